This is an optimization exercise on Yosys and OpenROAD, whose aim is small area, not a production implementation. The RTL was checked by simulation tests, not by an equivalence proof against the original design. Order is by start time. A run may have started before the one above it ended, and the first run may already hold edits. Some runs may be left out. An edit can pass the tests and still lose a function that they never use. In runs 7 to 14 the design's own scripts or RTL, not TritonCTS, make the clock network. The clock port is modelled as an ideal driver, which makes a skipped or thinned clock tree look cheaper than it is; a real chip needs a root buffer or a tree.

**design.v**
```verilog
`timescale 1ns / 1ps
module alarm_module(
    input clk,
    input rst,
    input [3:0] d0,
    input [3:0] d1,
    input [3:0] d2,
    input [3:0] d3,
    output reg buzzer
    );
    wire alarm_active;
    assign alarm_active = (d1 == 4'd1);
    always @(posedge clk or posedge rst) begin
        if (rst) begin
            buzzer <= 0;
        end else begin
            if (alarm_active)
                buzzer <= 1;
            else
                buzzer <= 0;
        end
    end
endmodule
`timescale 1ns / 1ps
module button_debounce(
    input clk,
    input rst,
    input btn_in,
    output reg btn_state,
    output wire btn_down
    );
    reg [7:0] count;
    reg btn_sync_0, btn_sync_1;
    always @(posedge clk or posedge rst) begin
        if (rst) begin
            btn_sync_0 <= 0;
            btn_sync_1 <= 0;
        end else begin
        btn_sync_0 <= btn_in;
        btn_sync_1 <= btn_sync_0;
        end
    end
    always @(posedge clk or posedge rst) begin
        if (rst) begin
            btn_state <= 0;
            count <= 0;
        end else
        if (btn_state != btn_sync_1) begin
            count <= count + 1;
            if (count == 200) begin
                btn_state <= btn_sync_1;
                count <= 0;
            end
        end else begin
            count <= 0;
        end
    end
    reg btn_state_prev;
    always @(posedge clk or posedge rst) begin
        if (rst) btn_state_prev <= 0;
        else btn_state_prev <= btn_state;
    end
    assign btn_down = btn_state & ~btn_state_prev;
endmodule
`timescale 1ns / 1ps
module clock_divider(
    input clk,           
    input rst,
    output reg tick_scan,   
    output reg tick_count   
    );
    reg [7:0] cnt_scan;
    reg [9:0] cnt_timer;
    always @(posedge clk or posedge rst) begin
        if (rst) begin
            cnt_scan <= 0;
            tick_scan <= 0;
            cnt_timer <= 0;
            tick_count <= 0;
        end else begin
            if (cnt_scan == 249) begin
                cnt_scan <= 0;
                tick_scan <= 1;
            end else begin
                cnt_scan <= cnt_scan + 1;
                tick_scan <= 0;
            end
            if (cnt_timer == 999) begin
                cnt_timer <= 0;
                tick_count <= 1;
            end else begin
                cnt_timer <= cnt_timer + 1;
                tick_count <= 0;
            end
        end
    end
endmodule
`timescale 1ns / 1ps
module counter_4digit(
    input clk,
    input rst,
    input tick_count,       
    output reg [3:0] dig0,  
    output reg [3:0] dig1,  
    output reg [3:0] dig2,  
    output reg [3:0] dig3   
    );
    always @(posedge clk or posedge rst) begin
        if (rst) begin
            dig0 <= 0;
            dig1 <= 0;
            dig2 <= 0;
            dig3 <= 0;
        end else if (tick_count) begin
            if (dig0 == 9) begin
                dig0 <= 0;
                if (dig1 == 9) begin
                    dig1 <= 0;
                    if (dig2 == 9) begin
                        dig2 <= 0;
                        if (dig3 == 9) begin
                            dig3 <= 0;
                        end else begin
                            dig3 <= dig3 + 1;
                        end
                    end else begin
                        dig2 <= dig2 + 1;
                    end
                end else begin
                    dig1 <= dig1 + 1;
                end
            end else begin
                dig0 <= dig0 + 1;
            end
        end
    end
endmodule
`timescale 1ns / 1ps
module display_scanner(
    input clk,
    input rst,
    input tick_scan,         
    input [3:0] d0,          
    input [3:0] d1,          
    input [3:0] d2,          
    input [3:0] d3,          
    output reg [15:0] shift_data,  
    output reg update_req    
    );
    reg [1:0] scan_idx;      
    reg [7:0] segments;
    reg [7:0] digit_sel;
    reg [3:0] current_hex;
    always @(*) begin
        case(current_hex)
            4'h0: segments = 8'b00111111;  
            4'h1: segments = 8'b00000110;  
            4'h2: segments = 8'b01011011;  
            4'h3: segments = 8'b01001111;  
            4'h4: segments = 8'b01100110;  
            4'h5: segments = 8'b01101101;  
            4'h6: segments = 8'b01111101;  
            4'h7: segments = 8'b00000111;  
            4'h8: segments = 8'b01111111;  
            4'h9: segments = 8'b01101111;  
            default: segments = 8'b00000000;
        endcase
    end
    always @(posedge clk or posedge rst) begin
        if (rst) begin
            scan_idx <= 0;
            update_req <= 0;
            shift_data <= 0;
            current_hex <= 0;
            digit_sel <= 8'b11111111;  
        end else begin
            update_req <= 0;  
            if (tick_scan) begin
                scan_idx <= scan_idx + 1;
                update_req <= 1;  
                case (scan_idx)  
                    2'b00: begin  
                        current_hex <= d0;
                        digit_sel <= 8'b11111110;  
                    end
                    2'b01: begin  
                        current_hex <= d1;
                        digit_sel <= 8'b11111101;
                    end
                    2'b10: begin  
                        current_hex <= d2;
                        digit_sel <= 8'b11111011;
                    end
                    2'b11: begin  
                        current_hex <= d3;
                        digit_sel <= 8'b11110111;  
                    end
                endcase
            end
            shift_data <= {digit_sel, segments};
        end
    end
endmodule
module hc595_driver(
    input wire clk,              
    input wire rst,
    input wire [15:0] data_in,   
    input wire start_send,
    output reg sclk,             
    output reg rclk,             
    output reg dio,              
    output reg busy
    );
    localparam IDLE = 0;
    localparam SHIFT = 1;
    localparam LATCH = 2;
    reg [1:0] state;
    reg [4:0] bit_cnt;           
    reg [15:0] shift_reg;
    reg [3:0] clk_div;  
    always @(posedge clk or posedge rst) begin
        if (rst) begin
            state <= IDLE;
            sclk <= 0;
            rclk <= 0;
            dio <= 0;
            busy <= 0;
            bit_cnt <= 0;
            shift_reg <= 0;
            clk_div <= 0;
        end else begin
            if (state != IDLE) begin
                if (clk_div == 9) clk_div <= 0;  
                else clk_div <= clk_div + 1;
            end else begin
                clk_div <= 0;
            end
            case (state)
                IDLE: begin
                    rclk <= 0;
                    sclk <= 0;
                    busy <= 0;
                    if (start_send) begin
                        shift_reg <= data_in;
                        state <= SHIFT;
                        busy <= 1;
                        bit_cnt <= 0;
                    end
                end
                SHIFT: begin
                    if (clk_div == 5) begin
                        sclk <= 0;
                        dio <= shift_reg[15];  
                    end else if (clk_div == 9) begin
                        sclk <= 1;
                        shift_reg <= {shift_reg[14:0], 1'b0};
                        if (bit_cnt == 15) begin
                            state <= LATCH;
                        end else begin
                            bit_cnt <= bit_cnt + 1;
                        end
                    end
                end
                LATCH: begin
                    if (clk_div == 5) rclk <= 1;
                    else if (clk_div == 9) begin
                        rclk <= 0;
                        state <= IDLE;
                        busy <= 0;
                    end
                end
            endcase
        end
    end
endmodule
module top_module(
    input clk,
    input btn_rst,
    input btn_pause,
    output sclk,
    output rclk,
    output dio,
    output buzzer
    );
    wire rst;
    assign rst = btn_rst;
    wire tick_scan;
    wire tick_count;
    wire [3:0] dig0, dig1, dig2, dig3;
    wire [15:0] shift_data;
    wire update_req;
    reg update_reg_latched;
    wire driver_busy;
    reg running;
    clock_divider u_clk_div (
        .clk(clk),
        .rst(rst),
        .tick_scan(tick_scan),
        .tick_count(tick_count)
    );
    wire count_enable;
    assign count_enable = tick_count & running;
    counter_4digit u_counter (
        .clk(clk),
        .rst(rst),
        .tick_count(count_enable),
        .dig0(dig0),
        .dig1(dig1),
        .dig2(dig2),
        .dig3(dig3)
    );
    display_scanner u_scanner (
        .clk(clk),
        .rst(rst),
        .tick_scan(tick_scan),
        .d0(dig0), .d1(dig1), .d2(dig2), .d3(dig3),
        .shift_data(shift_data),
        .update_req(update_req)
    );
    wire btn_pause_clean;  
    wire btn_pause_press;
    button_debounce u_btn_pause (
        .clk(clk),
        .rst(rst),
        .btn_in(btn_pause),
        .btn_state(),  
        .btn_down(btn_pause_press)
    );
    always @(posedge clk or posedge rst) begin
        if (rst) begin
            running <= 1;  
        end else begin
            if (btn_pause_press) begin
                running <= ~running;
            end
        end
    end
    hc595_driver u_driver (
        .clk(clk),
        .rst(rst),
        .data_in(shift_data),
        .start_send(update_req),  
        .sclk(sclk),
        .rclk(rclk),
        .dio(dio),
        .busy(driver_busy)
    );
    alarm_module u_alarm (
        .clk(clk),
        .rst(rst),
        .d0(dig0), .d1(dig1), .d2(dig2), .d3(dig3),
        .buzzer(buzzer)
    );
endmodule
```
**run.sh**
```bash
#!/bin/bash
# synth_recipe.tcl (not shown) runs the flow's synth.tcl, then flattens the netlist and writes it again
# the make line also repeats each setting of config.mk as NAME=value (left out here)
make -C /OpenROAD-flow-scripts/flow DESIGN_CONFIG=/design/flow/config.mk WORK_HOME=/design/flow/orfs CLKGATE_MAP_FILE= SYNTH_SCRIPT=/design/flow/synth_recipe.tcl finish
```
**config.mk**
```make
export PLATFORM = sky130hd
export DESIGN_NAME = top_module
export DESIGN_NICKNAME = top_module
export VERILOG_FILES = /design/flow/design.v
export SDC_FILE = /design/flow/constraint.sdc
export NUM_CORES = 4
export LEC_CHECK = 0
export CAP_MARGIN = 20
export CORE_MARGIN = 2
export CORE_UTILIZATION = 40
export SLEW_MARGIN = 20
```
**constraint.sdc**
```tcl
create_clock -name core_clock -period 20.0 [get_ports {clk}]
set_input_delay 4.0000 -clock core_clock [delete_from_list [all_inputs] [get_ports {clk}]]
set_output_delay 4.0000 -clock core_clock [all_outputs]
set_load 0.01 [all_outputs]
```
==> impl_metrics.ini, run 1 <==
[outcome]
outcome = finished clean

[floorplan]
dieArea_um2 = 13100
fp.dieW_um = 114
ios = 7
die_height_um = 114
coreArea_um2 = 12000
rows = 40
start_util_pct = 40.8

[finish]
area_growth_pct = 10.6
fin_area_um2 = 5400
fin_nets = 490
diodes = 0
stdcell_count = 616
nFillCells = 1117
largest_reg_flops = 16
layout-drive-gt1-share_pct = 7.89

[yosys]
synth_top_cell_area_share_pct = 50.3
synthArstFlopShare_pct = 100
synth_edf_count = 0
yosysMostFrequentCell = dfrtp_1
synth_area_um2 = 4880
synth-warning-count = 7
synth-seq-area-share_pct = 53.0
synthFlopType = dfrtp_1
synthesis.instances = 462
avgSynthCellArea_um2 = 10.6
ys_seq_elements = 103
synth_cell_type_count = 56
synth.area.top_cells = dfrtp_1 50%, ha_1 5.9%, nor2_1 3.5%
syn_nets = 488
synth_top_area_cell = dfrtp_1
synthTopCellsByCount = 98 x dfrtp_1, 45 x nor2_1, 28 x inv_1, 27 x nand2_1, 27 x o21ai_0

[critical_path]
critPathTopFamily = buffers and inverters
cp-start-kind = flip-flop
crit_buf_inv = 1
critPathSlowestCell = clkdlybuf4s50_1
worstPathRequired_ns = 16.00
crit_fanout = 4
crit_path_max_incr_delay_ns = 0.55
critPathKind = flip-flop to output pin
arrival_ns = 1.27
endpoint_kind = output pin
worstPathCellList = clkdlybuf4s50_1

[clocking]
clk_pin_slew_worst_paths_ns = 0.07
clkSinkCount = 103
cts_hold_buf = 0
cts_tree = built
clockBufferDepth = 2
clock_latency_ns = 0.34
cts_made_buffers = 9
htree_levels = 3
cts_resized = 0
clock-root-buffer = clkbuf_16
cts_post_setup_buffers_inserted = 0

[drt]
vias_per_cell = 5.16
routedWlPerCell_um = 12.5
initialDrtViolationCount = 240
drt-total-wl_um = 7690
dr.pass1.iters = 5
antenna_left = 0
drc = 0
via_count = 3181

[placement]
place_inst = 599
dp_hpwl_um = 5170
gp_congestion = 0.749
dpl_cell_area_um2 = 5060
io_buffer_count = 6

[min_path]
min_path_type = flip-flop to flip-flop

[global_routing]
global_route.usage.met2_pct = 22.8
track_usage_pct = 13.3
antenna_found_initial = 0
grt_max_degree = 80
grt_pass1_vias = 3156
grt-ovfl-total = 0
grtUsageMet1_pct = 16.0
met3_usage_pct = 3.55
grt_pass1_wl_um = 14100
busiest_layer = met2

[timing]
setup_viol = 0
timing.final.hold_violations = 0
fin_skew_ns = 0.00703
maxSlewViolCount = 0
rsz0062_at_grt = false
fin_tns_setup_ns = 0
period_minus_slack_ns = 5.27
fin_crit_sh_pct = 26.4
fmaxAchievable_mhz = 190

[run]
drv_cap = 0
-- cell usage in the layout (no fill, tap or decap), types with 15 or more instances in the layout --
cell     instances
inv_1           27
o21ai_0         27
dfrtp_1         98
xnor2_1         15
nand2_1         27
nor2_1          45
ha_1            23
mux2i_1         16
nand3_1         21
a21oi_1         23
-- stage by stage --
stage / setup WS, ns / util, % / hold WS [ns]
2_1_floorplan: 13.30 / - / 0.331
3_3_place_gp: 14.31 / 42.3 / 0.337
3_5_place_dp: 14.29 / 42.3 / 0.337
4_1_cts: 14.67 / 44.9 / 0.354
5_1_grt: 14.66 / 45.1 / 0.357
6_report: 14.73 / 45.1 / 0.352
-- area by class of cell --
| class | instances | area (µm²) | share of cell area, % |
|---|---|---|---|
| clock inverters | 6 | 70.1 | 1.30 |
| repair buffers | 10 | 110 | 2.04 |
| multi-input cells | 312 | 2100 | 38.9 |
| well taps | 147 | 184 | 3.41 |
| flip-flops and latches | 103 | 2580 | 47.9 |
| inverters | 28 | 108 | 1.99 |
| clock buffers | 10 | 239 | 4.43 |
-- worst paths after layout --
check,start,to,slack [ns],cells after the start
worst max-delay path,u_driver.rclk,rclk,14.73,1
worst min-delay path,u_btn_pause.btn_sync_0,u_btn_pause.btn_sync_1,0.35,0
worst max register to register,u_driver.bit_cnt[0],u_driver.bit_cnt[3],17.94,6
worst min register to register,u_btn_pause.btn_sync_0,u_btn_pause.btn_sync_1,0.35,0
max in group asynchronous,btn_rst,u_scanner.digit_sel[1],15.02,4
min in group asynchronous,btn_rst,u_clk_div.cnt_timer[5],3.96,2
-- metal layers --
metal / vias to the layer above / share of wire (%) / wire length (µm)
met1: 1545 / 45 / 3440
met2: 32 / 51 / 3880
met3: 12 / 2.7 / 208
li1: 1592 / - / -
met4: 0 / 1.9 / 148
met5: - / 0 / 0
-- kinds of logic (layout without fill, tap and decap cells) --
family / after synthesis / after routing / share of synthesized area (%)
simple gates: 154 / 154 / 16.8
buf+inv: 47 / 54 / 3.95
other cells: 1 / 1 / 0.0769
flops: 103 / 103 / 53.0
fa+ha+maj: 23 / 23 / 5.90
xor+xnor: 28 / 28 / 5.03
mux: 21 / 21 / 4.44
compound gates: 85 / 85 / 10.9
Power of run 1 is not shown: the default activity estimate is doubtful for this run.
==> inputs of run 2 (changes only) <==
==> design.v (replaced) <==
module top_module(
    input clk,
    input btn_rst,
    input btn_pause,
    output sclk,
    output rclk,
    output dio,
    output buzzer
    );
    wire rst = btn_rst;
    reg [3:0] L;       
    reg [4:0] H;       
    reg [1:0] Q;       
    reg       F;       
    wire l9   = (L == 4'd9);
    wire h24  = (H == 5'd24);
    wire wrap = l9 & h24;
    always @(posedge clk or posedge rst) begin
        if (rst) begin
            L <= 4'd8;
            H <= 5'd24;
            Q <= 2'd3;
            F <= 1'b1;
        end else begin
            L <= l9 ? 4'd0 : L + 4'd1;
            if (l9) H <= h24 ? 5'd0 : H + 5'd1;
            if (wrap) begin
                Q <= Q + 2'd1;
                if (Q == 2'd1) F <= 1'b0;
            end
        end
    end
    wire ctick = ~F & (Q == 2'd3) & h24 & (L == 4'd8);
    wire pupd  = wrap & (Q == 2'd1);
    reg       sync0, sync1, bstate, bprev, running;
    reg [7:0] cnt;     
    wire differ = bstate ^ sync1;
    wire hit    = ~cnt[7] & cnt[4] & ~cnt[3] & cnt[2] & ~cnt[1] & ~cnt[0];
    wire fb     = ~(cnt[7] ^ cnt[4] ^ cnt[3]);
    always @(posedge clk or posedge rst) begin
        if (rst) begin
            sync0 <= 1'b0;
            sync1 <= 1'b0;
            bstate <= 1'b0;
            bprev <= 1'b0;
            running <= 1'b1;
            cnt <= 8'd0;
        end else begin
            sync0 <= btn_pause;
            sync1 <= sync0;
            bprev <= bstate;
            if (bstate & ~bprev) running <= ~running;
            if (differ & hit) bstate <= sync1;
            cnt <= (differ & ~hit) ? {cnt[6:0], fb} : 8'd0;
        end
    end
    reg [3:0] d0, d1, d2, d3;
    reg       cpend;
    wire en = ctick & running;
    wire d0_9 = (d0 == 4'd9);
    wire d1_9 = (d1 == 4'd9);
    always @(posedge clk or posedge rst) begin
        if (rst) begin
            d0 <= 4'd0; d1 <= 4'd0; d2 <= 4'd0; d3 <= 4'd0;
            cpend <= 1'b0;
        end else begin
            if (en) begin
                d0 <= d0_9 ? 4'd0 : d0 + 4'd1;
                if (d0_9) d1 <= d1_9 ? 4'd0 : d1 + 4'd1;
            end
            if (ctick) cpend <= running & d0_9 & d1_9;
            if (pupd & cpend) begin
                d2 <= (d2 == 4'd9) ? 4'd0 : d2 + 4'd1;
                if (d2 == 4'd9) d3 <= (d3 == 4'd9) ? 4'd0 : d3 + 4'd1;
            end
        end
    end
    reg buz;
    always @(posedge clk or posedge rst) begin
        if (rst) buz <= 1'b0;
        else buz <= (d1 == 4'd1);
    end
    assign buzzer = buz;
    wire       active = ~F | Q[0];
    wire [1:0] didx = {~Q[1], Q[0]};
    reg  [3:0] dv;
    always @(*) begin
        case (didx)
            2'd0: dv = d0;
            2'd1: dv = d1;
            2'd2: dv = d2;
            default: dv = d3;
        endcase
    end
    reg [6:0] seg;     
    always @(*) begin
        case (dv)
            4'h0: seg = 7'b0111111;
            4'h1: seg = 7'b0000110;
            4'h2: seg = 7'b1011011;
            4'h3: seg = 7'b1001111;
            4'h4: seg = 7'b1100110;
            4'h5: seg = 7'b1101101;
            4'h6: seg = 7'b1111101;
            4'h7: seg = 7'b0000111;
            4'h8: seg = 7'b1111111;
            4'h9: seg = 7'b1101111;
            default: seg = 7'b0000000;
        endcase
    end
    reg bitv;
    always @(*) begin
        case (H[3:2])
            2'd0: bitv = 1'b1;
            2'd1: bitv = F | (didx != ~H[1:0]);
            2'd2: bitv = (H[1:0] == 2'd0) ? 1'b0 : seg[3'd7 - {1'b0, H[1:0]}];
            default: bitv = seg[3'd3 - {1'b0, H[1:0]}];
        endcase
    end
    reg dio_r;
    always @(posedge clk or posedge rst) begin
        if (rst) dio_r <= 1'b0;
        else if (active & ~H[4] & (L == 4'd5)) dio_r <= bitv;
    end
    assign dio = dio_r;
    assign sclk = active & (((H != 5'd0) & ~H[4] & (L <= 4'd5)) | (H == 5'd16) | ((H == 5'd17) & (L == 4'd0)));
    assign rclk = active & (H == 5'd16) & (L >= 4'd6);
endmodule
==> run 2 against run 1 <==
Compared with the run above:
- area after synthesis decreased by 49%
- first-iteration DRC count fell by 54%
- register-to-register slack got worse by 0.66 ns
- global-route usage increased by 1.7 points
- final area decreased by 50%
- count of clock-buffer cells in the layout decreased by 5
- final cell count is 47% lower
- sequential cell count down 59
- setup slack got worse by 1.0 ns
- critical path type unchanged
==> impl_metrics.ini, run 2 <==
[timing]
fin_ws_ns = 13.72
timing.final.hold_violations = 0
fmaxAchievable_mhz = 159
fin_skew_ns = 0.0158
maxSlewViolCount = 0
fin_crit_sh_pct = 31.4
tightest_slew_ns = 0.557
rsz0062_at_grt = false
period_minus_slack_ns = 6.28
fin_tns_setup_ns = 0
max_slew_margin_pct = 62.8
setup_viol = 0

[drt]
drt-total-wl_um = 4530
routedWlPerCell_um = 13.8
drc = 0
vias_per_cell = 5.37
via_count = 1767
initialDrtViolationCount = 110
antenna_left = 0
dr.pass1.iters = 5

[critical_path]
worstPathCellList = inv_1, ha_1, nor3b_1, nor4b_1, clkdlybuf4s50_1
rr_startpoint = Q[0]
rr_worst_depth = 8
crit_fanout = 10
path_depth = 5
endpoint_kind = output pin
worstPathRequired_ns = 16.00
r2r_slack_ns = 17.28
crit_path_max_incr_delay_ns = 0.58
endpoint = rclk
critPathKind = flip-flop to output pin
crit_start = H[0]
cp-start-kind = flip-flop
arrival_ns = 2.28
critPathSlowestCell = clkdlybuf4s50_1
crit_buf_inv = 2
rr_endpoint = dio_r
critPathTopFamily = buffers and inverters

[floorplan]
die_height_um = 82.8
start_util_pct = 41.7
ios = 7
coreArea_um2 = 5960
fp.dieW_um = 82.8
dieArea_um2 = 6860
rows = 28

[finish]
final_common_cell = dfrtp_1
largest_reg_flops = 8
utilization_pct = 45.7
fin_area_um2 = 2720
fin_nets = 266
diodes = 0
most-common-layout-cells = 37 x dfrtp_1, 24 x nand2_1, 16 x inv_1, 16 x o21ai_0, 12 x xnor2_1
layout-drive-gt1-share_pct = 11.8
area_growth_pct = 9.47
nFillCells = 565

[placement]
io_buffer_count = 6
preCtsSetupSlack_ns = 14.06
dp_hpwl_um = 3120
dpl_cell_area_um2 = 2600
gp_congestion = 0.786

[clocking]
clkSinkCount = 44
cts_made_buffers = 5
clock_latency_ns = 0.31
htree_levels = 2
clk_pin_slew_worst_paths_ns = 0.09
cts_post_setup_buffers_inserted = 0
clockBufferDepth = 2
clock-root-buffer = clkbuf_8
cts_tree = built
cts_resized = 0
cts_hold_buf = 0

[global_routing]
antenna_found_initial = 0
grt_pass1_wl_um = 7870
grt_max_degree = 45
grt-ovfl-total = 0
grt_pass1_vias = 1615
track_usage_pct = 15.0

[yosys]
synthTopCellsByCount = 37 x dfrtp_1, 24 x nand2_1, 17 x inv_1, 16 x o21ai_0, 12 x xnor2_1
avgSynthCellArea_um2 = 10.1
syn_nets = 260
synth.area.top_cells = dfrtp_1 37%, dfstp_2 7.4%, ha_1 5.0%
synth-warning-count = 1
synthesis.instances = 247
synth_top_cell_area_share_pct = 37.3
synth_area_um2 = 2480
synth_edf_count = 0
synthArstFlopShare_pct = 100
ys_seq_elements = 44
synth-seq-area-share_pct = 44.7
synthFlopType = dfrtp_1
synth_cell_type_count = 57
yosysMostFrequentCell = dfrtp_1
synth_top_area_cell = dfrtp_1

[min_path]
worstHoldStart = sync0
min_path_type = flip-flop to flip-flop

[run]
drv_cap = 0

[outcome]
outcome = finished clean
## run 2: layout make-up
cell class	count	area [µm²]	share of cell area, %
Timing Repair Buffer	7	67.6	2.49
Clock inverter	3	47.5	1.75
Multi-Input combinational cell	177	1260	46.5
Clock buffer	5	68.8	2.53
Inverter	18	67.6	2.49
Sequential cell	44	1110	40.8
Tap cell	75	93.8	3.45
## run 2: kinds of logic (layout without fill, tap and decap cells)
| family | Yosys count | after routing | share of synthesized area [%] |
|---|---|---|---|
| DFF | 44 | 44 | 44.7 |
| and+or+nand+nor | 92 | 92 | 22.8 |
| buffers and inverters | 26 | 33 | 4.43 |
| muxes | 7 | 7 | 3.22 |
| xor gates and xnor gates | 16 | 16 | 5.64 |
| adders and majority gates | 10 | 10 | 5.04 |
| AOI/OAI and AO/OA | 52 | 52 | 14.2 |
## run 2: layer usage
metal,up-vias,global-route usage [%],share of wire (%)
li1,882,-,-
met1,850,21.7,51
met2,29,21.9,44
met3,6,3.90,3.5
met4,0,4.43,1.3
met5,-,0,0
## run 2: worst min-delay path by stage
stage / endpoint / cells past startpoint
3_5_place_dp: sync1 / 0
6_report: sync1 / 0
5_1_grt: sync1 / 0
2_1_floorplan: sync1 / 0
4_1_cts: sync1 / 0
3_3_place_gp: sync1 / 0
## run 2: worst register-to-register path: stages (launching register included)
cell and delay, ns:
dfstp_2 0.59, inv_1 0.09, ha_1 0.24, a222oi_1 0.51
mux2_2 0.33, o21ai_0 0.11, a2111oi_0 0.52, o31ai_1 0.11
a31oi_1 0.14
## run 2: stage by stage
step | hold slack [ns] | cells
final | 0.356 | 329
after global routing | 0.372 | 329
after CTS | 0.360 | 329
after detailed placement | 0.337 | 321
after global placement | 0.332 | 321
after floorplan | 0.331 | 247
Power of run 2 is not shown: the default activity estimate is doubtful for this run.
==> inputs of run 3 (changes only) <==
--- a/design.v
+++ b/design.v
@@ -8,21 +8,26 @@
     output buzzer
     );
     wire rst = btn_rst;
-    reg [3:0] L;       
+    reg [4:0] J;       
     reg [4:0] H;       
     reg [1:0] Q;       
     reg       F;       
-    wire l9   = (L == 4'd9);
+    wire l5   = J[4] & J[0];
+    wire l8   = J[4] & J[3] & ~J[2];
+    wire l9   = J[4] & ~J[3];
+    wire l01  = ~J[4] & ~J[1];
+    wire lle5 = ~J[4] | J[0];    
+    wire l0   = ~J[4] & ~J[0];
     wire h24  = (H == 5'd24);
     wire wrap = l9 & h24;
     always @(posedge clk or posedge rst) begin
         if (rst) begin
-            L <= 4'd8;
+            J <= 5'b11000;   
             H <= 5'd24;
             Q <= 2'd3;
             F <= 1'b1;
         end else begin
-            L <= l9 ? 4'd0 : L + 4'd1;
+            J <= {J[3:0], ~J[4]};
             if (l9) H <= h24 ? 5'd0 : H + 5'd1;
             if (wrap) begin
                 Q <= Q + 2'd1;
@@ -30,8 +35,9 @@
             end
         end
     end
-    wire ctick = ~F & (Q == 2'd3) & h24 & (L == 4'd8);
-    wire pupd  = wrap & (Q == 2'd1);
+    wire ctick = ~F & (Q == 2'd3) & h24 & l8;
+    wire t1    = (Q == 2'd3) & h24 & l9;
+    wire tp    = (Q == 2'd2) & (H == 5'd0) & l01;
     reg       sync0, sync1, bstate, bprev, running;
     reg [7:0] cnt;     
     wire differ = bstate ^ sync1;
@@ -54,42 +60,36 @@
             cnt <= (differ & ~hit) ? {cnt[6:0], fb} : 8'd0;
         end
     end
-    reg [3:0] d0, d1, d2, d3;
-    reg       cpend;
-    wire en = ctick & running;
-    wire d0_9 = (d0 == 4'd9);
-    wire d1_9 = (d1 == 4'd9);
+    reg [3:0] r0, r1, r2, r3;
+    reg       c;       
+    wire      nine = (r0 == 4'd9);
+    wire      inc  = ctick ? running : ((t1 | tp) & c);
+    wire [3:0] g   = inc ? (nine ? 4'd0 : r0 + 4'd1) : r0;
     always @(posedge clk or posedge rst) begin
         if (rst) begin
-            d0 <= 4'd0; d1 <= 4'd0; d2 <= 4'd0; d3 <= 4'd0;
-            cpend <= 1'b0;
+            r0 <= 4'd0; r1 <= 4'd0; r2 <= 4'd0; r3 <= 4'd0;
+            c <= 1'b0;
         end else begin
-            if (en) begin
-                d0 <= d0_9 ? 4'd0 : d0 + 4'd1;
-                if (d0_9) d1 <= d1_9 ? 4'd0 : d1 + 4'd1;
-            end
-            if (ctick) cpend <= running & d0_9 & d1_9;
-            if (pupd & cpend) begin
-                d2 <= (d2 == 4'd9) ? 4'd0 : d2 + 4'd1;
-                if (d2 == 4'd9) d3 <= (d3 == 4'd9) ? 4'd0 : d3 + 4'd1;
-            end
+            r0 <= r1; r1 <= r2; r2 <= r3; r3 <= g;
+            if (ctick | t1 | tp) c <= inc & nine;
         end
     end
     reg buz;
     always @(posedge clk or posedge rst) begin
         if (rst) buz <= 1'b0;
-        else buz <= (d1 == 4'd1);
+        else if (t1) buz <= (g == 4'd1);
     end
     assign buzzer = buz;
     wire       active = ~F | Q[0];
-    wire [1:0] didx = {~Q[1], Q[0]};
+    wire [1:0] didx = {~Q[1], Q[0]};           
+    wire [1:0] pos  = {~Q[1] ^ H[0], ~Q[0]};   
     reg  [3:0] dv;
     always @(*) begin
-        case (didx)
-            2'd0: dv = d0;
-            2'd1: dv = d1;
-            2'd2: dv = d2;
-            default: dv = d3;
+        case (pos)
+            2'd0: dv = r0;
+            2'd1: dv = r1;
+            2'd2: dv = r2;
+            default: dv = r3;
         endcase
     end
     reg [6:0] seg;     
@@ -120,9 +120,9 @@
     reg dio_r;
     always @(posedge clk or posedge rst) begin
         if (rst) dio_r <= 1'b0;
-        else if (active & ~H[4] & (L == 4'd5)) dio_r <= bitv;
+        else if (active & ~H[4] & l5) dio_r <= bitv;
     end
     assign dio = dio_r;
-    assign sclk = active & (((H != 5'd0) & ~H[4] & (L <= 4'd5)) | (H == 5'd16) | ((H == 5'd17) & (L == 4'd0)));
-    assign rclk = active & (H == 5'd16) & (L >= 4'd6);
+    assign sclk = active & (((H != 5'd0) & ~H[4] & lle5) | (H == 5'd16) | ((H == 5'd17) & l0));
+    assign rclk = active & (H == 5'd16) & ~lle5;
 endmodule
==> run 3 against run 2 <==
Compared with the run above:
- via count fell by 22%
- maximum frequency rose by 0.38%
- final cell count fell by 19%
- count of clock-buffer cells in the layout rose by 1
- global-route usage fell by 1.2 points
- critical path type unchanged
- highest routed layer unchanged
==> impl_metrics.ini, run 3 <==
[floorplan]
fp.dieW_um = 76.9
dieArea_um2 = 5910
coreArea_um2 = 5110
start_util_pct = 41.6
ios = 7
rows = 26
die_height_um = 76.9

[yosys]
avgSynthCellArea_um2 = 11.3
synth_area_um2 = 2120
synth_edf_count = 0
synth-seq-area-share_pct = 53.5
syn_nets = 200
synth-warning-count = 1
synthesis.instances = 188
synthFlopType = dfrtp_1
synth_top_cell_area_share_pct = 43.6
synth_cell_type_count = 45
synth.area.top_cells = dfrtp_1 44%, dfstp_2 9.9%, ha_1 5.3%
yosysMostFrequentCell = dfrtp_1
synth_top_area_cell = dfrtp_1
ys_seq_elements = 45
synthArstFlopShare_pct = 100
synthTopCellsByCount = 37 x dfrtp_1, 14 x nor2_1, 12 x nand2_1, 12 x o21ai_0, 11 x inv_1

[clocking]
clkSinkCount = 45
cts_hold_buf = 0
clockBufferDepth = 2
cts_resized = 0
cts_post_setup_buffers_inserted = 0
clock-root-buffer = clkbuf_8
cts_tree = built
htree_levels = 2
clk_pin_slew_worst_paths_ns = 0.08
clock_latency_ns = 0.29
cts_made_buffers = 5

[min_path]
holdPathEnd = sync1
hold_depth = 0
worstHoldStart = sync0
min_path_type = flip-flop to flip-flop

[global_routing]
grt_max_degree = 46
grt_pass1_vias = 1358
grt-ovfl-total = 0
grt_pass1_wl_um = 6510
track_usage_pct = 13.8
antenna_found_initial = 0

[critical_path]
critPathKind = flip-flop to output pin
rr_startpoint = H[0]
crit_fanout = 11
worstPathRequired_ns = 16.00
critPathSlowestCell = dfrtp_1
r2r_slack_ns = 16.99
crit_path_max_incr_delay_ns = 0.60
arrival_ns = 2.26
critPathTopFamily = buffers and inverters
endpoint_kind = output pin
rr_worst_depth = 9
worstPathCellList = inv_1, ha_1, a21o_1, a32oi_1, a21oi_1, clkdlybuf4s50_1
cp-start-kind = flip-flop
crit_buf_inv = 2
rr_endpoint = dio_r

[timing]
holdWs_ns = 0.354
max_slew_margin_pct = 63.3
tightest_slew_ns = 0.550
fin_skew_ns = 0.00507
fin_crit_sh_pct = 31.3
period_minus_slack_ns = 6.26
maxSlewViolCount = 0
rsz0062_at_grt = false
fin_tns_setup_ns = 0
fmaxAchievable_mhz = 160
timing.final.hold_violations = 0
setup_viol = 0

[drt]
initialDrtViolationCount = 82
drt-total-wl_um = 3670
routedWlPerCell_um = 13.7
dr.pass1.iters = 4
vias_per_cell = 5.19
via_count = 1385
drc = 0
antenna_left = 0

[finish]
largest_reg_flops = 8
nFillCells = 464
final_common_cell = dfrtp_1
layout-drive-gt1-share_pct = 12.7
fin_nets = 208
diodes = 0
stdcell_count = 267
most-common-layout-cells = 37 x dfrtp_1, 14 x nor2_1, 12 x nand2_1, 12 x o21ai_0, 11 x inv_1
area_growth_pct = 9.25

[placement]
io_buffer_count = 6
place_inst = 259
gp_congestion = 0.800
dp_hpwl_um = 2650

[outcome]
outcome = finished clean

[run]
drv_cap = 0
[run 3: cell count changes in the layout (fill, tap and decap cells not counted), moves of 3 or more]
cell and delta:
a21oi_1 -5, o21ai_0 -4, and2_1 -3, and3_1 +5, nand4b_1 +3, nor2b_1 -5
nor3_1 -3, nand2_1 -12, xnor2_1 -8, nor3b_1 -3, nor2_1 +3, inv_1 -5
a222oi_1 -4
[run 3: area by class of cell]
class                   instances  area (µm²)  share of cell area, %
clock buffers                   6        72.6                   3.13
clock inverters                 2        10.0                  0.431
inverters                      12        45.0                   1.94
multi-input cells             125         902                   38.9
flip-flops and latches         45        1140                   48.9
well taps                      70        87.6                   3.77
repair buffers                  7        67.6                   2.91
[run 3: routing by layer]
metal	wire length, µm	part of all wire, %	GRT usage (%)	vias to the layer above
li1	-	-	-	678
met1	1880	51	19.9	687
met2	1650	45	20.0	16
met3	99	2.7	3.29	4
met4	36	0.98	5.27	0
met5	0	0	0	-
[run 3: stage by stage]
stage	utilization (%)	area (µm²)	setup slack (ns)
after floorplan	-	2120	14.76
after global placement	43.8	2240	14.12
after detailed placement	43.8	2240	14.08
after CTS	45.4	2320	13.74
after global routing	45.4	2320	13.57
final	45.4	2320	13.74
[run 3: worst reg2reg max path: cells and delay by family, from the launching register on]
kind,cells,cell delay [ns]
adders and majority gates,1,0.15
and+or+nand+nor,1,0.30
xor gates and xnor gates,1,0.37
buffers and inverters,2,0.17
DFF,1,0.60
AOI/OAI and AO/OA,3,0.64
muxes,1,0.66
[run 3: cells by family (layout without fill, tap and decap cells)]
logic type                 count (synthesis)  in the layout  share of synthesized area [%]
AOI/OAI and AO/OA                         34             34                           10.9
xor gates and xnor gates                   8              8                           3.65
adders and majority gates                  9              9                           5.30
buffers and inverters                     18             27                           4.06
DFF                                       45             45                           53.5
muxes                                      8              8                           6.18
and+or+nand+nor                           66             66                           16.4
[run 3: worst max path at each step]
stage | startpoint | end | slack, ns | cells past startpoint
after detailed placement | H[0] | sclk | 14.08 | 6
after global placement | H[0] | sclk | 14.12 | 6
after CTS | H[0] | sclk | 13.74 | 6
final | H[0] | sclk | 13.74 | 6
after global routing | H[0] | sclk | 13.57 | 6
after floorplan | H[0] | sclk | 14.76 | 6
Power of run 3 is not shown: the default activity estimate is doubtful for this run.
==> inputs of run 4 (changes only) <==
--- a/design.v
+++ b/design.v
@@ -18,7 +18,7 @@
     wire l01  = ~J[4] & ~J[1];
     wire lle5 = ~J[4] | J[0];    
     wire l0   = ~J[4] & ~J[0];
-    wire h24  = (H == 5'd24);
+    wire h24  = H[4] & H[3];     
     wire wrap = l9 & h24;
     always @(posedge clk or posedge rst) begin
         if (rst) begin
@@ -28,11 +28,14 @@
             F <= 1'b1;
         end else begin
             J <= {J[3:0], ~J[4]};
-            if (l9) H <= h24 ? 5'd0 : H + 5'd1;
-            if (wrap) begin
-                Q <= Q + 2'd1;
-                if (Q == 2'd1) F <= 1'b0;
-            end
+            H[0] <= H[0] ^ (l9 & ~h24);
+            H[1] <= H[1] ^ (l9 & H[0]);
+            H[2] <= H[2] ^ (l9 & H[0] & H[1]);
+            H[3] <= H[3] ^ (l9 & ((H[0] & H[1] & H[2]) | h24));
+            H[4] <= H[4] ^ (l9 & ((H[0] & H[1] & H[2] & H[3]) | h24));
+            Q[0] <= Q[0] ^ wrap;
+            Q[1] <= Q[1] ^ (wrap & Q[0]);
+            if (wrap & (Q == 2'd1)) F <= 1'b0;
         end
     end
     wire ctick = ~F & (Q == 2'd3) & h24 & l8;
@@ -62,9 +65,13 @@
     end
     reg [3:0] r0, r1, r2, r3;
     reg       c;       
-    wire      nine = (r0 == 4'd9);
+    wire      nine = r0[3] & r0[0];    
     wire      inc  = ctick ? running : ((t1 | tp) & c);
-    wire [3:0] g   = inc ? (nine ? 4'd0 : r0 + 4'd1) : r0;
+    wire [3:0] g;
+    assign g[0] = r0[0] ^ inc;
+    assign g[1] = r0[1] ^ (inc & r0[0] & ~r0[3]);
+    assign g[2] = r0[2] ^ (inc & r0[0] & r0[1]);
+    assign g[3] = r0[3] ^ (inc & r0[0] & (r0[3] | (r0[2] & r0[1])));
     always @(posedge clk or posedge rst) begin
         if (rst) begin
             r0 <= 4'd0; r1 <= 4'd0; r2 <= 4'd0; r3 <= 4'd0;
==> run 4 against run 3 <==
Compared with the run above:
- core utilization increased by 1.3 points
- via count shrank 9.7%
- non-clock buffer count unchanged
- maximum frequency grew 1.7%
- setup slack improved by 0.11 ns
- register-to-register slack better by 0.29 ns
- still clean on timing, DRC and antenna
- sequential share of layout area rose by 2.2 points
- die area fell by 5.9%
- highest routed layer unchanged
- synthesized cell count down 11%
==> impl_metrics.ini, run 4 <==
[yosys]
synthesis.instances = 167
yosysMostFrequentCell = dfrtp_1
syn_nets = 176
synth-warning-count = 1
synth_edf_count = 0
synth.area.top_cells = dfrtp_1 46%, dfstp_2 11%, mux4_2 4.5%
synth_cell_type_count = 40
synthArstFlopShare_pct = 100
synth_top_cell_area_share_pct = 46.5
synth_area_um2 = 1990
synthFlopType = dfrtp_1
synth_top_area_cell = dfrtp_1
ys_seq_elements = 45
synth-seq-area-share_pct = 57.0
avgSynthCellArea_um2 = 11.9
synthTopCellsByCount = 37 x dfrtp_1, 19 x nand2_1, 11 x inv_1, 9 x and2_1, 8 x dfstp_2

[floorplan]
dieArea_um2 = 5560
ios = 7
fp.dieW_um = 74.6
start_util_pct = 41.9
coreArea_um2 = 4750
die_height_um = 74.6
rows = 25

[timing]
rsz0062_at_grt = false
max_slew_margin_pct = 63.4
fin_crit_sh_pct = 30.7
fmaxAchievable_mhz = 163
period_minus_slack_ns = 6.15
setup_viol = 0
maxSlewViolCount = 0
timing.final.hold_violations = 0
fin_tns_setup_ns = 0
tightest_slew_ns = 0.548
fin_skew_ns = 0.00806

[finish]
area_growth_pct = 11.4
nFillCells = 450
fin_nets = 186
largest_reg_flops = 8
most-common-layout-cells = 37 x dfrtp_1, 19 x nand2_1, 10 x inv_1
layout-drive-gt1-share_pct = 14.6
diodes = 0
final_common_cell = dfrtp_1

[critical_path]
crit_buf_inv = 1
critPathSlowestCell = dfrtp_1
critPathKind = flip-flop to output pin
crit_path_max_incr_delay_ns = 0.55
cp-start-kind = flip-flop
worstPathCellList = nor4_1, and4b_1, clkdlybuf4s50_1
critPathTopFamily = simple AND/OR/NAND/NOR gates
crit_fanout = 11
arrival_ns = 2.15
worstPathRequired_ns = 16.00
endpoint_kind = output pin

[drt]
dr.pass1.iters = 4
antenna_left = 0
routedWlPerCell_um = 13.6
drt-total-wl_um = 3340
via_count = 1250
initialDrtViolationCount = 51
vias_per_cell = 5.10
drc = 0

[clocking]
clockBufferDepth = 2
cts_tree = built
cts_hold_buf = 0
cts_resized = 0
cts_post_setup_buffers_inserted = 0
clock-root-buffer = clkbuf_8
cts_made_buffers = 5
clk_pin_slew_worst_paths_ns = 0.08
clkSinkCount = 45
clock_latency_ns = 0.29
htree_levels = 2

[global_routing]
grt-ovfl-total = 0
grt_max_degree = 46
track_usage_pct = 13.9
grt_pass1_wl_um = 5760
antenna_found_initial = 0
grt_pass1_vias = 1201

[placement]
dp_hpwl_um = 2420
io_buffer_count = 6
gp_congestion = 0.785

[min_path]
min_path_type = flip-flop to flip-flop

[run]
drv_cap = 0

[outcome]
outcome = finished clean
==> run 4: changes by cell type in the layout (fill, tap and decap cells not counted), sizes merged, moves of 3 or more <==
cell,before,now
ha,9,6
nor3,4,7
nand3,8,3
nand2,12,19
xor2,4,7
a21o,3,0
and3,5,1
nor2,14,6
and2,5,9
o21ai,13,7
==> run 4: final timing paths <==
path / start / endpoint / slack, ns / depth (start not counted)
setup / recovery: H[0] / rclk / 13.85 / 3
max in group asynchronous: btn_rst / Q[0] / 15.46 / 3
setup reg to reg: H[3] / buz / 17.28 / 11
hold reg to reg: sync0 / sync1 / 0.36 / 0
min in group asynchronous: btn_rst / r1[3] / 4.14 / 3
hold / removal: sync0 / sync1 / 0.36 / 0
==> run 4: area by class of cell <==
type	instances	area (µm²)	area share, %
Sequential cell	45	1140	51.2
Timing Repair Buffer	7	67.6	3.04
Multi-Input combinational cell	107	791	35.6
Tap cell	67	83.8	3.77
Clock buffer	7	96.3	4.34
Clock inverter	1	5.00	0.225
Inverter	11	41.3	1.86
==> run 4: per-layer routing <==
metal	vias to the layer above	part of all wire, %	GRT usage, %
li1	597	-	-
met1	624	48	18.8
met2	23	47	21.2
met3	6	2.6	2.98
met4	0	2.0	6.75
met5	-	0	0
==> run 4: per-stage QoR <==
step                setup WS [ns]  std cells  instance area (µm²)  util [%]  hold WS (ns)
detailed placement          14.18        237                 2120      44.6         0.339
CTS                         13.85        245                 2220      46.7         0.360
floorplan                   14.68        167                 1990         -         0.331
global route                13.70        245                 2220      46.7         0.373
global placement            14.23        237                 2120      44.6         0.341
finish                      13.85        245                 2220      46.7         0.357
==> run 4: cell families (layout without fill, tap and decap cells) <==
logic type                 Yosys count  in the layout  share of synthesized area [%]
DFF                                 45             45                           57.0
xor gates and xnor gates            11             11                           5.78
adders and majority gates            6              6                           3.77
muxes                                6              6                           5.59
buffers and inverters               15             26                           3.33
AOI/OAI and AO/OA                   22             22                           8.16
and+or+nand+nor                     62             62                           16.4
Power of run 4 is not shown: the default activity estimate is doubtful for this run.
==> inputs of run 5 (changes only) <==
--- a/config.mk
+++ b/config.mk
@@ -8,4 +8,6 @@
 export CAP_MARGIN = 20
 export CORE_MARGIN = 2
 export CORE_UTILIZATION = 40
+export CTS_CLUSTER_DIAMETER = 500
+export CTS_CLUSTER_SIZE = 50
 export SLEW_MARGIN = 20
==> run 5 against run 4 <==
Compared with the run above:
- synthesized cell count stayed put
- maximum frequency unchanged
- global-route usage is the same
- count of clock-buffer cells in the layout is the same
- core utilization unchanged
- sequential cell count unchanged
- hold slack is the same
- non-clock buffer count did not move
==> impl_metrics.ini, run 5 <==
[yosys]
synth.area.top_cells = dfrtp_1 46%, dfstp_2 11%, mux4_2 4.5%
ys_seq_elements = 45
synthArstFlopShare_pct = 100
yosysMostFrequentCell = dfrtp_1
synth_edf_count = 0
synth_top_area_cell = dfrtp_1
syn_nets = 176
synthFlopType = dfrtp_1
synth_top_cell_area_share_pct = 46.5
synthTopCellsByCount = 37 x dfrtp_1, 19 x nand2_1, 11 x inv_1, 9 x and2_1, 8 x dfstp_2
synth-warning-count = 1
synth_area_um2 = 1990
synth-seq-area-share_pct = 57.0
synthesis.instances = 167
synth_cell_type_count = 40
avgSynthCellArea_um2 = 11.9

[drt]
via_count = 1250
antenna_left = 0
drc = 0
drt-total-wl_um = 3340
dr.pass1.iters = 4
initialDrtViolationCount = 51
routedWlPerCell_um = 13.6
vias_per_cell = 5.10

[timing]
tightest_slew_ns = 0.548
setup_viol = 0
fin_crit_sh_pct = 30.7
max_slew_margin_pct = 63.4
fmaxAchievable_mhz = 163
fin_skew_ns = 0.00806
holdWs_ns = 0.357
maxSlewViolCount = 0
timing.final.hold_violations = 0
period_minus_slack_ns = 6.15
rsz0062_at_grt = false
fin_tns_setup_ns = 0

[finish]
fin_nets = 186
most-common-layout-cells = 37 x dfrtp_1, 19 x nand2_1, 10 x inv_1
largest_reg_flops = 8
final_common_cell = dfrtp_1
nFillCells = 450
diodes = 0
area_growth_pct = 11.4
layout-drive-gt1-share_pct = 14.6
utilization_pct = 46.7

[global_routing]
grt-ovfl-total = 0
grt_pass1_wl_um = 5760
track_usage_pct = 13.9
grt_pass1_vias = 1201
antenna_found_initial = 0
grt_max_degree = 46

[clocking]
cts_resized = 0
clock_latency_ns = 0.29
htree_levels = 2
cts_tree = built
cts_post_setup_buffers_inserted = 0
clk_pin_slew_worst_paths_ns = 0.08
cts_made_buffers = 5
clock-root-buffer = clkbuf_8
clockBufferDepth = 2
clkSinkCount = 45
cts_hold_buf = 0

[floorplan]
rows = 25
dieArea_um2 = 5560
coreArea_um2 = 4750
ios = 7
fp.dieW_um = 74.6
start_util_pct = 41.9
die_height_um = 74.6

[critical_path]
critPathTopFamily = simple AND/OR/NAND/NOR gates
cp-start-kind = flip-flop
crit_path_max_incr_delay_ns = 0.55
crit_fanout = 11
critPathSlowestCell = dfrtp_1
worstPathRequired_ns = 16.00
arrival_ns = 2.15
endpoint_kind = output pin
worstPathCellList = nor4_1, and4b_1, clkdlybuf4s50_1
crit_buf_inv = 1
critPathKind = flip-flop to output pin

[outcome]
outcome = finished clean

[placement]
dp_hpwl_um = 2420
io_buffer_count = 6
gp_congestion = 0.785

[run]
drv_cap = 0

[min_path]
min_path_type = flip-flop to flip-flop
-- run 5: through the flow --
step / setup slack [ns] / cells / area, µm²
detailed placement: 14.18 / 237 / 2120
finish: 13.85 / 245 / 2220
CTS: 13.85 / 245 / 2220
global placement: 14.23 / 237 / 2120
global route: 13.70 / 245 / 2220
floorplan: 14.68 / 167 / 1990
-- run 5: path summary, 6_finish.rpt --
path	from	to	slack, ns	cells after the start
worst max-delay path	H[0]	rclk	13.85	3
min in group asynchronous	btn_rst	r1[3]	4.14	3
worst min register to register	sync0	sync1	0.36	0
worst min-delay path	sync0	sync1	0.36	0
max in group asynchronous	btn_rst	Q[0]	15.46	3
worst max register to register	H[3]	buz	17.28	11
-- run 5: final cells by class --
type | instances | area [µm²] | share of cell area (%)
Clock inverter | 1 | 5.00 | 0.225
Tap cell | 67 | 83.8 | 3.77
Sequential cell | 45 | 1140 | 51.2
Inverter | 11 | 41.3 | 1.86
Timing Repair Buffer | 7 | 67.6 | 3.04
Multi-Input combinational cell | 107 | 791 | 35.6
Clock buffer | 7 | 96.3 | 4.34
-- run 5: logic make-up (layout without fill, tap and decap cells) --
family | Yosys count | count (layout) | synth area share, %
AOI/OAI and AO/OA | 22 | 22 | 8.16
xor gates and xnor gates | 11 | 11 | 5.78
muxes | 6 | 6 | 5.59
DFF | 45 | 45 | 57.0
and+or+nand+nor | 62 | 62 | 16.4
buffers and inverters | 15 | 26 | 3.33
adders and majority gates | 6 | 6 | 3.77
-- run 5: per-layer routing --
metal  global-route usage (%)  vias to the layer above  wire length (µm)  part of all wire, %
li1                         -                      597                 -                    -
met1                     18.8                      624              1620                   48
met2                     21.2                       23              1560                   47
met3                     2.98                        6                86                  2.6
met4                     6.75                        0                68                  2.0
met5                        0                        -                 0                    0
Power of run 5 is not shown: the default activity estimate is doubtful for this run.
==> inputs of run 6 (changes only) <==
--- a/config.mk
+++ b/config.mk
@@ -7,7 +7,6 @@
 export LEC_CHECK = 0
 export CAP_MARGIN = 20
 export CORE_MARGIN = 2
-export CORE_UTILIZATION = 40
-export CTS_CLUSTER_DIAMETER = 500
-export CTS_CLUSTER_SIZE = 50
+export CORE_UTILIZATION = 70
+export CTS_BUF_LIST = sky130_fd_sc_hd__clkbuf_8
 export SLEW_MARGIN = 20
==> run 6 against run 5 <==
Compared with the run above:
- still clean
- non-clock buffer count unchanged
- count of clock-buffer cells in the layout down 2
- global-route usage up 11 points
==> impl_metrics.ini, run 6 <==
[global_routing]
track_usage_pct = 24.7
antenna_found_initial = 0
grt_pass1_vias = 1319
grt-ovfl-total = 0
grt_pass1_wl_um = 6120
grt_max_degree = 46

[finish]
most-common-layout-cells = 37 x dfrtp_1, 19 x nand2_1, 13 x inv_1
regArea_um2 = 1140
final_common_cell = dfrtp_1
area_growth_pct = 8.29
layout-drive-gt1-share_pct = 13.5
largest_reg_flops = 8
diodes = 0
nFillCells = 177
multi_input_comb_area_um2 = 791
fin_nets = 186

[clocking]
clk_pin_slew_worst_paths_ns = 0.08
cts_made_buffers = 5
clkSinkCount = 45
htree_levels = 2
cts_tree = built
cts_hold_buf = 0
clock_latency_ns = 0.29
cts_post_setup_buffers_inserted = 0
clock-root-buffer = clkbuf_8
cts_resized = 0
clockBufferDepth = 2

[yosys]
syn_nets = 176
synth_top_cell_area_share_pct = 46.5
avgSynthCellArea_um2 = 11.9
synth-warning-count = 1
synthFlopType = dfrtp_1
synthesis.instances = 167
synth-seq-area-share_pct = 57.0
synth_area_um2 = 1990
synth_top_area_cell = dfrtp_1
yosysMostFrequentCell = dfrtp_1
synth_cell_type_count = 40
synth.area.top_cells = dfrtp_1 46%, dfstp_2 11%, mux4_2 4.5%
synth_edf_count = 0
synthArstFlopShare_pct = 100
synthTopCellsByCount = 37 x dfrtp_1, 19 x nand2_1, 11 x inv_1, 9 x and2_1, 8 x dfstp_2
ys_seq_elements = 45

[timing]
timing.final.hold_violations = 0
tightest_slew_ns = 0.536
fin_crit_sh_pct = 31.1
rsz0062_at_grt = false
maxSlewViolCount = 0
period_minus_slack_ns = 6.22
max_slew_margin_pct = 63.9
fin_tns_setup_ns = 0
fin_skew_ns = 0.00511
setup_viol = 0
fmaxAchievable_mhz = 161

[placement]
dp_hpwl_um = 2540
gp_congestion = 0.927
io_buffer_count = 6

[critical_path]
cp-start-kind = flip-flop
worstPathRequired_ns = 16.00
crit_buf_inv = 1
arrival_ns = 2.22
r2r_slack_ns = 17.27
critPathSlowestCell = nor4_1
crit_start = H[0]
rr_startpoint = Q[0]
crit_fanout = 11
worstPathCellList = nor4_1, and4b_1, clkdlybuf4s50_1
endpoint_kind = output pin
crit_path_max_incr_delay_ns = 0.57
critPathKind = flip-flop to output pin
critPathTopFamily = simple AND/OR/NAND/NOR gates

[drt]
drc = 0
initialDrtViolationCount = 86
antenna_left = 0
drt-total-wl_um = 3530
via_count = 1261
dr.pass1.iters = 5
vias_per_cell = 6.03
routedWlPerCell_um = 16.9

[min_path]
min_path_type = flip-flop to flip-flop
worstHoldStart = sync0

[floorplan]
start_util_pct = 72.9
dieArea_um2 = 3290
ios = 7
fp.dieW_um = 57.4
coreArea_um2 = 2730
die_height_um = 57.4
rows = 19

[outcome]
outcome = finished clean

[run]
drv_cap = 0
[run 6: cell counts after synthesis]
Identical to the previous run, type by type.
[run 6: final timing paths]
path / to / cells after the start
hold / removal: sync1 / 0
min in group asynchronous: H[1] / 3
setup reg to reg: buz / 10
setup / recovery: rclk / 3
hold reg to reg: sync1 / 0
max in group asynchronous: running / 3
[run 6: per-stage QoR]
| stage | setup WS, ns | util, % | instance area (µm²) | hold slack [ns] | std cells |
|---|---|---|---|---|---|
| detailed placement | 14.13 | 75.9 | 2070 | 0.338 | 201 |
| global placement | 14.25 | 75.9 | 2070 | 0.346 | 201 |
| global route | 13.57 | 78.9 | 2160 | 0.369 | 209 |
| floorplan | 14.68 | - | 1990 | 0.331 | 167 |
| CTS | 13.81 | 78.9 | 2160 | 0.367 | 209 |
| finish | 13.78 | 78.9 | 2160 | 0.370 | 209 |
[run 6: layer usage]
layer | wire length (µm) | part of all wire [%] | vias up | global-route usage [%]
met5 | 0 | 0 | - | 0
met2 | 1740 | 49 | 39 | 39.3
met3 | 120 | 3.4 | 10 | 6.12
li1 | - | - | 596 | -
met4 | 61 | 1.7 | 0 | 8.31
met1 | 1610 | 45 | 616 | 33.9
[run 6: final cells by class]
type                       count  area share, %
multi-input combinational    107           36.6
sequential                    45           52.6
timing repair buffer           7           3.13
tap                           31           1.80
clock buffer                   5           3.19
clock inverter                 3          0.696
inverter                      11           1.91
[run 6: worst reg2reg max path, stage by stage, from the launching register on]
cell      delay (ns)
dfstp_2         0.69
nand4b_1        0.14
nor4b_1         0.40
nand2b_1        0.21
o21ai_0         0.09
ha_1            0.22
nor2b_1         0.16
nand3_1         0.08
o21ai_0         0.10
or2_2           0.29
o41ai_1         0.25
[run 6: kinds of logic (layout without fill, tap and decap cells)]
| group | Yosys count | count (layout) | synth area share, % |
|---|---|---|---|
| compound gates | 22 | 22 | 8.16 |
| flops | 45 | 45 | 57.0 |
| xor+xnor | 11 | 11 | 5.78 |
| mux | 6 | 6 | 5.59 |
| buf+inv | 15 | 26 | 3.33 |
| simple gates | 62 | 62 | 16.4 |
| fa+ha+maj | 6 | 6 | 3.77 |
Power of run 6 is not shown: the default activity estimate is doubtful for this run.
==> inputs of run 7 (changes only) <==
==> flow/run.sh (new file) <==
#!/bin/bash
# Layout flow: the standard flow (standard.sh) with three changes.
#  1. After the standard synthesis, the same synthesis is run again with an
#     area-oriented ABC script (flow/abc_area.script) in place of ORFS's
#     abc_speed.script. Only the combinational mapping changes; its netlist
#     is used only if it has exactly the standard synthesis's registers
#     (same names, same cell types).
#  2. Ports are buffered with buf_1 cells.
#  3. The clock tree is one level of buffers: flow/manual_cts.tcl, sourced
#     as ORFS's PRE_CTS hook, replaces clock_tree_synthesis so that the clock
#     port drives 3 buf_6 cells, each driving a third of the registers.
# Each tool's output goes to a log_*.txt file in the work folder.
set -euo pipefail
W=$(pwd)
R=$W/orfs/results/$FLOW_PLATFORM/top_module/base

bash standard.sh synth > $W/log_1_synth_standard.txt 2>&1

# 1. area-oriented synthesis in a separate ORFS work folder
rm -rf $W/scripts_area
cp -r $FLOW_HOME/scripts $W/scripts_area
cp $W/flow/abc_area.script $W/scripts_area/abc_speed.script
A=$W/orfs_area/results/$FLOW_PLATFORM/top_module/base
if make -C $FLOW_HOME DESIGN_CONFIG=$W/config.mk WORK_HOME=$W/orfs_area \
        CLKGATE_MAP_FILE= SYNTH_SCRIPT=$W/synth_recipe.tcl \
        SCRIPTS_DIR=$W/scripts_area $A/1_2_yosys.v > $W/log_1_synth_area.txt 2>&1; then
    regs() { grep -oE '^\s*sky130_fd_sc_hd__(df|sdf|edf|dl)[a-z0-9_]+\s+\S+' "$1" | sed -E 's/_[0-9]+\s+/ /' | sort; }
    if [[ -s $A/1_2_yosys.v ]] && diff <(regs $R/1_2_yosys.v) <(regs $A/1_2_yosys.v) > $W/log_1_regs_diff.txt; then
        echo "using the area-oriented netlist ($(regs $A/1_2_yosys.v | wc -l) registers match)" | tee -a $W/log_1_regs_diff.txt
        cp $A/1_2_yosys.v $R/1_2_yosys.v
        touch $R/1_2_yosys.v
    else
        echo "registers differ: keeping the standard netlist" | tee -a $W/log_1_regs_diff.txt
    fi
fi

# 2., 3. the rest of the standard flow
export BUFFER_PORTS_ARGS="-buffer_cell sky130_fd_sc_hd__buf_1"
export PRE_CTS_TCL=$W/flow/manual_cts.tcl
export MANUAL_CTS_PORT=clk
export MANUAL_CTS_NB=3
export MANUAL_CTS_BUF=sky130_fd_sc_hd__buf_6
bash standard.sh finish > $W/log_2_finish.txt 2>&1
==> flow/abc_area.script (new file) <==
strash
&get -n
&deepsyn -T 10
&put
&get -n
&dch -f
&nf -R 1000
&put
&get -n
&dch -f
&nf -R 1000
&put
topo
dnsize
==> flow/manual_cts.tcl (new file) <==
# PRE_CTS hook: replaces the clock tree that CTS would build with one level of
# clock buffers. The clock port drives MANUAL_CTS_NB buffers of type
# MANUAL_CTS_BUF; each drives the clock pins of one group of registers. The
# groups split the registers into equal parts by recursive bisection of their
# placement, and each buffer is placed at its group's centre. Every register
# gets its clock through one buffer of the same type, as in a balanced tree.
rename clock_tree_synthesis orfs_clock_tree_synthesis

proc mcts_split { items k } {
  if { $k <= 1 } { return [list $items] }
  set xs {}; set ys {}
  foreach it $items { lappend xs [lindex $it 1]; lappend ys [lindex $it 2] }
  set dx [expr { [tcl::mathfunc::max {*}$xs] - [tcl::mathfunc::min {*}$xs] }]
  set dy [expr { [tcl::mathfunc::max {*}$ys] - [tcl::mathfunc::min {*}$ys] }]
  set idx [expr { $dx >= $dy ? 1 : 2 }]
  set sorted [lsort -integer -index $idx $items]
  set k1 [expr { $k / 2 }]
  set n1 [expr { ([llength $items] * $k1 + $k / 2) / $k }]
  return [concat [mcts_split [lrange $sorted 0 [expr { $n1 - 1 }]] $k1] \
                 [mcts_split [lrange $sorted $n1 end] [expr { $k - $k1 }]]]
}

proc clock_tree_synthesis { args } {
  set nb $::env(MANUAL_CTS_NB)
  set db [ord::get_db]
  set block [ord::get_db_block]
  set master [$db findMaster $::env(MANUAL_CTS_BUF)]
  set clk [[$block findBTerm $::env(MANUAL_CTS_PORT)] getNet]
  $clk setSigType CLOCK
  set items {}
  foreach it [$clk getITerms] {
    set box [[$it getInst] getBBox]
    lappend items [list $it [expr { ([$box xMin] + [$box xMax]) / 2 }] [expr { ([$box yMin] + [$box yMax]) / 2 }]]
  }
  puts "manual CTS: [llength $items] clock pins, $nb x $::env(MANUAL_CTS_BUF)"
  set g 0
  foreach group [mcts_split $items $nb] {
    set net [odb::dbNet_create $block "clknet_$g"]
    $net setSigType CLOCK
    set inst [odb::dbInst_create $block $master "clkbuf_$g"]
    [$inst findITerm A] connect $clk
    [$inst findITerm X] connect $net
    set sx 0; set sy 0
    foreach item $group {
      set it [lindex $item 0]
      $it disconnect
      $it connect $net
      incr sx [lindex $item 1]; incr sy [lindex $item 2]
    }
    set n [llength $group]
    $inst setLocation [expr { $sx / $n }] [expr { $sy / $n }]
    $inst setPlacementStatus PLACED
    puts "manual CTS: clkbuf_$g drives $n clock pins"
    incr g
  }
  set_propagated_clock [all_clocks]
}
==> standard.sh (new file) <==
#!/bin/bash
# synth_recipe.tcl (not shown) runs the flow's synth.tcl, then flattens the netlist and writes it again
# the make line also repeats each setting of config.mk as NAME=value (left out here)
make -C /OpenROAD-flow-scripts/flow DESIGN_CONFIG=/design/flow/config.mk WORK_HOME=/design/flow/orfs CLKGATE_MAP_FILE= SYNTH_SCRIPT=/design/flow/synth_recipe.tcl "${@:-finish}"
--- a/config.mk
+++ b/config.mk
@@ -8,5 +8,4 @@
 export CAP_MARGIN = 20
 export CORE_MARGIN = 2
 export CORE_UTILIZATION = 70
-export CTS_BUF_LIST = sky130_fd_sc_hd__clkbuf_8
 export SLEW_MARGIN = 20
removed: run.sh
==> run 7 against run 6 <==
Compared with the run above:
- maximum frequency rose by 12%
- first-iteration DRC count fell by 24%
- largest cell class unchanged
- die area fell by 5.5%
- critical endpoint unchanged
==> impl_metrics.ini, run 7 <==
[outcome]
outcome = finished clean

[finish]
most-common-layout-cells = 37 x dfrtp_1, 15 x nor2_1, 11 x nand2_1, 11 x clkinv_1, 9 x and3_1
area_growth_pct = 5.40
largest_reg_flops = 8
diodes = 0
layout-drive-gt1-share_pct = 7.47
nFillCells = 154
final_common_cell = dfrtp_1
fin_nets = 185

[critical_path]
crit_fanout = 8
rr_worst_depth = 13
arrival_ns = 1.58
cpMostUsedCell = nor3_1
cp-start-kind = flip-flop
r2r_slack_ns = 16.68
worstPathCellList = nor3_1, nor3b_1, nor3_1, and3_1, buf_1
rr_endpoint = dio_r
critPathKind = flip-flop to output pin
critPathTopFamily = simple AND/OR/NAND/NOR gates
endpoint_kind = output pin
rr_startpoint = H[0]
crit_buf_inv = 1
crit_path_max_incr_delay_ns = 0.47
worstPathRequired_ns = 16.00
critPathSlowestCell = dfrtp_1

[floorplan]
die_height_um = 55.8
rows = 18
dieArea_um2 = 3110
ios = 7
fp.dieW_um = 55.8
coreArea_um2 = 2500
start_util_pct = 75.0

[drt]
via_count = 1245
drt-total-wl_um = 3220
initialDrtViolationCount = 65
drc = 0
vias_per_cell = 6.10
routedWlPerCell_um = 15.8
dr.pass1.iters = 4
antenna_left = 0

[yosys]
synth-warning-count = 1
synthesis.instances = 164
avgSynthCellArea_um2 = 11.4
syn_nets = 173
synth_area_um2 = 1880

[min_path]
worstHoldStart = sync0
hold_depth = 0
holdPathEnd = sync1
min_path_type = flip-flop to flip-flop

[timing]
rsz0062_at_grt = false
maxSlewViolCount = 0
fin_tns_setup_ns = 0
timing.final.hold_violations = 0
period_minus_slack_ns = 5.58
fin_crit_sh_pct = 27.9
fin_skew_ns = 0.0125
tightest_slew_ns = 0.531
fmaxAchievable_mhz = 179
max_slew_margin_pct = 64.6
setup_viol = 0

[placement]
gp_congestion = 0.851
dp_hpwl_um = 2340
io_buffer_count = 6

[global_routing]
grt_pass1_wl_um = 5690
grt_max_degree = 46
antenna_found_initial = 0
grt_pass1_vias = 1268
grt-ovfl-total = 0
track_usage_pct = 22.6

[clocking]
clock_latency_ns = 0.13
clk_pin_slew_worst_paths_ns = 0.10
cts_post_setup_buffers_inserted = 0
cts_resized = 0
cts_hold_buf = 0

[run]
drv_cap = 0
-- run 7: worst max-delay path by stage --
stage | cells past startpoint | to | slack [ns] | startpoint
after floorplan | 4 | rclk | 14.67 | H[1]
final | 5 | rclk | 14.42 | H[1]
after global routing | 5 | rclk | 14.30 | H[1]
after CTS | 5 | rclk | 14.44 | H[1]
after detailed placement | 5 | rclk | 14.60 | H[1]
after global placement | 5 | rclk | 14.69 | H[1]
-- run 7: per-layer routing --
metal  vias up  wire (µm)  GRT usage (%)
met3         5         69          0.930
met4         0         38           2.44
met1       625       1480           30.8
met5         -          0              0
li1        598          -              -
met2        17       1630           41.8
-- run 7: worst register-to-register path: cells and delay by family, from the launching register on --
| family | cells | cell delay [ns] |
|---|---|---|
| xor gates and xnor gates | 1 | 0.41 |
| DFF | 1 | 0.63 |
| adders and majority gates | 1 | 0.33 |
| AOI/OAI and AO/OA | 5 | 0.78 |
| buffers and inverters | 1 | 0.16 |
| and+or+nand+nor | 5 | 0.92 |
-- run 7: final cells by class --
type	count	area (µm²)	area share [%]
Sequential cell	45	1140	57.5
Multi-Input combinational cell	108	698	35.3
Inverter	11	41.3	2.09
Tap cell	30	37.5	1.90
Buffer	3	33.8	1.71
Timing Repair Buffer	7	30.0	1.52
-- run 7: metrics by stage --
step / instances / hold WS, ns / setup WS, ns / util [%] / instance area (µm²)
after global placement: 201 / 0.341 / 14.69 / 77.7 / 1940
after floorplan: 164 / 0.331 / 14.67 / - / 1880
after detailed placement: 201 / 0.355 / 14.60 / 77.7 / 1940
after global routing: 204 / 0.374 / 14.30 / 79.1 / 1980
after CTS: 204 / 0.367 / 14.44 / 79.1 / 1980
final: 204 / 0.368 / 14.42 / 79.1 / 1980
Power of run 7 is not shown: the default activity estimate is doubtful for this run.
==> inputs of run 8 (changes only) <==
==> flow/run.sh (replaced) <==
#!/bin/bash
# Layout flow: the standard flow (standard.sh) with three changes.
#  1. After the standard synthesis, the same synthesis is run again with
#     area-oriented ABC scripts (flow/abc_N.script, in parallel) in place of
#     ORFS's abc_speed.script. Only the combinational mapping changes. The
#     smallest of those netlists that has exactly the standard synthesis's
#     registers (same names, same cell types) replaces the standard one.
#  2. Ports are buffered with buf_1 cells.
#  3. The clock tree is one level of buffers: flow/manual_cts.tcl, sourced
#     as ORFS's PRE_CTS hook, replaces clock_tree_synthesis so that the clock
#     port drives 3 buf_6 cells, each driving a third of the registers.
# Each tool's output goes to a log_*.txt file in the work folder.
set -euo pipefail
W=$(pwd)
R=$W/orfs/results/$FLOW_PLATFORM/top_module/base

bash standard.sh synth > $W/log_1_synth_standard.txt 2>&1

regs() { grep -oE '^\s*sky130_fd_sc_hd__(df|sdf|edf|dl)[a-z0-9_]+\s+\S+' "$1" | sed -E 's/_[0-9]+\s+/ /' | sort; }
area() { grep -oE 'Chip area for module .*: [0-9.]+' "$1" | awk '{print $NF}'; }

# 1. area-oriented syntheses, each in its own ORFS work folder
for s in $W/flow/abc_*.script; do
    n=$(basename $s .script)
    (
        rm -rf $W/scripts_$n
        cp -r $FLOW_HOME/scripts $W/scripts_$n
        cp $s $W/scripts_$n/abc_speed.script
        make -C $FLOW_HOME DESIGN_CONFIG=$W/config.mk WORK_HOME=$W/orfs_$n \
            CLKGATE_MAP_FILE= SYNTH_SCRIPT=$W/synth_recipe.tcl \
            SCRIPTS_DIR=$W/scripts_$n \
            $W/orfs_$n/results/$FLOW_PLATFORM/top_module/base/1_2_yosys.v > $W/log_1_synth_$n.txt 2>&1 || true
    ) &
done
wait

best=""; best_area=$(area $W/orfs/reports/$FLOW_PLATFORM/top_module/base/synth_stat.txt)
echo "standard: $best_area" > $W/log_1_choice.txt
for s in $W/flow/abc_*.script; do
    n=$(basename $s .script)
    A=$W/orfs_$n/results/$FLOW_PLATFORM/top_module/base/1_2_yosys.v
    S=$W/orfs_$n/reports/$FLOW_PLATFORM/top_module/base/synth_stat.txt
    [[ -s $A && -s $S ]] || { echo "$n: failed" >> $W/log_1_choice.txt; continue; }
    if ! diff <(regs $R/1_2_yosys.v) <(regs $A) > /dev/null; then
        echo "$n: registers differ" >> $W/log_1_choice.txt; continue
    fi
    a=$(area $S)
    echo "$n: $a" >> $W/log_1_choice.txt
    if awk -v a=$a -v b=$best_area 'BEGIN { exit !(a < b) }'; then best=$n; best_area=$a; fi
done
if [[ -n $best ]]; then
    echo "using $best ($best_area)" >> $W/log_1_choice.txt
    cp $W/orfs_$best/results/$FLOW_PLATFORM/top_module/base/1_2_yosys.v $R/1_2_yosys.v
    touch $R/1_2_yosys.v
else
    echo "using the standard netlist" >> $W/log_1_choice.txt
fi

# 2., 3. the rest of the standard flow
export BUFFER_PORTS_ARGS="-buffer_cell sky130_fd_sc_hd__buf_1"
export PRE_CTS_TCL=$W/flow/manual_cts.tcl
export MANUAL_CTS_PORT=clk
export MANUAL_CTS_NB=3
export MANUAL_CTS_BUF=sky130_fd_sc_hd__buf_6
bash standard.sh finish > $W/log_2_finish.txt 2>&1
==> flow/abc_1.script (new file) <==
strash
&get -n
&deepsyn -T 20 -S 1
&put
&get -n
&dch -f
&nf -R 1000
&put
&get -n
&dch -f
&nf -R 1000
&put
topo
dnsize
==> flow/abc_2.script (new file) <==
strash
&get -n
&deepsyn -T 20 -S 2
&put
&get -n
&dch -f
&nf -R 1000
&put
&get -n
&dch -f
&nf -R 1000
&put
topo
dnsize
==> flow/abc_3.script (new file) <==
strash
&get -n
&deepsyn -T 20 -S 3
&put
&get -n
&dch -f
&nf -R 1000
&put
&get -n
&dch -f
&nf -R 1000
&put
topo
dnsize
==> flow/abc_4.script (new file) <==
strash
dc2
&get -n
&dch -f
&nf -R 1000
&put
&get -n
&dch -f
&nf -R 1000
&put
topo
dnsize
--- a/config.mk
+++ b/config.mk
@@ -6,6 +6,6 @@
 export NUM_CORES = 4
 export LEC_CHECK = 0
 export CAP_MARGIN = 20
-export CORE_MARGIN = 2
-export CORE_UTILIZATION = 70
+export CORE_AREA = 2 2 64 64
+export DIE_AREA = 0 0 66 66
 export SLEW_MARGIN = 20
removed: flow/abc_area.script
==> run 8 against run 7 <==
Compared with the run above:
- critical path depth stayed put
- via count is 9.8% lower
- global-route usage is 6.9 points lower
- final cell count is 1.5% higher
- synthesized cell count is 9.1% lower
- still clean
==> impl_metrics.ini, run 8 <==
[outcome]
outcome = finished clean

[min_path]
min_path_type = flip-flop to flip-flop

[drt]
dr.pass1.iters = 4
drt-total-wl_um = 3010
antenna_left = 0
drc = 0
via_count = 1123
vias_per_cell = 5.43
initialDrtViolationCount = 50
routedWlPerCell_um = 14.5

[global_routing]
grt_max_degree = 46
grt_pass1_wl_um = 5420
grt_pass1_vias = 1193
track_usage_pct = 15.7
antenna_found_initial = 0
grt-ovfl-total = 0

[critical_path]
crit_path_max_incr_delay_ns = 0.49
crit_fanout = 8
cpMostUsedCell = nor3_1
worstPathRequired_ns = 16.00
r2r_slack_ns = 17.20
endpoint_kind = output pin
cp-start-kind = flip-flop
critPathSlowestCell = dfrtp_1
worstPathCellList = nor3_1, a21oi_1, nor3_1, and3_1, buf_1
arrival_ns = 1.61
critPathKind = flip-flop to output pin

[finish]
final_common_cell = dfrtp_1
nFillCells = 327
diodes = 0
fin_nets = 170
area_growth_pct = 6.68
largest_reg_flops = 8
most-common-layout-cells = 37 x dfrtp_1, 10 x nand2_1, 10 x nor2_1
layout-drive-gt1-share_pct = 10.1
fin_area_um2 = 1980

[clocking]
cts_post_setup_buffers_inserted = 0
cts_resized = 0
clock_latency_ns = 0.13
clk_pin_slew_worst_paths_ns = 0.10
cts_hold_buf = 0

[timing]
fin_crit_sh_pct = 28.1
tightest_slew_ns = 0.529
fin_skew_ns = 0.00733
max_slew_margin_pct = 64.7
period_minus_slack_ns = 5.61
timing.final.hold_violations = 0
rsz0062_at_grt = false
fin_ws_ns = 14.39
setup_viol = 0
fmaxAchievable_mhz = 178
maxSlewViolCount = 0
fin_tns_setup_ns = 0

[floorplan]
fp.dieW_um = 66
start_util_pct = 50.2
die_height_um = 66
rows = 22
dieArea_um2 = 4360
coreArea_um2 = 3690
ios = 7

[placement]
io_buffer_count = 6
dp_hpwl_um = 2120
gp_congestion = 0.805
dpl_cell_area_um2 = 1940
preCtsSetupSlack_ns = 14.57

[yosys]
synth_area_um2 = 1850
synthesis.instances = 149
syn_nets = 158
synth-warning-count = 1
avgSynthCellArea_um2 = 12.4

[run]
drv_cap = 0
[run 8: cell count changes in the layout (fill, tap and decap cells not counted), sizes merged, moves of 3 or more]
cell and delta:
nor2 -5, xnor2 +4, clkinv -3, mux4 +3, o21ai -3
[run 8: metal layers]
layer | track usage (%) | up-vias | share of wire (%)
met1 | 21.6 | 571 | 47
met5 | 0 | - | 0
met2 | 28.3 | 8 | 49
li1 | - | 540 | -
met3 | 0.852 | 4 | 1.8
met4 | 2.30 | 0 | 1.7
[run 8: worst paths after layout]
kind / from / end / cells past startpoint
worst max-delay path: H[1] / rclk / 5
worst min-delay path: sync0 / sync1 / 0
worst max register to register: H[1] / buz / 10
worst min register to register: sync0 / sync1 / 0
max in group asynchronous: btn_rst / Q[0] / 3
min in group asynchronous: btn_rst / sync0 / 3
[run 8: area by class of cell]
| type | instances | area (µm²) | share of cell area [%] |
|---|---|---|---|
| buffer | 3 | 33.8 | 1.71 |
| inverter | 8 | 30.0 | 1.52 |
| multi-input combinational | 96 | 687 | 34.7 |
| sequential | 45 | 1140 | 57.5 |
| tap | 48 | 60.1 | 3.04 |
| timing repair buffer | 7 | 30.0 | 1.52 |
[run 8: per-stage QoR]
| step | cells | utilization (%) | hold WS, ns |
|---|---|---|---|
| floorplan | 149 | - | 0.331 |
| global placement | 204 | 52.7 | 0.338 |
| CTS | 207 | 53.6 | 0.374 |
| global route | 207 | 53.6 | 0.377 |
| finish | 207 | 53.6 | 0.367 |
| detailed placement | 204 | 52.7 | 0.348 |
[run 8: worst max-delay path: cells and delay by family (launching register included)]
family / cells / cell delay (ns)
and+or+nand+nor: 3 / 0.74
DFF: 1 / 0.49
buffers and inverters: 1 / 0.15
AOI/OAI and AO/OA: 1 / 0.10
Power of run 8 is not shown: the default activity estimate is doubtful for this run.
==> inputs of run 9 (changes only) <==
--- a/design.v
+++ b/design.v
@@ -42,10 +42,11 @@
     wire t1    = (Q == 2'd3) & h24 & l9;
     wire tp    = (Q == 2'd2) & (H == 5'd0) & l01;
     reg       sync0, sync1, bstate, bprev, running;
-    reg [7:0] cnt;     
+    reg [7:0] cnt;
+    wire [7:0] s = cnt ^ 8'h55;
     wire differ = bstate ^ sync1;
-    wire hit    = ~cnt[7] & cnt[4] & ~cnt[3] & cnt[2] & ~cnt[1] & ~cnt[0];
-    wire fb     = ~(cnt[7] ^ cnt[4] ^ cnt[3]);
+    wire hit    = (s & 8'hf7) == 8'hd4;
+    wire fb     = s[7] ^ s[2];
     always @(posedge clk or posedge rst) begin
         if (rst) begin
             sync0 <= 1'b0;
@@ -60,7 +61,7 @@
             bprev <= bstate;
             if (bstate & ~bprev) running <= ~running;
             if (differ & hit) bstate <= sync1;
-            cnt <= (differ & ~hit) ? {cnt[6:0], fb} : 8'd0;
+            cnt <= (differ & ~hit) ? ({s[6:0], fb} ^ 8'h55) : 8'd0;
         end
     end
     reg [3:0] r0, r1, r2, r3;
==> run 9 against run 8 <==
Compared with the run above:
- global-route usage shrank 0.13 points
- final area shrank 1.1%
- sequential share of layout area grew 0.63 points
- core utilization shrank 0.58 points
- area after synthesis shrank 1.1%
- register-to-register slack lost 0.08 ns
- sequential cell count is the same
- synthesized cell count grew 9.4%
- largest cell class unchanged
==> impl_metrics.ini, run 9 <==
[outcome]
outcome = finished clean

[timing]
fin_crit_sh_pct = 28.4
rsz0062_at_grt = false
tightest_slew_ns = 0.537
setup_viol = 0
maxSlewViolCount = 0
fin_skew_ns = 0.0101
max_slew_margin_pct = 64.2
fin_tns_setup_ns = 0
fmaxAchievable_mhz = 176
period_minus_slack_ns = 5.68
timing.final.hold_violations = 0

[finish]
fin_nets = 183
most-common-layout-cells = 37 x dfrtp_1, 24 x nor2_1, 12 x o22ai_1
largest_reg_flops = 8
final_common_cell = dfrtp_1
diodes = 0
layout-drive-gt1-share_pct = 6.94
fin_area_um2 = 1960
area_growth_pct = 6.76

[critical_path]
crit_start = H[0]
critPathSlowestCell = dfrtp_1
worstPathCellList = nor4_1, a21oi_1, nor4_1, buf_1
cp-start-kind = flip-flop
endpoint_kind = output pin
crit_path_max_incr_delay_ns = 0.53
arrival_ns = 1.68
rr_startpoint = H[0]
critPathKind = flip-flop to output pin
crit_fanout = 12
worstPathRequired_ns = 16.00
cpMostUsedCell = nor4_1

[drt]
drt-total-wl_um = 3140
vias_per_cell = 5.54
via_count = 1224
antenna_left = 0
drc = 0
routedWlPerCell_um = 14.2
initialDrtViolationCount = 156
dr.pass1.iters = 4

[yosys]
avgSynthCellArea_um2 = 11.2
synth_area_um2 = 1830
synthesis.instances = 163
synth-warning-count = 1
syn_nets = 171

[global_routing]
grt_pass1_vias = 1196
grt-ovfl-total = 0
grt_max_degree = 46
track_usage_pct = 15.6
antenna_found_initial = 0
grt_pass1_wl_um = 5460

[floorplan]
fp.dieW_um = 66
start_util_pct = 49.7
dieArea_um2 = 4360
ios = 7
coreArea_um2 = 3690
rows = 22
die_height_um = 66

[run]
drv_cap = 0

[clocking]
cts_hold_buf = 0
cts_post_setup_buffers_inserted = 0
clk_pin_slew_worst_paths_ns = 0.10
clock_latency_ns = 0.13
cts_resized = 0

[placement]
io_buffer_count = 6
dp_hpwl_um = 2310
gp_congestion = 0.871
dpl_cell_area_um2 = 1920

[min_path]
min_path_type = flip-flop to flip-flop
worstHoldStart = sync0
-- run 9: final cells by class --
class                   instances  area [µm²]
fillers                       342        1730
inverters                       8        30.0
repair buffers                  7        30.0
multi-input cells             110         666
plain buffers                   3        33.8
well taps                      48        60.1
flip-flops and latches         45        1140
-- run 9: layer usage --
layer  part of all wire, %  track usage, %  vias up
li1                      -               -      601
met1                    49            22.5      596
met2                    48            27.1       23
met3                   2.4           0.852        4
met4                   1.1            1.53        0
met5                     0               0        -
-- run 9: path summary, 6_finish.rpt --
check	endpoint	slack [ns]	cells after the start
setup / recovery	rclk	14.32	4
hold / removal	sync1	0.36	0
min in group asynchronous	c	3.95	3
setup reg to reg	dio_r	17.12	12
hold reg to reg	sync1	0.36	0
max in group asynchronous	J[3]	15.66	3
-- run 9: critical path: cells and delay by family, from the launching register on --
| kind | cells | cell delay (ns) |
|---|---|---|
| compound gates | 1 | 0.10 |
| buf+inv | 1 | 0.19 |
| flops | 1 | 0.53 |
| simple gates | 2 | 0.73 |
-- run 9: through the flow --
step,utilization [%],setup WS (ns),instances,hold WS (ns)
2_1_floorplan,-,14.63,163,0.331
4_1_cts,53.0,14.33,221,0.369
3_3_place_gp,52.1,14.58,218,0.344
6_report,53.0,14.32,221,0.361
5_1_grt,53.0,14.24,221,0.378
3_5_place_dp,52.1,14.52,218,0.336
Power of run 9 is not shown: the default activity estimate is doubtful for this run.
==> inputs of run 10 (changes only) <==
--- a/flow/run.sh
+++ b/flow/run.sh
@@ -1,14 +1,14 @@
 #!/bin/bash
 # Layout flow: the standard flow (standard.sh) with three changes.
 #  1. After the standard synthesis, the same synthesis is run again with
-#     area-oriented ABC scripts (flow/abc_N.script, in parallel) in place of
+#     area-oriented ABC scripts (flow/abc_N.script, NUM_CORES at a time) in place of
 #     ORFS's abc_speed.script. Only the combinational mapping changes. The
 #     smallest of those netlists that has exactly the standard synthesis's
 #     registers (same names, same cell types) replaces the standard one.
 #  2. Ports are buffered with buf_1 cells.
 #  3. The clock tree is one level of buffers: flow/manual_cts.tcl, sourced
 #     as ORFS's PRE_CTS hook, replaces clock_tree_synthesis so that the clock
-#     port drives 3 buf_6 cells, each driving a third of the registers.
+#     port drives 4 buf_4 cells, each driving a quarter of the registers.
 # Each tool's output goes to a log_*.txt file in the work folder.
 set -euo pipefail
 W=$(pwd)
@@ -20,19 +20,20 @@
 area() { grep -oE 'Chip area for module .*: [0-9.]+' "$1" | awk '{print $NF}'; }
 
 # 1. area-oriented syntheses, each in its own ORFS work folder
-for s in $W/flow/abc_*.script; do
+synth_one() {
+    local s=$1 n
     n=$(basename $s .script)
-    (
-        rm -rf $W/scripts_$n
-        cp -r $FLOW_HOME/scripts $W/scripts_$n
-        cp $s $W/scripts_$n/abc_speed.script
-        make -C $FLOW_HOME DESIGN_CONFIG=$W/config.mk WORK_HOME=$W/orfs_$n \
-            CLKGATE_MAP_FILE= SYNTH_SCRIPT=$W/synth_recipe.tcl \
-            SCRIPTS_DIR=$W/scripts_$n \
-            $W/orfs_$n/results/$FLOW_PLATFORM/top_module/base/1_2_yosys.v > $W/log_1_synth_$n.txt 2>&1 || true
-    ) &
-done
-wait
+    rm -rf $W/scripts_$n
+    cp -r $FLOW_HOME/scripts $W/scripts_$n
+    cp $s $W/scripts_$n/abc_speed.script
+    make -C $FLOW_HOME DESIGN_CONFIG=$W/config.mk WORK_HOME=$W/orfs_$n \
+        CLKGATE_MAP_FILE= SYNTH_SCRIPT=$W/synth_recipe.tcl \
+        SCRIPTS_DIR=$W/scripts_$n \
+        $W/orfs_$n/results/$FLOW_PLATFORM/top_module/base/1_2_yosys.v > $W/log_1_synth_$n.txt 2>&1 || true
+}
+export -f synth_one
+export W
+ls $W/flow/abc_*.script | xargs -P ${NUM_CORES:-4} -I{} bash -c 'synth_one {}'
 
 best=""; best_area=$(area $W/orfs/reports/$FLOW_PLATFORM/top_module/base/synth_stat.txt)
 echo "standard: $best_area" > $W/log_1_choice.txt
@@ -60,6 +61,6 @@
 export BUFFER_PORTS_ARGS="-buffer_cell sky130_fd_sc_hd__buf_1"
 export PRE_CTS_TCL=$W/flow/manual_cts.tcl
 export MANUAL_CTS_PORT=clk
-export MANUAL_CTS_NB=3
-export MANUAL_CTS_BUF=sky130_fd_sc_hd__buf_6
+export MANUAL_CTS_NB=4
+export MANUAL_CTS_BUF=sky130_fd_sc_hd__buf_4
 bash standard.sh finish > $W/log_2_finish.txt 2>&1
==> flow/abc_4.script (replaced) <==
strash
&get -n
&deepsyn -T 20 -S 4
&put
&get -n
&dch -f
&nf -R 1000
&put
&get -n
&dch -f
&nf -R 1000
&put
topo
dnsize
==> flow/abc_5.script (new file) <==
strash
&get -n
&deepsyn -T 20 -S 5
&put
&get -n
&dch -f
&nf -R 1000
&put
&get -n
&dch -f
&nf -R 1000
&put
topo
dnsize
==> flow/abc_6.script (new file) <==
strash
&get -n
&deepsyn -T 20 -S 6
&put
&get -n
&dch -f
&nf -R 1000
&put
&get -n
&dch -f
&nf -R 1000
&put
topo
dnsize
==> flow/abc_7.script (new file) <==
strash
&get -n
&deepsyn -T 20 -S 7
&put
&get -n
&dch -f
&nf -R 1000
&put
&get -n
&dch -f
&nf -R 1000
&put
topo
dnsize
==> flow/abc_8.script (new file) <==
strash
dc2
&get -n
&dch -f
&nf -R 1000
&put
&get -n
&dch -f
&nf -R 1000
&put
topo
dnsize
==> run 10 against run 9 <==
Compared with the run above:
- still clean
- synthesized cell count decreased by 0.61%
- final cell count unchanged
- via count is 1.4% lower
- hold slack improved by 0.0046 ns
- maximum frequency rose by 2.3%
- core utilization down 0.37 points
- register-to-register slack better by 0.19 ns
- clock skew fell by 0.0037 ns
- final area down 0.70%
- critical path type unchanged
- critical endpoint unchanged
- highest routed layer unchanged
==> impl_metrics.ini, run 10 <==
[clocking]
cts_resized = 0
cts_post_setup_buffers_inserted = 0
cts_hold_buf = 0
clk_pin_slew_worst_paths_ns = 0.10
clock_latency_ns = 0.14

[finish]
layout-drive-gt1-share_pct = 7.51
fin_nets = 183
diodes = 0
fin_area_um2 = 1940
most-common-layout-cells = 37 x dfrtp_1, 23 x nor2_1, 13 x nand2_1
area_growth_pct = 6.59
final_common_cell = dfrtp_1
largest_reg_flops = 8

[min_path]
min_path_type = flip-flop to flip-flop
hold_depth = 0
holdPathEnd = sync1
worstHoldStart = sync0

[yosys]
avgSynthCellArea_um2 = 11.2
synthesis.instances = 162
synth-warning-count = 1
syn_nets = 170
synth_area_um2 = 1820

[drt]
drc = 0
vias_per_cell = 5.46
routedWlPerCell_um = 14.2
initialDrtViolationCount = 64
drt-total-wl_um = 3140
dr.pass1.iters = 4
via_count = 1207
antenna_left = 0

[global_routing]
grt_pass1_wl_um = 5580
antenna_found_initial = 0
grt-ovfl-total = 0
grt_max_degree = 46
grt_pass1_vias = 1201
track_usage_pct = 16.2

[outcome]
outcome = finished clean

[critical_path]
rr_startpoint = H[0]
rr_worst_depth = 11
r2r_slack_ns = 17.31
worstPathRequired_ns = 16.00
critPathKind = flip-flop to output pin
cp-start-kind = flip-flop
rr_endpoint = dio_r
crit_fanout = 8
arrival_ns = 1.55
endpoint_kind = output pin

[timing]
max_slew_margin_pct = 64.3
maxSlewViolCount = 0
fmaxAchievable_mhz = 180
tightest_slew_ns = 0.535
setup_viol = 0
timing.final.hold_violations = 0
fin_skew_ns = 0.00633
fin_crit_sh_pct = 27.8
holdWs_ns = 0.366
fin_ws_ns = 14.45
fin_tns_setup_ns = 0
rsz0062_at_grt = false
period_minus_slack_ns = 5.55

[placement]
dpl_cell_area_um2 = 1910
io_buffer_count = 6
dp_hpwl_um = 2310
gp_congestion = 0.920
preCtsSetupSlack_ns = 14.63

[run]
drv_cap = 0

[floorplan]
ios = 7
start_util_pct = 49.4
dieArea_um2 = 4360
die_height_um = 66
fp.dieW_um = 66
coreArea_um2 = 3690
rows = 22
-- run 10: cell types whose count changed in the layout (fill, tap and decap cells not counted), sizes merged, moves of 2 or more --
cell,change
nor3b,+2
xor2,+2
nand3,+2
nor4,-3
o22ai,-3
nand2,+2
-- run 10: metrics by stage --
stage / instances / utilization [%]
finish: 221 / 52.6
detailed placement: 217 / 51.8
floorplan: 162 / -
global route: 221 / 52.6
global placement: 217 / 51.8
CTS: 221 / 52.6
-- run 10: how the worst max path moves through the flow --
| stage | slack [ns] | cells after the start | startpoint | end |
|---|---|---|---|---|
| 2_1_floorplan | 14.66 | 4 | H[1] | rclk |
| 3_3_place_gp | 14.65 | 5 | H[1] | rclk |
| 3_5_place_dp | 14.63 | 5 | H[1] | rclk |
| 4_1_cts | 14.45 | 5 | H[1] | rclk |
| 5_1_grt | 14.29 | 5 | H[1] | rclk |
| 6_report | 14.45 | 5 | H[1] | rclk |
-- run 10: routing by layer --
layer | share of wire [%] | GRT usage (%) | vias to the layer above
li1 | - | - | 582
met5 | 0 | 0 | -
met4 | 1.1 | 2.30 | 0
met2 | 49 | 28.5 | 28
met1 | 45 | 22.3 | 593
met3 | 4.8 | 1.70 | 4
-- run 10: critical path, stage by stage, from the launching register on --
cell and delay, ns:
dfrtp_1 0.48, nor3_1 0.26, nor3b_1 0.28, nor3_1 0.10
and3_1 0.19, buf_1 0.12
-- run 10: final cells by class --
class	count	area [µm²]
fill	346	1750
multi-input combinational	110	659
sequential	45	1140
buffer	4	30.0
tap	48	60.1
timing repair buffer	7	30.0
inverter	7	26.3
Power of run 10 is not shown: the default activity estimate is doubtful for this run.
==> inputs of run 11 (changes only) <==
--- a/design.v
+++ b/design.v
@@ -38,36 +38,35 @@
             if (wrap & (Q == 2'd1)) F <= 1'b0;
         end
     end
-    wire ctick = ~F & (Q == 2'd3) & h24 & l8;
+    wire ctick = (Q == 2'd3) & h24 & l8;
     wire t1    = (Q == 2'd3) & h24 & l9;
     wire tp    = (Q == 2'd2) & (H == 5'd0) & l01;
-    reg       sync0, sync1, bstate, bprev, running;
+    reg       sync0, bstate, run;
     reg [7:0] cnt;
     wire [7:0] s = cnt ^ 8'h55;
-    wire differ = bstate ^ sync1;
+    wire differ = bstate ^ sync0;
     wire hit    = (s & 8'hf7) == 8'hd4;
     wire fb     = s[7] ^ s[2];
     always @(posedge clk or posedge rst) begin
         if (rst) begin
             sync0 <= 1'b0;
-            sync1 <= 1'b0;
             bstate <= 1'b0;
-            bprev <= 1'b0;
-            running <= 1'b1;
+            run <= 1'b1;
             cnt <= 8'd0;
         end else begin
             sync0 <= btn_pause;
-            sync1 <= sync0;
-            bprev <= bstate;
-            if (bstate & ~bprev) running <= ~running;
-            if (differ & hit) bstate <= sync1;
+            if (differ & hit) begin
+                bstate <= sync0;
+                if (sync0) run <= ~run;
+            end
             cnt <= (differ & ~hit) ? ({s[6:0], fb} ^ 8'h55) : 8'd0;
         end
     end
     reg [3:0] r0, r1, r2, r3;
     reg       c;       
+    wire      tr   = (Q == 2'd3) & h24 & J[1] & ~J[0];    
     wire      nine = r0[3] & r0[0];    
-    wire      inc  = ctick ? running : ((t1 | tp) & c);
+    wire      inc  = (ctick | t1 | tp) & c;
     wire [3:0] g;
     assign g[0] = r0[0] ^ inc;
     assign g[1] = r0[1] ^ (inc & r0[0] & ~r0[3]);
@@ -79,7 +78,8 @@
             c <= 1'b0;
         end else begin
             r0 <= r1; r1 <= r2; r2 <= r3; r3 <= g;
-            if (ctick | t1 | tp) c <= inc & nine;
+            if (tr) c <= run;
+            else if (ctick | t1 | tp) c <= inc & nine;
         end
     end
     reg buz;
==> run 11 against run 10 <==
Compared with the run above:
- still clean
- register-to-register slack got worse by 0.32 ns
- final cell count increased by 0.45%
- routed wire length increased by 7.9%
- clock skew about the same
- via count increased by 2.8%
- maximum frequency increased by 1.6%
- sequential share of layout area decreased by 1.2 points
- hold slack improved by 0.015 ns
- largest cell class unchanged
- highest routed layer unchanged
==> impl_metrics.ini, run 11 <==
[outcome]
outcome = finished clean

[clocking]
cts_hold_buf = 0
cts_post_setup_buffers_inserted = 0
cts_resized = 0
clock_latency_ns = 0.14
clk_pin_slew_worst_paths_ns = 0.10

[placement]
place_inst = 218
io_buffer_count = 6
dp_hpwl_um = 2450
gp_congestion = 0.802

[timing]
setup_viol = 0
fin_crit_sh_pct = 27.3
fmaxAchievable_mhz = 183
rsz0062_at_grt = false
fin_tns_setup_ns = 0
timing.final.hold_violations = 0
fin_skew_ns = 0.00682
period_minus_slack_ns = 5.47
maxSlewViolCount = 0
max_slew_margin_pct = 63.0
tightest_slew_ns = 0.552

[critical_path]
worstPathRequired_ns = 16.00
r2r_slack_ns = 16.99
cp-start-kind = flip-flop
critPathKind = flip-flop to output pin
critPathSlowestCell = dfrtp_1
worstPathCellList = clkinv_1, a21oi_1, a21oi_1, nor4_1, buf_1
crit_path_max_incr_delay_ns = 0.44
arrival_ns = 1.47
endpoint_kind = output pin
crit_start = J[0]
crit_fanout = 5
cpMostUsedCell = a21oi_1
rr_endpoint = dio_r
rr_startpoint = H[0]
rr_worst_depth = 12

[drt]
dr.pass1.iters = 4
vias_per_cell = 5.59
drt-total-wl_um = 3390
via_count = 1241
initialDrtViolationCount = 42
antenna_left = 0
routedWlPerCell_um = 15.3
drc = 0

[yosys]
syn_nets = 171
synthesis.instances = 163
avgSynthCellArea_um2 = 10.9
synth_area_um2 = 1780
synth-warning-count = 1

[finish]
fin_nets = 184
area_growth_pct = 6.76
regArea_um2 = 1090
most-common-layout-cells = 35 x dfrtp_1, 26 x nor2_1, 14 x nand2_1
nFillCells = 350
final_common_cell = dfrtp_1
largest_reg_flops = 8
diodes = 0
stdcell_count = 222
utilization_pct = 51.4
multi_input_comb_area_um2 = 664
layout-drive-gt1-share_pct = 7.47

[global_routing]
grt_pass1_wl_um = 5710
grt_max_degree = 44
grt-ovfl-total = 0
track_usage_pct = 16.6
grt_pass1_vias = 1263
antenna_found_initial = 0

[min_path]
hold_depth = 0
min_path_type = flip-flop to flip-flop
worstHoldStart = r3[0]
holdPathEnd = r2[0]

[floorplan]
start_util_pct = 48.2
die_height_um = 66
dieArea_um2 = 4360
coreArea_um2 = 3690
fp.dieW_um = 66
rows = 22
ios = 7

[run]
drv_cap = 0
-- run 11: how the worst max path moves through the flow --
stage / slack (ns) / end / depth (start not counted)
after CTS: 14.54 / rclk / 4
after detailed placement: 14.72 / rclk / 4
after global routing: 14.41 / rclk / 5
after global placement: 14.76 / rclk / 4
after floorplan: 14.81 / rclk / 3
final: 14.53 / rclk / 5
-- run 11: final cells by class --
| class | count | share of cell area, % |
|---|---|---|
| inverter | 7 | 1.39 |
| multi-input combinational | 113 | 35.0 |
| sequential | 43 | 57.3 |
| buffer | 4 | 1.58 |
| timing repair buffer | 7 | 1.58 |
| tap | 48 | 3.17 |
-- run 11: per-layer routing --
layer | global-route usage [%] | wire length, µm | vias up
li1 | - | - | 597
met1 | 23.0 | 1590 | 612
met2 | 29.7 | 1660 | 26
met3 | 1.02 | 89 | 6
met4 | 2.30 | 55 | 0
met5 | 0 | 0 | -
-- run 11: per-stage QoR --
| stage | hold slack, ns | instance area [µm²] | worst slack [ns] |
|---|---|---|---|
| after global placement | 0.363 | 1870 | 14.76 |
| after detailed placement | 0.362 | 1870 | 14.72 |
| final | 0.380 | 1900 | 14.53 |
| after global routing | 0.401 | 1900 | 14.41 |
| after floorplan | 0.349 | 1780 | 14.81 |
| after CTS | 0.384 | 1900 | 14.54 |
-- run 11: critical path: cells and delay by family (launching register included) --
kind / cells / cell delay (ns)
flip-flops: 1 / 0.44
AND/OR/NAND/NOR: 1 / 0.25
AO/OA/AOI/OAI: 2 / 0.34
buffers and inverters: 2 / 0.30
Power of run 11 is not shown: the default activity estimate is doubtful for this run.
==> inputs of run 12 (changes only) <==
--- a/design.v
+++ b/design.v
@@ -11,7 +11,8 @@
     reg [4:0] J;       
     reg [4:0] H;       
     reg [1:0] Q;       
-    reg       F;       
+    reg       nF;      
+    wire      F = ~nF;
     wire l5   = J[4] & J[0];
     wire l8   = J[4] & J[3] & ~J[2];
     wire l9   = J[4] & ~J[3];
@@ -25,7 +26,7 @@
             J <= 5'b11000;   
             H <= 5'd24;
             Q <= 2'd3;
-            F <= 1'b1;
+            nF <= 1'b0;
         end else begin
             J <= {J[3:0], ~J[4]};
             H[0] <= H[0] ^ (l9 & ~h24);
@@ -35,13 +36,13 @@
             H[4] <= H[4] ^ (l9 & ((H[0] & H[1] & H[2] & H[3]) | h24));
             Q[0] <= Q[0] ^ wrap;
             Q[1] <= Q[1] ^ (wrap & Q[0]);
-            if (wrap & (Q == 2'd1)) F <= 1'b0;
+            if (wrap & (Q == 2'd1)) nF <= 1'b1;
         end
     end
     wire ctick = (Q == 2'd3) & h24 & l8;
     wire t1    = (Q == 2'd3) & h24 & l9;
     wire tp    = (Q == 2'd2) & (H == 5'd0) & l01;
-    reg       sync0, bstate, run;
+    reg       sync0, bstate, paused;    
     reg [7:0] cnt;
     wire [7:0] s = cnt ^ 8'h55;
     wire differ = bstate ^ sync0;
@@ -51,13 +52,13 @@
         if (rst) begin
             sync0 <= 1'b0;
             bstate <= 1'b0;
-            run <= 1'b1;
+            paused <= 1'b0;
             cnt <= 8'd0;
         end else begin
             sync0 <= btn_pause;
             if (differ & hit) begin
                 bstate <= sync0;
-                if (sync0) run <= ~run;
+                if (sync0) paused <= ~paused;
             end
             cnt <= (differ & ~hit) ? ({s[6:0], fb} ^ 8'h55) : 8'd0;
         end
@@ -78,7 +79,7 @@
             c <= 1'b0;
         end else begin
             r0 <= r1; r1 <= r2; r2 <= r3; r3 <= g;
-            if (tr) c <= run;
+            if (tr) c <= ~paused;
             else if (ctick | t1 | tp) c <= inc & nine;
         end
     end
==> run 12 against run 11 <==
Compared with the run above:
- maximum frequency fell by 2.6%
- still clean
- core utilization fell by 0.14 points
- hold slack got worse by 0.0011 ns
- largest cell class unchanged
- synthesized cell count fell by 0.61%
- area after synthesis fell by 0.28%
- final area fell by 0.26%
- register-to-register slack barely moved
==> impl_metrics.ini, run 12 <==
[global_routing]
global_route.usage.met2_pct = 27.4
grt_pass1_wl_um = 5730
track_usage_pct = 16.5
antenna_found_initial = 0
grt-ovfl-total = 0
busiest_layer = met2
met3_usage_pct = 1.70
grt_pass1_vias = 1220
grtUsageMet1_pct = 24.1
grt_max_degree = 44

[critical_path]
worstPathCellList = nor3_1, nor3b_1, nor3_1, and3_1, buf_1
worstPathRequired_ns = 16.00
crit_fanout = 8
critPathKind = flip-flop to output pin
cpMostUsedCell = nor3_1
critPathSlowestCell = dfrtp_1
crit_path_max_incr_delay_ns = 0.47
cp-start-kind = flip-flop
endpoint_kind = output pin
arrival_ns = 1.62

[timing]
period_minus_slack_ns = 5.62
max_slew_margin_pct = 65.6
tightest_slew_ns = 0.510
rsz0062_at_grt = false
setup_viol = 0
fin_tns_setup_ns = 0
fmaxAchievable_mhz = 178
maxSlewViolCount = 0
fin_crit_sh_pct = 28.1
fin_ws_ns = 14.38
timing.final.hold_violations = 0
fin_skew_ns = 0.0101

[finish]
layout-drive-gt1-share_pct = 6.36
most-common-layout-cells = 37 x dfrtp_1, 28 x nor2_1, 10 x nand2_1, 10 x o21ai_0, 9 x a21oi_1
diodes = 0
fin_nets = 183
area_growth_pct = 6.78
largest_reg_flops = 8
multi_input_comb_area_um2 = 669
nFillCells = 348
regArea_um2 = 1080
final_common_cell = dfrtp_1
fin_area_um2 = 1890

[floorplan]
rows = 22
ios = 7
fp.dieW_um = 66
coreArea_um2 = 3690
dieArea_um2 = 4360
start_util_pct = 48.0
die_height_um = 66

[placement]
dp_hpwl_um = 2340
preCtsSetupSlack_ns = 14.58
dpl_cell_area_um2 = 1860
gp_congestion = 0.856
io_buffer_count = 6

[drt]
routedWlPerCell_um = 14.6
drt-total-wl_um = 3230
dr.pass1.iters = 4
drc = 0
via_count = 1209
initialDrtViolationCount = 72
vias_per_cell = 5.47
antenna_left = 0

[min_path]
min_path_type = flip-flop to flip-flop

[clocking]
cts_hold_buf = 0
cts_resized = 0
clk_pin_slew_worst_paths_ns = 0.10
cts_post_setup_buffers_inserted = 0
clock_latency_ns = 0.14

[yosys]
avgSynthCellArea_um2 = 10.9
syn_nets = 170
synthesis.instances = 162
synth-warning-count = 1
synth_area_um2 = 1770

[run]
drv_cap = 0

[outcome]
outcome = finished clean
-- run 12: layout make-up --
type	instances	share of cell area, %
sequential	43	57.3
buffer	4	1.59
inverter	5	0.992
timing repair buffer	7	1.59
multi-input combinational	114	35.4
tap	48	3.17
-- run 12: worst paths after layout --
kind                            endpoint  depth (start not counted)  slack (ns)     from
worst max-delay path                rclk                          5       14.38     H[1]
worst min-delay path               r1[0]                          0        0.38    r2[0]
worst max register to register       buz                         11       16.98     H[0]
worst min register to register     r1[0]                          0        0.38    r2[0]
max in group asynchronous           H[4]                          3       15.68  btn_rst
min in group asynchronous          r0[3]                          3        3.94  btn_rst
-- run 12: routing by layer --
layer / part of all wire [%] / wire (µm) / vias up
li1: - / - / 592
met1: 47 / 1520 / 594
met2: 49 / 1590 / 23
met3: 3.6 / 117 / 0
met4: 0 / 0 / 0
met5: 0 / 0 / -
-- run 12: per-stage QoR --
step                hold WS (ns)  instances  utilization [%]
finish                     0.379        221             51.3
global route               0.381        221             51.3
CTS                        0.384        221             51.3
detailed placement         0.364        217             50.5
global placement           0.361        217             50.5
floorplan                  0.349        162                -
-- run 12: worst max-delay path, delay by kind of cell (launching register included) --
kind,cells,cell delay [ns]
buffers and inverters,1,0.12
flip-flops,1,0.47
AND/OR/NAND/NOR,4,0.88
Power of run 12 is not shown: the default activity estimate is doubtful for this run.
==> inputs of run 13 (changes only) <==
--- a/config.mk
+++ b/config.mk
@@ -8,4 +8,5 @@
 export CAP_MARGIN = 20
 export CORE_AREA = 2 2 64 64
 export DIE_AREA = 0 0 66 66
+export PLACE_DENSITY = 0.9
 export SLEW_MARGIN = 20
==> run 13 against run 12 <==
Compared with the run above:
- sequential share of layout area unchanged
- final cell count unchanged
- final area unchanged
- largest cell class unchanged
- routed wire length down 2.7%
- hold slack worse by 0.0075 ns
- maximum frequency up 0.78%
- clock skew down 0.0017 ns
- highest routed layer is now met4
==> impl_metrics.ini, run 13 <==
[clocking]
cts_resized = 0
cts_post_setup_buffers_inserted = 0
clk_pin_slew_worst_paths_ns = 0.10
clock_latency_ns = 0.14
cts_hold_buf = 0

[critical_path]
crit_buf_inv = 1
rr_endpoint = buz
endpoint_kind = output pin
cpMostUsedCell = nor3_1
worstPathCellList = nor3_1, nor3b_1, nor3_1, and3_1, buf_1
crit_path_max_incr_delay_ns = 0.60
rr_startpoint = H[0]
r2r_slack_ns = 17.04
arrival_ns = 1.57
critPathTopFamily = simple AND/OR/NAND/NOR gates
critPathKind = flip-flop to output pin
crit_fanout = 7
critPathSlowestCell = dfstp_2
crit_start = H[3]
rr_worst_depth = 11
cp-start-kind = flip-flop
worstPathRequired_ns = 16.00

[finish]
final_common_cell = dfrtp_1
most-common-layout-cells = 37 x dfrtp_1, 28 x nor2_1, 10 x nand2_1, 10 x o21ai_0, 9 x a21oi_1
fin_nets = 183
area_growth_pct = 6.78
regArea_um2 = 1080
nFillCells = 333
diodes = 0
fin_area_um2 = 1890
layout-drive-gt1-share_pct = 6.36
multi_input_comb_area_um2 = 669
largest_reg_flops = 8

[timing]
fin_crit_sh_pct = 27.9
fmaxAchievable_mhz = 179
tightest_slew_ns = 0.518
rsz0062_at_grt = false
fin_tns_setup_ns = 0
fin_skew_ns = 0.00839
period_minus_slack_ns = 5.57
setup_viol = 0
timing.final.hold_violations = 0
max_slew_margin_pct = 65.4
maxSlewViolCount = 0

[placement]
gp_congestion = 0.870
dpl_cell_area_um2 = 1860
dp_hpwl_um = 2300
io_buffer_count = 6

[drt]
drt-total-wl_um = 3140
dr.pass1.iters = 4
drc = 0
vias_per_cell = 5.49
initialDrtViolationCount = 32
via_count = 1213
routedWlPerCell_um = 14.2
antenna_left = 0

[floorplan]
dieArea_um2 = 4360
coreArea_um2 = 3690
ios = 7
rows = 22
start_util_pct = 48.0
die_height_um = 66
fp.dieW_um = 66

[outcome]
outcome = finished clean

[yosys]
synthesis.instances = 162
avgSynthCellArea_um2 = 10.9
synth-warning-count = 1
syn_nets = 170
synth_area_um2 = 1770

[global_routing]
grt_pass1_wl_um = 5620
grt_pass1_vias = 1233
antenna_found_initial = 0
grt-ovfl-total = 0
track_usage_pct = 16.0
grt_max_degree = 44

[run]
drv_cap = 0

[min_path]
holdPathEnd = r1[0]
worstHoldStart = r2[0]
hold_depth = 0
min_path_type = flip-flop to flip-flop
## run 13: per-stage QoR
step	util [%]	instances	worst slack, ns	hold WS, ns
finish	51.3	221	14.43	0.372
global route	51.3	221	14.35	0.396
CTS	51.3	221	14.43	0.371
detailed placement	50.5	217	14.60	0.354
global placement	50.5	217	14.65	0.357
floorplan	-	162	14.62	0.349
## run 13: worst register-to-register path, cell delays in order, from the launching register on
cell and delay [ns]:
dfrtp_1 0.52, xnor2_1 0.30, or2_0 0.34, nor3_1 0.08, a22o_1 0.23, and2_0 0.17, ha_1 0.22, and3_1 0.22
nor2_1 0.10, a21oi_1 0.06, or4_1 0.50, o21ai_0 0.14
## run 13: per-layer routing
layer / GRT usage [%] / part of all wire [%]
met5: 0 / 0
met4: 2.55 / 1.8
met3: 0.852 / 2.8
met2: 26.1 / 44
met1: 24.4 / 51
## run 13: cell type report
type / instances / share of cell area, %
repair buffers: 7 / 1.59
well taps: 48 / 3.17
flip-flops and latches: 43 / 57.3
multi-input cells: 114 / 35.4
inverters: 5 / 0.992
plain buffers: 4 / 1.59
## run 13: worst max path at each step
stage / end / slack, ns / cells after the start
3_3_place_gp: rclk / 14.65 / 5
3_5_place_dp: rclk / 14.60 / 5
6_report: rclk / 14.43 / 5
5_1_grt: rclk / 14.35 / 5
4_1_cts: rclk / 14.43 / 5
2_1_floorplan: rclk / 14.62 / 4
Power of run 13 is not shown: the default activity estimate is doubtful for this run.
==> inputs of run 14 (changes only) <==
==> flow/abc_10.script (new file) <==
strash
&get -n
&deepsyn -T 20 -S 1
&put
&get -n
&dch -f
&nf -R 1000
&put
mfs3 -a
topo
dnsize
==> flow/abc_11.script (new file) <==
strash
&get -n
&deepsyn -T 20 -S 1
&put
&get -n
&dch -f
&nf -R 1000 -C 32
&put
&get -n
&dch -f
&nf -R 1000 -C 32
&put
&get -n
&dch -f
&nf -R 1000 -C 32
&put
mfs3 -a
topo
dnsize
==> flow/abc_12.script (new file) <==
strash
&get -n
&deepsyn -T 20 -S 1
&put
&get -n
&dch -f
&nf -R 1000 -C 32
&put
&get -n
&dch -f
&nf -R 1000 -C 32
&put
mfs3 -a
topo
dnsize
==> flow/abc_13.script (new file) <==
strash
&get -n
&deepsyn -T 20 -S 2
&put
&get -n
&dch -f
&nf -R 1000 -C 32
&put
&get -n
&dch -f
&nf -R 1000 -C 32
&put
&get -n
&dch -f
&nf -R 1000 -C 32
&put
mfs3 -a
topo
dnsize
==> flow/abc_9.script (new file) <==
strash
&get -n
&deepsyn -T 20 -S 1
&put
&get -n
&dch -f
&nf -R 1000 -C 32
&put
&get -n
&dch -f
&nf -R 1000 -C 32
&put
topo
dnsize
--- a/config.mk
+++ b/config.mk
@@ -8,5 +8,4 @@
 export CAP_MARGIN = 20
 export CORE_AREA = 2 2 64 64
 export DIE_AREA = 0 0 66 66
-export PLACE_DENSITY = 0.9
 export SLEW_MARGIN = 20
==> run 14 against run 13 <==
Compared with the run above:
- still clean
- first-iteration DRC count up 34%
- critical path depth unchanged
- synthesized cell count down 0.62%
- die area unchanged
- critical endpoint unchanged
- largest cell class unchanged
==> impl_metrics.ini, run 14 <==
[outcome]
outcome = finished clean

[drt]
drt-total-wl_um = 3210
antenna_left = 0
via_count = 1227
drc = 0
initialDrtViolationCount = 43
vias_per_cell = 5.58
dr.pass1.iters = 4
routedWlPerCell_um = 14.6

[yosys]
synthesis.instances = 161
synth-warning-count = 1
avgSynthCellArea_um2 = 10.9
syn_nets = 169
synth_area_um2 = 1760

[finish]
layout-drive-gt1-share_pct = 6.40
most-common-layout-cells = 37 x dfrtp_1, 23 x nor2_1, 17 x nand2_1
nFillCells = 358
diodes = 0
largest_reg_flops = 8
fin_nets = 182
area_growth_pct = 6.82
final_common_cell = dfrtp_1
regArea_um2 = 1080
multi_input_comb_area_um2 = 654

[clocking]
clk_pin_slew_worst_paths_ns = 0.10
cts_post_setup_buffers_inserted = 0
cts_resized = 0
cts_hold_buf = 0
clock_latency_ns = 0.14

[timing]
max_slew_margin_pct = 62.8
timing.final.hold_violations = 0
period_minus_slack_ns = 5.67
fin_skew_ns = 0.00924
fin_ws_ns = 14.33
fmaxAchievable_mhz = 176
fin_crit_sh_pct = 28.3
tightest_slew_ns = 0.554
setup_viol = 0
maxSlewViolCount = 0
rsz0062_at_grt = false
fin_tns_setup_ns = 0

[global_routing]
grtUsageMet1_pct = 23.0
global_route.usage.met2_pct = 26.9
antenna_found_initial = 0
grt-ovfl-total = 0
grt_max_degree = 44
track_usage_pct = 16.0
grt_pass1_vias = 1205
met3_usage_pct = 2.04
grt_pass1_wl_um = 5530
busiest_layer = met2

[critical_path]
endpoint_kind = output pin
arrival_ns = 1.67
worstPathRequired_ns = 16.00
critPathKind = flip-flop to output pin
crit_fanout = 7
cp-start-kind = flip-flop
r2r_slack_ns = 17.03

[floorplan]
ios = 7
fp.dieW_um = 66
dieArea_um2 = 4360
die_height_um = 66
start_util_pct = 47.7
rows = 22
coreArea_um2 = 3690

[run]
drv_cap = 0

[placement]
dp_hpwl_um = 2340
gp_congestion = 0.872
preCtsSetupSlack_ns = 14.56
io_buffer_count = 6

[min_path]
min_path_type = flip-flop to flip-flop
-- run 14: changes by cell type in the layout (fill, tap and decap cells not counted), moves of 2 or more --
cell	before	now
a21oi_1	9	6
a32o_1	0	2
nand2_1	10	17
nand3_1	1	3
nor2_1	28	23
o21ai_0	10	7
o22ai_1	8	10
-- run 14: layer usage --
metal | part of all wire [%] | vias up
met3 | 4.1 | 2
li1 | - | 590
met4 | 0.84 | 0
met5 | 0 | -
met2 | 50 | 27
met1 | 45 | 608
-- run 14: per-stage QoR --
| step | std cells | hold slack (ns) | area, µm² | util [%] |
|---|---|---|---|---|
| 3_5_place_dp | 216 | 0.366 | 1850 | 50.2 |
| 3_3_place_gp | 216 | 0.359 | 1850 | 50.2 |
| 5_1_grt | 220 | 0.402 | 1880 | 51.0 |
| 6_report | 220 | 0.375 | 1880 | 51.0 |
| 2_1_floorplan | 161 | 0.354 | 1760 | - |
| 4_1_cts | 220 | 0.382 | 1880 | 51.0 |
-- run 14: layout make-up --
type / instances / share of cell area, %
Timing Repair Buffer: 7 / 1.60
Tap cell: 48 / 3.19
Multi-Input combinational cell: 112 / 34.8
Inverter: 6 / 1.20
Buffer: 4 / 1.60
Sequential cell: 43 / 57.6
-- run 14: path summary, 6_finish.rpt --
check	startpoint	cells past startpoint	end
max reg2reg	H[0]	11	dio_r
max in group asynchronous	btn_rst	3	Q[0]
min in group asynchronous	btn_rst	3	sync0
min	r1[0]	0	r0[0]
min reg2reg	r1[0]	0	r0[0]
max	H[1]	5	rclk
-- run 14: worst max-delay path, cell delays in order (launching register included) --
cell	delay [ns]
dfrtp_1	0.46
nor3_1	0.29
nor3b_1	0.35
nor3_1	0.12
and3_1	0.19
buf_1	0.12
Power of run 14 is not shown: the default activity estimate is doubtful for this run.

==> separate check: timing with driven ports <==
How much do the figures lean on ideal ports? The routed layouts below were timed once more, with nothing changed but the port constraints. Step 1, drivers: a clkbuf_16 drives clk and a buf_2 each remaining input, both assumed. Step 2 also shifts input and output timing later by t, the mid clock arrival at the registers, as if the neighbouring blocks saw the same clock. Three values: ideal, step 1, step 2; two values: the first two.
run	shift t [ns]	setup slack, ns	hold slack, ns	slew at the worst register clock pin (ns)
run 1	0.376	14.725 / 14.686 / 14.659	0.352 / 0.352 / 0.352	0.07 / 0.07
run 2	0.323	13.720 / 13.696 / 14.019	0.356 / 0.356 / 0.356	0.10 / 0.10
run 3	0.311	13.743 / 13.718 / 14.029	0.354 / 0.354 / 0.354	0.08 / 0.08
run 4	0.311	13.850 / 13.823 / 14.134	0.357 / 0.357 / 0.357	0.08 / 0.08
run 5	0.311	13.850 / 13.823 / 14.134	0.357 / 0.357 / 0.357	0.08 / 0.08
run 6	0.310	13.775 / 13.753 / 14.063	0.370 / 0.370 / 0.370	0.08 / 0.08
run 7	0.165	14.423 / 14.380 / 14.546	0.368 / 0.368 / 0.368	0.10 / 0.10
run 8	0.171	14.387 / 14.339 / 14.511	0.367 / 0.367 / 0.367	0.10 / 0.10
run 9	0.166	14.320 / 14.278 / 14.444	0.361 / 0.361 / 0.361	0.10 / 0.10
run 10	0.183	14.446 / 14.399 / 14.582	0.366 / 0.366 / 0.366	0.10 / 0.10
run 11	0.182	14.531 / 14.486 / 14.668	0.380 / 0.380 / 0.380	0.10 / 0.10
run 12	0.181	14.385 / 14.341 / 14.522	0.379 / 0.379 / 0.379	0.10 / 0.10
run 13	0.179	14.428 / 14.382 / 14.562	0.372 / 0.372 / 0.372	0.10 / 0.10
run 14	0.181	14.331 / 14.286 / 14.467	0.375 / 0.375 / 0.375	0.10 / 0.10
After both steps every run listed still meets setup and hold. The setup slack of run 1, which loses most, moves by -0.039 ns with the drivers and by -0.066 ns with both steps. The worst setup slack also covers recovery checks on asynchronous resets.
